Background: an optimization exercise with open tools, aiming at small area. Do not read the settings as production practice.
In this exercise RTL edits were held to simulation tests only and were not proved equivalent to the original.
The runs stand in the order in which they began. Some may have run side by side, so a run need not build on the results above it, and the first need not be the original design.
The series may have gaps, and a smaller design here may also do less where the tests do not look.
The clock cells of runs 5 to 7 and 9 to 14 come from the design's own scripts or RTL, not from TritonCTS.
The flow treats the clock pin as an ideal source. Dropping or thinning the clock tree relies on that and would not hold on a real chip.

[flow/config.mk]
export PLATFORM = sky130hd
export DESIGN_NAME = testcounter
export DESIGN_NICKNAME = testcounter
export VERILOG_FILES = /design/flow/design.v
export SDC_FILE = /design/flow/constraint.sdc
export NUM_CORES = 4
export LEC_CHECK = 0
export CAP_MARGIN = 20
export CORE_MARGIN = 2
export CORE_UTILIZATION = 40
export SLEW_MARGIN = 20
[flow/constraint.sdc]
create_clock -name core_clock -period 20.0 [get_ports {clk}]
set_input_delay 4.0000 -clock core_clock [delete_from_list [all_inputs] [get_ports {clk}]]
set_output_delay 4.0000 -clock core_clock [all_outputs]
set_load 0.01 [all_outputs]
[flow/design.v]
module testcounter(clk,rst,sw1,sw2,sw3, sw4, teststart,teststop1,teststop2,
						teststop3,teststop4,led,clkout);
    input clk;
	input rst;
    input sw1;
	 input sw2;
	 input sw3;
	 input sw4;
	 output [4:0] led;
    output teststart;
    output teststop1;
	 output teststop2;
	 output teststop3;
	 output teststop4;
	 output clkout;
reg [27:0] test1;
reg [3:0] test2;
reg [27:0] value;
reg [11:0] shift1;
reg [11:0] shift2;
reg [2:0] cnt;
reg teststart1;
reg teststop;
reg [4:0] ledreg;
wire sw1;
wire teststart;
wire sw3_sync;
wire sw2_sync;
wire clk4x;
wire clk1x;
parameter s0=0, s1=1,s2=2,s3=3;
reg [1:2] cs;
reg trig_pulse;
reg inc;
reg rst1;
reg rst2;
reg [3:0] pulse_cnt;
reg [16:0] delay_cnt;
wire time_5sec;
assign clkout=trig_pulse; 
assign clk4x=clk;
assign teststart =  teststart1;
assign teststop1  =  teststop;
assign teststop2 =   teststop;
assign teststop3 =   teststop;
assign teststop4 =   teststop;
 always  @(posedge clk4x or posedge rst)
 if(rst)
 	shift1<=0;
 else	 if (~sw3)	 
  shift1<=12'h3ff; 
 else	if (shift1==5)
  shift1<=shift1;
 else
 	shift1<=shift1-1;
assign sw3_sync = (shift1==10)?1:0;
always  @(posedge clk4x or posedge rst)
 if (rst)
 	test1<=0;
 else if(trig_pulse)
 	test1<=0;
else if (test1==28'h0_C0_00_00)
  test1<=test1;
 else
 	test1<=test1+1;
always  @(posedge clk4x or posedge rst)
 if (rst)
 	delay_cnt<=0;
 else if(rst1)
 	delay_cnt<=0;
 else	
  delay_cnt<=delay_cnt+1;
assign  time_5sec=delay_cnt[16]&delay_cnt[15];
always  @(posedge clk4x or posedge rst)
 if (rst)
 	pulse_cnt<=0;
 else if(rst2)
   pulse_cnt<=0;
 else	if(inc) 
  pulse_cnt<=pulse_cnt+1;
 else
 	pulse_cnt<=pulse_cnt;
always @(posedge clk4x or posedge rst)
if(rst)
	begin
	cs<=s0;
	trig_pulse<=0;
	inc <=0;
	rst1<=1;
	rst2<=1;
	end
else
begin
case(cs)
s0:	begin 
		trig_pulse<=0;
		inc<=0;
		rst1<=1;
		rst2<=1;
		if(sw3_sync==1) 
			cs <= s1 ;
		else 
			cs <= s0;
		end
s1:	begin
		trig_pulse<=1;
		if(sw4==0) 
			cs <=s2;
		else
			cs <=s0; 	 
		end
s2:	begin
			trig_pulse<=0;
			inc<=0;
			rst1<=0;
			rst2<=0;
			if(time_5sec==1)
				begin
				cs<=s3;
				rst1<=1;
				end
			else
				cs<=s2;
		end
s3:	begin
      trig_pulse<=1;
		inc<=1;
		if(pulse_cnt==8)
			cs<=s0;
		else
			cs<=s2;
		end
default: cs<=s0;
endcase
end
always @(negedge clk4x or posedge rst)
if(rst)
	teststart1<=0;
else if (test1==80)
	teststart1<=1;
else if (test1==90) 
	teststart1<=0;
else
	teststart1<=teststart1;
always @(negedge clk4x or posedge rst)
if(rst)
	teststop<=0;
else if (test1==value+80)
	teststop<=1;
else if (test1==value+90) 
	teststop<=0;
 always  @(posedge clk4x or posedge rst)
 if(rst)
 	shift2<=0;
 else	 if (~sw2)	  
  shift2<=12'h3ff;
 else	if (shift2==5)
  shift2<=shift2;
 else
 	shift2<=shift2-1;
assign sw2_sync = (shift2==10)?1:0;
always @(negedge clk4x or posedge rst)
if (rst)
	cnt<=0;
else if (cnt==5)
	cnt<=0;
else if (sw2_sync)
	cnt<= cnt + 1;		
else 
	cnt<=cnt;
always @ (cnt or   sw1)
case ({~sw1,cnt})	  
0:	value<=25;        
1:	value<=125;  
2:	value<=250; 
3:	value<=1250; 
4:	value<=2250; 
8:	 value<=25_000; 
9:	 value<=125_000; 
10: value<=250_000; 
11: value<=1250_000; 
12: value<=2250_000; 
default:	value<=25; 
endcase
always @ (cnt)
case (cnt)
0:	ledreg<= 5'b00001;
1:	ledreg<= 5'b00010;
2:	ledreg<= 5'b00100;
3:	ledreg<= 5'b01000;
4:	ledreg<= 5'b10000;
default:	ledreg<= 5'b00001;
endcase
assign led[0] = ledreg[0]& (~delay_cnt[14]);
assign led[1] = ledreg[1]&(~delay_cnt[14]);
assign led[2] = ledreg[2]&(~delay_cnt[14]);
assign led[3] = ledreg[3]&(~delay_cnt[14]);
assign led[4] = ledreg[4]&(~delay_cnt[14]);
endmodule
[flow/run.sh]
#!/bin/bash
# synth_recipe.tcl (not shown) runs the flow's synth.tcl, then flattens the netlist and writes it again
# the make line also repeats each setting of config.mk as NAME=value (left out here)
make -C /OpenROAD-flow-scripts/flow DESIGN_CONFIG=/design/flow/config.mk WORK_HOME=/design/flow/orfs CLKGATE_MAP_FILE= SYNTH_SCRIPT=/design/flow/synth_recipe.tcl finish
==> results of run 1 <==
[cell families (layout without fill, tap and decap cells)]
logic type / count (synthesis) / count (layout) / share of synthesized area [%]
compound gates: 68 / 68 / 8.27
xor+xnor: 85 / 85 / 14.1
flops: 84 / 84 / 39.9
mux: 6 / 6 / 1.33
buf+inv: 50 / 58 / 4.60
simple gates: 253 / 253 / 26.1
fa+ha+maj: 24 / 24 / 5.69
[area by class of cell]
cell class              instances  area share (%)
flip-flops and latches         84            36.3
clock inverters                 5           0.906
well taps                     172            3.71
repair buffers                 17            2.89
clock buffers                  11            4.01
inverters                      25            1.64
multi-input cells             436            50.6
[through the flow]
step                hold slack [ps]  std cells
finish                          444        750
global route                    499        750
CTS                             447        750
detailed placement              438        734
global placement                431        734
floorplan                       417        570
[worst max-delay path, delay by kind of cell, from the launching register on]
family	cells	cell delay (ps)
simple gates	1	210
buf+inv	2	1010
fa+ha+maj	1	450
flops	1	1010
[layout by cell type (no fill, tap or decap), types with 3 or more instances in the layout]
| cell | n |
|---|---|
| a211oi_1 | 4 |
| a21oi_1 | 20 |
| a31oi_1 | 3 |
| and2_1 | 5 |
| and3_1 | 11 |
| and4_1 | 5 |
| clkbuf_16 | 9 |
| clkdlybuf4s50_1 | 16 |
| clkinv_2 | 4 |
| dfrtn_1 | 5 |
| dfrtp_1 | 77 |
| ha_1 | 24 |
| inv_1 | 23 |
| mux2i_1 | 4 |
| nand2_1 | 39 |
| nand3_1 | 34 |
| nand4_1 | 9 |
| nor2_1 | 77 |
| nor2b_1 | 10 |
| nor3_1 | 11 |
| nor4_1 | 9 |
| o2111ai_1 | 3 |
| o21ai_0 | 15 |
| o21ai_1 | 6 |
| o22ai_1 | 3 |
| or3_1 | 6 |
| or4_4 | 3 |
| xnor2_1 | 50 |
| xor2_1 | 35 |
[metal layers]
metal / vias to the layer above / routed length [µm]
met5: - / 0
met1: 1882 / 5090
li1: 1959 / -
met2: 41 / 4920
met4: 0 / 195
met3: 16 / 315
[final timing paths]
path	from	to	slack [ps]	depth (start not counted)
hold / removal	delay_cnt[0]$_DFF_PP0_	delay_cnt[0]$_DFF_PP0_	440	1
max in group asynchronous	rst	teststop$_DFFE_NP0P_	5540	2
min in group asynchronous	rst	delay_cnt[5]$_DFF_PP0_	4080	2
hold reg to reg	delay_cnt[0]$_DFF_PP0_	delay_cnt[0]$_DFF_PP0_	440	1
setup reg to reg	test1[18]$_DFFE_PP0P_	teststop$_DFFE_NP0P_	7760	7
setup / recovery	cnt[2]$_DFFE_NP0P_	led[3]	2980	4
[sequential cells by signal (all words and copies together), names as in the netlist]
register	cells
rst2	1
cs	2
delay_cnt	17
test1	28
rst1	1
cnt	3
shift1	12
teststart1	1
inc	1
shift2	12
teststop	1
pulse_cnt	4
trig_pulse	1
==> parameters.txt, run 1 <==
Parameter                              Value

Run status
  Outcome  timing/DRC/antenna clean

Cells and area
  Nets    603
  Final core occ    between 40% and 50%
  Layout overhead on the synthesized area    9.86%
  Layout filler cell count    between 1,000 and 1,500
  Antenna Cells    0
  Fraction of final layout cells sized beyond drive strength 1    7.44%
  Area of all placed cells without fillers    5800 µm²
  Area occupied by multi-input gates    2930 µm²
  Register area    2100 µm²

Global routing
  Met2 capacity usage during global routing    25.5%
  GR Util All Layers    16.0%
  Maximum number of pins on one net before global-route repair    44
  Most Crowded Layer GR    met2
  Vias in the first global route    3,844
  First-pass GRT wire length    between 15,000 and 20,000 µm
  Met1 usage in global routing    21.2%
  GR met3 Demand/Resource    between 3 and 4%
  Number of antenna violations at the first check in global routing    0
  Aggregate global routing overflow    0

Synth
  Primary FF master, synth    dfrtp_1
  Number of library cell types mapped by synthesis    73
  Synthesized netlist net count    600
  Post-synthesis sequential area ratio    39.9%
  Leading post-synthesis cells by instance count    dfrtp_1, nor2_1, xnor2_1
  Average size of a mapped cell    9.26 µm²
  Fraction of synthesized cell area taken by the top area cell type    36.5%
  Area of the mapped netlist    5280 µm²
  #FFs+latches synth    84
  Count of warnings emitted by yosys    1
  Share of flip-flops with an asynchronous set or reset    100%
  Cell types with the largest area share after synthesis    dfrtp_1, xnor2_1, xor2_1
  Number of enable-type register cells in the synthesized netlist    0
  Largest area contributor in the netlist    dfrtp_1
  Synthesized instance count    between 500 and 600

Drt
  Post-detailed-route count of antenna-violating nets    0
  Via density    slightly above 5
  Count of routing violations after the opening detailed-route iteration    180
  Post-DR wirelength/cell    ~14 µm
  Post-route DRC violation count    0
  Detailed Routing Iterations Pass 1    6
  Wire length after detailed routing    roughly 11,000 µm
  Total vias in the final route    3,898

Setup path
  CP max FO    29
  Slowest cell on the critical path    dfrtn_1
  CP peak stage delay    slightly above 1000 ps
  Category of the worst setup path capture point    output port
  Crit-path cells    clkinv_1 -> ha_1 -> and3b_1 -> clkdlybuf4s50_1
  Data arrival, critical path    ~13,000 ps
  CP required    16,000 ps
  Worst setup path class    reg2out
  Type of element launching the critical path    register

Floorplanning
  Die Span X    approximately 120 µm
  Row count    between 40 and 50
  IO Pins    17
  Height of the die    approximately 120 µm
  Effective utilization at floorplan    41.3%
  Die Area    14,100 µm²
  Floorplan Core Area    12,800 µm²

CTS
  H-tree level count    3
  TritonCTS clock tree    done
  Skew-Pair Late Insertion Delay    350 ps
  Count of instances resized after the clock tree is built    0
  Number of post-CTS setup repair buffers    0
  Root buf cell    clkbuf_16
  Clock slew seen by the registers of the worst setup and hold paths    roughly 60 ps
  Number of clock sinks    84
  Max Buffers Root-to-Sink    2
  CTS Hold Buffers Added    0
  CTS buffer count    9

STA
  Headroom to the max-slew limit    36.3%
  Minimum setup slack in the final design    2980 ps
  Number of hold violations in the final report    0
  Setup violators final    0
  RSZ-0062 raised after global routing    no
  Number of pins with negative max-slew slack in the final report    0
  Total negative slack for setup checks    0 ps
  Final Skew    10.3 ps
  Slew of the pin with the lowest slew margin    around 950 ps

Placed design
  Post-detailed-placement half-perimeter wirelength    7530 µm
  Routability-driven placement congestion ratio    0.856
  Area post-placement    roughly 5500 µm²
  Buffers added on ports    16
  Setup slack after placement    roughly 3000 ps

Flow run
  Max capacitance violation total    0

Min path
  Class of the tightest hold or removal check    reg2reg
Power of run 1 is not shown: the default activity estimate is doubtful for this run.
==> inputs of run 2 (changes only) <==
==> flow/design.v (replaced) <==
module testcounter(clk,rst,sw1,sw2,sw3,sw4,teststart,teststop1,teststop2,
                   teststop3,teststop4,led,clkout);
  input clk;
  input rst;
  input sw1;
  input sw2;
  input sw3;
  input sw4;
  output [4:0] led;
  output teststart;
  output teststop1;
  output teststop2;
  output teststop3;
  output teststop4;
  output clkout;
  localparam [11:0] DB_RST  = 12'h1b7;
  localparam [11:0] DB_LOAD = 12'h275;
  reg [11:0] shift1;
  reg [11:0] shift2;
  wire z1 = ~|shift1[10:0];
  wire z2 = ~|shift2[10:0];
  wire fb1 = (shift1[11] ^ shift1[7] ^ shift1[1] ^ shift1[0]) & ~z1;
  wire fb2 = (shift2[11] ^ shift2[7] ^ shift2[1] ^ shift2[0]) & ~z2;
  wire sw3_sync = shift1[11] & z1;
  wire sw2_sync = shift2[11] & z2;
  always @(posedge clk or posedge rst)
    if (rst)       shift1 <= DB_RST;
    else if (~sw3) shift1 <= DB_LOAD;
    else           shift1 <= {shift1[10:0], fb1};
  always @(posedge clk or posedge rst)
    if (rst)       shift2 <= DB_RST;
    else if (~sw2) shift2 <= DB_LOAD;
    else           shift2 <= {shift2[10:0], fb2};
  reg [21:0] test1;
  reg trig_pulse;
  always @(posedge clk or posedge rst)
    if (rst)             test1 <= 0;
    else if (trig_pulse) test1 <= 0;
    else                 test1 <= test1 + {21'd0, ~(test1[21] & test1[20])};
  localparam [1:0] S0 = 2'd0, S1 = 2'd1, S2 = 2'd2, S3 = 2'd3;
  reg [1:0] cs;
  reg [3:0] pulse_cnt;
  wire time_5sec = ~trig_pulse & test1[16] & test1[15];
  always @(posedge clk or posedge rst)
    if (rst) begin
      cs <= S0;
      trig_pulse <= 1'b0;
      pulse_cnt <= 4'd0;
    end else begin
      trig_pulse <= cs[0];
      case (cs)
        S0: begin
          pulse_cnt <= 4'd0;
          if (sw3_sync) cs <= S1;
        end
        S1: cs <= sw4 ? S0 : S2;
        S2: if (time_5sec) cs <= S3;
        S3: begin
          pulse_cnt <= pulse_cnt + 4'd1;
          cs <= pulse_cnt[3] ? S0 : S2;
        end
      endcase
    end
  reg [2:0] cnt;
  always @(negedge clk or posedge rst)
    if (rst)             cnt <= 3'd0;
    else if (cnt == 3'd5) cnt <= 3'd0;
    else if (sw2_sync)   cnt <= cnt + 3'd1;
  reg [21:0] value;
  always @(*)
    case ({~sw1, cnt})
      4'd0:  value = 22'd25;
      4'd1:  value = 22'd125;
      4'd2:  value = 22'd250;
      4'd3:  value = 22'd1250;
      4'd4:  value = 22'd2250;
      4'd8:  value = 22'd25000;
      4'd9:  value = 22'd125000;
      4'd10: value = 22'd250000;
      4'd11: value = 22'd1250000;
      4'd12: value = 22'd2250000;
      default: value = 22'd25;
    endcase
  reg teststart1;
  reg teststop;
  wire [21:0] start_pt = teststart1 ? 22'd90 : 22'd80;
  wire [21:0] stop_pt  = value + (teststop ? 22'd90 : 22'd80);
  always @(negedge clk or posedge rst)
    if (rst) teststart1 <= 1'b0;
    else     teststart1 <= teststart1 ^ (test1 == start_pt);
  always @(negedge clk or posedge rst)
    if (rst) teststop <= 1'b0;
    else     teststop <= teststop ^ (test1 == stop_pt);
  assign clkout    = trig_pulse;
  assign teststart = teststart1;
  assign teststop1 = teststop;
  assign teststop2 = teststop;
  assign teststop3 = teststop;
  assign teststop4 = teststop;
  wire blank = cs[1] & ~trig_pulse & test1[14];
  assign led[0] = ((cnt == 3'd0) | (cnt == 3'd5)) & ~blank;
  assign led[1] = (cnt == 3'd1) & ~blank;
  assign led[2] = (cnt == 3'd2) & ~blank;
  assign led[3] = (cnt == 3'd3) & ~blank;
  assign led[4] = (cnt == 3'd4) & ~blank;
endmodule
==> parameters.txt, run 2 <==
Parameter                              Value

Run status
  Outcome  timing/DRC/antenna clean (unchanged)

STA
  Slew of the pin with the lowest slew margin    1060 ps (was 953 ps)
  RSZ-0062 raised after global routing    no (unchanged)
  Number of pins with negative max-slew slack in the final report    0 (unchanged)
  Setup violators final    0 (unchanged)
  Final worst hold slack    465 ps (was 444 ps)
  Headroom to the max-slew limit    28.9% (was 36.3%)
  Number of hold violations in the final report    0 (unchanged)
  Total negative slack for setup checks    0 ps (unchanged)
  Final Skew    16.3 ps (was 10.3 ps)

Synth
  Leading post-synthesis cells by instance count    dfrtp_1, nand2_1, nor2_1 (was dfrtp_1, nor2_1, xnor2_1)
  Number of library cell types mapped by synthesis    67 (was 73)
  Post-synthesis sequential area ratio    39.2% (was 39.9%)
  Fraction of synthesized cell area taken by the top area cell type    26.1% (was 36.5%)
  Number of enable-type register cells in the synthesized netlist    0 (unchanged)
  #FFs+latches synth    58 (was 84)
  Largest area contributor in the netlist    dfrtp_1 (unchanged)
  Cell types with the largest area share after synthesis    dfrtp_1, dfstp_2, ha_1 (was dfrtp_1, xnor2_1, xor2_1)
  Synthesized instance count    396 (was 570)
  Share of flip-flops with an asynchronous set or reset    100% (unchanged)
  Average size of a mapped cell    9.46 µm² (was 9.26 µm²)
  Most common cell in the synthesized netlist    dfrtp_1
  Count of warnings emitted by yosys    1 (unchanged)
  Primary FF master, synth    dfrtp_1 (unchanged)
  Area of the mapped netlist    3740 µm² (was 5280 µm²)
  Synthesized netlist net count    420 (was 600)

Setup path
  CP peak stage delay    1170 ps (was 1010 ps)
  Type of element launching the critical path    primary input (was register)
  Number of buffer and inverter instances along the worst setup path    2 (unchanged)
  Slowest cell on the critical path    clkdlybuf4s50_1 (was dfrtn_1)
  Worst setup path class    in2reg (was reg2out)
  Critical path's most frequent cell    a21oi_1
  Data arrival, critical path    7560 ps (was 13,020 ps)
  Crit-path cells    clkdlybuf4s50_1 -> inv_1 -> nand2_1 -> a21oi_1 -> a31oi_1 -> ha_1 -> a211oi_1 -> nor3_1 -> o2111ai_1 -> a21oi_1 -> nor4b_2 -> nor4_2 -> xor2_1 (was clkinv_1 -> ha_1 -> and3b_1 -> clkdlybuf4s50_1)
  Largest delay share family, worst path    buffers and inverters (was flip-flops)
  CP required    10,160 ps (was 16,000 ps)
  CP max FO    31 (was 29)
  Category of the worst setup path capture point    register (was output port)

Floorplanning
  IO Pins    17 (unchanged)
  Effective utilization at floorplan    40.9% (was 41.3%)
  Height of the die    101 µm (was 119 µm)
  Floorplan Core Area    9150 µm² (was 12,800 µm²)
  Die Span X    101 µm (was 119 µm)
  Die Area    10,200 µm² (was 14,100 µm²)
  Row count    35 (was 41)

Drt
  Count of routing violations after the opening detailed-route iteration    171 (was 180)
  Detailed Routing Iterations Pass 1    4 (was 6)
  Total vias in the final route    2,800 (was 3,898)
  Post-route DRC violation count    0 (unchanged)
  Via density    5.38 (was 5.20)
  Wire length after detailed routing    8310 µm (was 10,500 µm)
  Post-detailed-route count of antenna-violating nets    0 (unchanged)
  Post-DR wirelength/cell    16.0 µm (was 14.0 µm)

CTS
  Root buf cell    clkbuf_8 (was clkbuf_16)
  Clock slew seen by the registers of the worst setup and hold paths    70 ps (was 60 ps)
  Count of instances resized after the clock tree is built    0 (unchanged)
  Max Buffers Root-to-Sink    2 (unchanged)
  TritonCTS clock tree    done (unchanged)
  Skew-Pair Late Insertion Delay    340 ps (was 350 ps)
  CTS Hold Buffers Added    0 (unchanged)
  Number of clock sinks    58 (was 84)
  CTS buffer count    9 (unchanged)
  Number of post-CTS setup repair buffers    0 (unchanged)
  H-tree level count    3 (unchanged)

Flow run
  Max capacitance violation total    0 (unchanged)

Global routing
  GR Util All Layers    17.5% (was 16.0%)
  Aggregate global routing overflow    0 (unchanged)
  Maximum number of pins on one net before global-route repair    59 (was 44)
  Number of antenna violations at the first check in global routing    0 (unchanged)
  Vias in the first global route    2,716 (was 3,844)
  First-pass GRT wire length    13,900 µm (was 18,300 µm)

Cells and area
  Top library cells by usage in the layout, fill and taps aside    dfrtp_1, nand2_1, nor2_1 (was nor2_1, dfrtp_1, xnor2_1)
  Fraction of final layout cells sized beyond drive strength 1    12.2% (was 7.44%)
  Registers with the highest flip-flop counts    test1 x22, shift1 x12, shift2 x12 (was test1 x28, delay_cnt x17)
  Nets    428 (was 603)
  Antenna Cells    0 (unchanged)
  Number of flip-flops under the largest register name    22 (was 28)
  Top reg by flops    test1 (unchanged)
  Layout overhead on the synthesized area    9.62% (was 9.86%)
  Commonest non-fill, non-tap cell in the layout    dfrtp_1

Min path
  Class of the tightest hold or removal check    reg2reg (unchanged)

Placed design
  Routability-driven placement congestion ratio    0.862 (was 0.856)
  Post-detailed-placement half-perimeter wirelength    5830 µm (was 7530 µm)
  Buffers added on ports    16 (unchanged)
==> run 2: final cells by class <==
type	instances	area, µm²
tap	111	139
clock buffer	9	124
sequential	58	1470
clock inverter	7	70.1
timing repair buffer	18	175
fill	884	5050
inverter	12	45.0
multi-input combinational	305	2080
==> run 2: worst register-to-register path, delay by kind of cell, from the launching register on <==
kind                      cells  cell delay, ps
AOI/OAI and AO/OA             4            1010
xor gates and xnor gates      1             100
DFF                           1             510
and+or+nand+nor               2             330
==> run 2: worst paths after layout <==
path / from / end / slack [ps] / cells after the start
hold reg to reg: cs[0]$_DFFE_PP0P_ / trig_pulse$_DFF_PP0_ / 470 / 0
setup reg to reg: test1[8]$_DFF_PP0_ / teststop$_DFF_NP0_ / 7860 / 7
min in group asynchronous: rst / shift2[6]$_DFF_PP0_ / 4200 / 3
max in group asynchronous: rst / teststart1$_DFF_NP0_ / 5380 / 3
setup / recovery: sw1 / teststop$_DFF_NP0_ / 2600 / 13
hold / removal: cs[0]$_DFFE_PP0P_ / trig_pulse$_DFF_PP0_ / 470 / 0
==> run 2: per-stage QoR <==
step	instances	instance area, µm²	util, %	worst slack (ps)
4_1_cts	520	4110	44.9	2690
6_report	520	4110	44.9	2600
2_1_floorplan	396	3740	-	3730
5_1_grt	520	4110	44.9	2300
3_5_place_dp	504	3910	42.7	2370
3_3_place_gp	504	3910	42.7	2480
==> run 2: per-layer routing <==
| layer | global-route usage, % | vias to the layer above | part of all wire, % |
|---|---|---|---|
| li1 | - | 1405 | - |
| met1 | 25.2 | 1339 | 49 |
| met2 | 26.5 | 44 | 46 |
| met3 | 3.26 | 12 | 3.5 |
| met4 | 6.11 | 0 | 1.9 |
| met5 | 0 | - | 0 |
==> run 2: cell families (layout without fill, tap and decap cells) <==
logic type | after synthesis | in the layout | synth area share (%)
multiplexers | 4 | 4 | 1.14
flip-flops | 58 | 58 | 39.2
AO/OA/AOI/OAI | 80 | 80 | 15.2
adder cells (fa/ha/maj) | 18 | 18 | 6.01
XOR/XNOR | 37 | 37 | 8.65
AND/OR/NAND/NOR | 166 | 166 | 24.6
buffers and inverters | 33 | 46 | 5.15
Power of run 2 is not shown: the default activity estimate is doubtful for this run.
==> inputs of run 3 (changes only) <==
--- a/flow/config.mk
+++ b/flow/config.mk
@@ -6,6 +6,8 @@
 export NUM_CORES = 4
 export LEC_CHECK = 0
+export ABC_AREA = 1
 export CAP_MARGIN = 20
 export CORE_MARGIN = 2
-export CORE_UTILIZATION = 40
+export CORE_UTILIZATION = 75
+export PLACE_DENSITY = 0.85
 export SLEW_MARGIN = 20
==> parameters.txt, run 3 <==
Parameter                              Value

Run status
  Outcome  timing/DRC/antenna clean (unchanged)

Floorplanning
  Die Span X    74.3 µm (was 101 µm)
  Floorplan Core Area    4750 µm² (was 9150 µm²)
  Die Area    5520 µm² (was 10,200 µm²)
  Effective utilization at floorplan    77.9% (was 40.9%)
  Row count    25 (was 35)
  IO Pins    17 (unchanged)
  Height of the die    74.3 µm (was 101 µm)

STA
  Number of pins with negative max-slew slack in the final report    0 (unchanged)
  Minimum setup slack in the final design    3770 ps (was 2600 ps)
  Final Skew    20.4 ps (was 16.3 ps)
  Setup violators final    0 (unchanged)
  Total negative slack for setup checks    0 ps (unchanged)
  Slew of the pin with the lowest slew margin    692 ps (was 1060 ps)
  Number of hold violations in the final report    0 (unchanged)
  RSZ-0062 raised after global routing    no (unchanged)
  Headroom to the max-slew limit    53.9% (was 28.9%)

Cells and area
  Top library cells by usage in the layout, fill and taps aside    nand2_1, inv_1, dfrtp_1 (was dfrtp_1, nand2_1, nor2_1)
  Antenna Cells    0 (unchanged)
  Registers with the highest flip-flop counts    test1 x22, shift1 x12, shift2 x12 (unchanged)
  Final cell count without fillers    568 (was 520)
  Fraction of final layout cells sized beyond drive strength 1    12.2% (about the same)
  Nets    520 (was 428)
  Commonest non-fill, non-tap cell in the layout    nand2_1 (was dfrtp_1)
  Top reg by flops    test1 (unchanged)
  Final core occ    86.1% (was 44.9%)
  Layout overhead on the synthesized area    10.4% (was 9.62%)
  Number of flip-flops under the largest register name    22 (unchanged)

Setup path
  Largest delay share family, worst path    simple AND/OR/NAND/NOR gates (was buffers and inverters)
  Worst setup path class    in2reg (unchanged)
  Category of the worst setup path capture point    register (unchanged)
  CP peak stage delay    630 ps (was 1170 ps)
  Data arrival, critical path    6410 ps (was 7560 ps)
  Type of element launching the critical path    primary input (unchanged)
  Critical path's most frequent cell    nand2_1 (was a21oi_1)
  Levels on crit path    17 (was 13)
  Register-to-Register Setup Slack    8190 ps (was 7860 ps)
  CP max FO    13 (was 31)
  Count of cells along the worst register-to-register path    5 (was 7)
  CP required    10,190 ps (was 10,160 ps)
  Slowest cell on the critical path    clkdlybuf4s50_1 (unchanged)
  Number of buffer and inverter instances along the worst setup path    2 (unchanged)
  Crit-path cells    clkdlybuf4s50_1 -> nand2_1 -> inv_1 -> ha_1 -> ha_1 -> a21oi_1 -> nand2_1 -> nand2_2 -> nand2_1 -> nand2_1 -> nand2_1 -> nor2_1 -> nand3_1 -> nor2_1 -> nand3_1 -> nand2_1 -> nand2_1 (was clkdlybuf4s50_1 -> inv_1 -> nand2_1 -> a21oi_1 -> a31oi_1 -> ha_1 -> a211oi_1 -> nor3_1 -> o2111ai_1 -> a21oi_1 -> nor4b_2 -> nor4_2 -> xor2_1)

Placed design
  Setup slack after placement    3500 ps (was 2370 ps)
  Post-detailed-placement half-perimeter wirelength    5730 µm (was 5830 µm)
  Routability-driven placement congestion ratio    0.974 (was 0.862)
  Cells after DPL    552 (was 504)
  Buffers added on ports    16 (unchanged)

Drt
  Post-route DRC violation count    0 (unchanged)
  Post-DR wirelength/cell    15.3 µm (was 16.0 µm)
  Post-detailed-route count of antenna-violating nets    0 (unchanged)
  Detailed Routing Iterations Pass 1    6 (was 4)
  Total vias in the final route    3,214 (was 2,800)
  Wire length after detailed routing    8680 µm (was 8310 µm)
  Via density    5.66 (was 5.38)
  Count of routing violations after the opening detailed-route iteration    259 (was 171)

CTS
  CTS buffer count    9 (unchanged)
  Count of instances resized after the clock tree is built    0 (unchanged)
  Root buf cell    clkbuf_8 (unchanged)
  Max Buffers Root-to-Sink    2 (unchanged)
  TritonCTS clock tree    done (unchanged)
  Number of clock sinks    58 (unchanged)
  Clock slew seen by the registers of the worst setup and hold paths    70 ps (about the same)
  CTS Hold Buffers Added    0 (unchanged)
  H-tree level count    3 (unchanged)
  Skew-Pair Late Insertion Delay    350 ps (was 340 ps)
  Number of post-CTS setup repair buffers    0 (unchanged)

Global routing
  Vias in the first global route    3,068 (was 2,716)
  Maximum number of pins on one net before global-route repair    59 (unchanged)
  Aggregate global routing overflow    0 (unchanged)
  GR Util All Layers    34.5% (was 17.5%)
  Number of antenna violations at the first check in global routing    0 (unchanged)
  First-pass GRT wire length    14,100 µm (was 13,900 µm)

Flow run
  Max capacitance violation total    0 (unchanged)

Synth
  #FFs+latches synth    58 (unchanged)
  Share of flip-flops with an asynchronous set or reset    100% (unchanged)
  Cell types with the largest area share after synthesis    dfrtp_1, nand2_1, dfstp_2 (was dfrtp_1, dfstp_2, ha_1)
  Fraction of synthesized cell area taken by the top area cell type    26.3% (was 26.1%)
  Synthesized instance count    478 (was 396)
  Primary FF master, synth    dfrtp_1 (unchanged)
  Largest area contributor in the netlist    dfrtp_1 (unchanged)
  Count of warnings emitted by yosys    1 (unchanged)
  Most common cell in the synthesized netlist    nand2_1 (was dfrtp_1)
  Post-synthesis sequential area ratio    39.6% (was 39.2%)
  Area of the mapped netlist    3710 µm² (was 3740 µm²)
  Average size of a mapped cell    7.75 µm² (was 9.46 µm²)
  Number of enable-type register cells in the synthesized netlist    0 (unchanged)
  Leading post-synthesis cells by instance count    nand2_1, inv_1, dfrtp_1 (was dfrtp_1, nand2_1, nor2_1)
  Synthesized netlist net count    502 (was 420)
  Number of library cell types mapped by synthesis    41 (was 67)

Min path
  Class of the tightest hold or removal check    reg2reg (unchanged)
  Worst hold path depth    2 (was 0)
[run 3: changes by cell type in the layout (fill, tap and decap cells not counted), moves of 9 or more]
cell,before,now
nand2b_1,13,0
xnor2_1,18,6
nand2_1,33,113
nor2b_1,9,0
and2_1,13,0
inv_1,11,77
nand3_1,9,28
[run 3: cell families (layout without fill, tap and decap cells)]
| family | Yosys count | in the layout | share of synthesized area (%) |
|---|---|---|---|
| AND/OR/NAND/NOR | 233 | 233 | 30.4 |
| buffers and inverters | 93 | 116 | 11.1 |
| flip-flops | 58 | 58 | 39.6 |
| AO/OA/AOI/OAI | 55 | 55 | 7.80 |
| XOR/XNOR | 21 | 21 | 4.96 |
| adder cells (fa/ha/maj) | 18 | 18 | 6.08 |
[run 3: worst paths after layout]
path                                     start                    to
max                                        sw1    teststop$_DFF_NP0_
min reg2reg                shift1[6]$_DFF_PP0_   shift1[7]$_DFF_PP1_
max in group asynchronous                  rst    teststop$_DFF_NP0_
min                        shift1[6]$_DFF_PP0_   shift1[7]$_DFF_PP1_
min in group asynchronous                  rst   shift2[9]$_DFF_PP0_
max reg2reg                 test1[7]$_DFF_PP0_  teststart1$_DFF_NP0_
[run 3: area by class of cell]
class / instances / area, µm²
Sequential cell: 58 / 1470
Clock inverter: 6 / 90.1
Tap cell: 67 / 83.8
Inverter: 83 / 319
Timing Repair Buffer: 17 / 168
Multi-Input combinational cell: 327 / 1820
Clock buffer: 10 / 138
Fill cell: 274 / 663
[run 3: per-stage QoR]
step | instance area [µm²] | hold WS (ps)
final | 4090 | 453
after global routing | 4090 | 462
after CTS | 4090 | 455
after detailed placement | 3860 | 434
after global placement | 3860 | 425
after floorplan | 3710 | 405
[run 3: per-layer routing]
layer  GRT usage (%)  wire length, µm
met1            40.4             3480
met2            60.9             4460
met3            7.72              489
met4            15.5              257
met5               0                0
[run 3: tightest hold or removal path, delay by kind of cell, from the launching register on]
family,cells,cell delay [ps]
DFF,1,340
buffers and inverters,1,40
and+or+nand+nor,1,50
Power of run 3 is not shown: the default activity estimate is doubtful for this run.
==> inputs of run 4 (changes only) <==
==> flow/flow/run.sh (new file) <==
#!/bin/bash
# Layout flow: the standard synthesis, then the combinational gates are
# mapped again with an area-oriented ABC script (flip-flops untouched), then
# the standard ORFS flow from floorplan to finish with a smaller clock tree
# and minimum-size port buffers.
set -euo pipefail
W=$(pwd)
F=$W/flow
R=$W/orfs/results/$FLOW_PLATFORM/testcounter/base
LIB=$FLOW_HOME/platforms/$FLOW_PLATFORM/lib/sky130_fd_sc_hd__tt_025C_1v80.lib
YOSYS=$(command -v yosys || echo "$FLOW_HOME/../tools/install/yosys/bin/yosys")

bash standard.sh synth > $W/log_synth_std.txt 2>&1

cp $R/1_2_yosys.v $W/synth_std.v
python3 $F/gencells.py $LIB > $W/cellfuncs.v 2> $W/log_gencells.txt
export REMAP_LIB=$LIB REMAP_IN=$W/synth_std.v REMAP_TOP=$FLOW_TOP REMAP_CELLS=$W/cellfuncs.v
export REMAP_ABC=$F/area.abc REMAP_STAT=$W/remap_stat.txt REMAP_OUT=$W/synth_remap.v
export REMAP_DONT_USE="$(sed -n '/DONT_USE_CELLS/,/^$/p' $FLOW_HOME/platforms/$FLOW_PLATFORM/config.mk | grep -o 'sky130_fd_sc_hd__[a-z0-9_]*' | tr '\n' ' ')"
$YOSYS -c $F/remap.tcl > $W/log_remap.txt 2>&1
cp $W/synth_remap.v $R/1_2_yosys.v
touch $R/1_2_yosys.v

bash standard.sh \
  "CTS_ARGS=-sink_clustering_enable -repair_clock_nets -dont_use_dummy_load -buf_list sky130_fd_sc_hd__clkbuf_8 -sink_clustering_size 30 -sink_clustering_max_diameter 200" \
  "BUFFER_PORTS_ARGS=-buffer_cell sky130_fd_sc_hd__buf_1" \
  finish > $W/log_finish.txt 2>&1
==> flow/flow/area.abc (new file) <==
strash
balance -l
resub -K 6 -l
rewrite -l
resub -K 6 -N 2 -l
refactor -l
resub -K 8 -l
balance -l
resub -K 8 -N 2 -l
rewrite -l
resub -K 10 -l
rewrite -z -l
resub -K 10 -N 2 -l
balance -l
resub -K 12 -l
refactor -z -l
resub -K 12 -N 2 -l
rewrite -z -l
balance -l
balance -l
resub -K 6 -l
rewrite -l
resub -K 6 -N 2 -l
refactor -l
resub -K 8 -l
balance -l
resub -K 8 -N 2 -l
rewrite -l
resub -K 10 -l
rewrite -z -l
resub -K 10 -N 2 -l
balance -l
resub -K 12 -l
refactor -z -l
resub -K 12 -N 2 -l
rewrite -z -l
balance -l
dch -f
amap
==> flow/flow/gencells.py (new file) <==
# Writes a Yosys techmap file with the logic function of every combinational
# sky130hd cell, read from the liberty file, so that a mapped netlist's gates
# can be turned back into logic and mapped again.
import re, sys
lib = open(sys.argv[1]).read()
out = []
for m in re.finditer(r'\n\s*cell\s*\(\s*"?(\w+)"?\s*\)\s*\{', lib):
    name = m.group(1)
    # find the cell body by brace matching
    i = m.end(); depth = 1
    while depth:
        c = lib[i]
        if c == '{': depth += 1
        elif c == '}': depth -= 1
        i += 1
    body = lib[m.end():i]
    if re.search(r'\b(ff|latch|statetable|ff_bank)\s*\(', body): continue
    if 'three_state' in body: continue
    pins = []
    for pm in re.finditer(r'\n\s*pin\s*\(\s*"?(\w+)"?\s*\)\s*\{', body):
        j = pm.end(); d = 1
        while d:
            c = body[j]
            if c == '{': d += 1
            elif c == '}': d -= 1
            j += 1
        pb = body[pm.end():j]
        dm = re.search(r'direction\s*:\s*"?(\w+)"?', pb)
        fm = re.search(r'\bfunction\s*:\s*"([^"]*)"', pb)
        pins.append((pm.group(1), dm.group(1) if dm else None, fm.group(1) if fm else None))
    outs = [p for p in pins if p[1] == 'output']
    ins = [p for p in pins if p[1] == 'input']
    if not outs or any(p[2] is None for p in outs): continue
    names = {p[0] for p in ins}
    if any(set(re.findall(r'[A-Za-z_]\w*', p[2])) - names for p in outs): continue
    lines = [f"module {name}(" + ", ".join(p[0] for p in ins + outs) + ");"]
    for p in ins: lines.append(f"  input {p[0]};")
    for p in outs: lines.append(f"  output {p[0]};")
    for p in outs:
        f = p[2].replace('!', '~').replace('+', '|').replace('*', '&')
        lines.append(f"  assign {p[0]} = {f};")
    lines.append("endmodule")
    out.append("\n".join(lines))
print("(* techmap_celltype *)\n" if False else "", end="")
print("\n\n".join(out))
==> flow/flow/remap.tcl (new file) <==
# Re-maps the combinational gates of the standard synthesis netlist with a
# stronger ABC script; flip-flops are left as they are (same names and cells).
set lib $::env(REMAP_LIB)
yosys read_liberty -lib $lib
yosys read_verilog $::env(REMAP_IN)
yosys hierarchy -top $::env(REMAP_TOP)
yosys techmap -map $::env(REMAP_CELLS)
yosys techmap
yosys opt -fast
yosys opt -purge
set dont_use {}
foreach c $::env(REMAP_DONT_USE) { lappend dont_use -dont_use $c }
yosys abc -liberty $lib {*}$dont_use -script $::env(REMAP_ABC)
yosys opt_clean -purge
yosys splitnets
yosys opt_clean -purge
yosys hilomap -singleton -hicell sky130_fd_sc_hd__conb_1 HI -locell sky130_fd_sc_hd__conb_1 LO
yosys insbuf -buf sky130_fd_sc_hd__buf_4 A X
yosys check -assert -mapped
yosys tee -o $::env(REMAP_STAT) stat -liberty $lib
yosys write_verilog -noattr -nohex -nodec $::env(REMAP_OUT)
==> flow/standard.sh (new file) <==
#!/bin/bash
# synth_recipe.tcl (not shown) runs the flow's synth.tcl, then flattens the netlist and writes it again
# the make line also repeats each setting of config.mk as NAME=value (left out here)
make -C /OpenROAD-flow-scripts/flow DESIGN_CONFIG=/design/flow/config.mk WORK_HOME=/design/flow/orfs CLKGATE_MAP_FILE= SYNTH_SCRIPT=/design/flow/synth_recipe.tcl "${@:-finish}"
--- a/flow/config.mk
+++ b/flow/config.mk
@@ -6,8 +6,7 @@
 export NUM_CORES = 4
 export LEC_CHECK = 0
-export ABC_AREA = 1
 export CAP_MARGIN = 20
 export CORE_MARGIN = 2
-export CORE_UTILIZATION = 75
+export CORE_UTILIZATION = 70
 export PLACE_DENSITY = 0.85
 export SLEW_MARGIN = 20
removed: flow/run.sh
==> parameters.txt, run 4 <==
Parameter                              Value

CTS
  Number of post-CTS setup repair buffers    0 (unchanged)
  TritonCTS clock tree    done (unchanged)
  Clock slew seen by the registers of the worst setup and hold paths    60 ps (was 70 ps)
  CTS Hold Buffers Added    0 (unchanged)
  Skew-Pair Late Insertion Delay    330 ps (was 350 ps)
  CTS buffer count    9 (unchanged)
  Count of instances resized after the clock tree is built    0 (unchanged)
  Max Buffers Root-to-Sink    2 (unchanged)
  Root buf cell    clkbuf_8 (unchanged)
  Number of clock sinks    58 (unchanged)
  H-tree level count    3 (unchanged)

STA
  Number of pins with negative max-slew slack in the final report    0 (unchanged)
  RSZ-0062 raised after global routing    no (unchanged)
  Headroom to the max-slew limit    53.3% (was 53.9%)
  Setup violators final    0 (unchanged)
  Total negative slack for setup checks    0 ps (unchanged)
  Final Skew    16.5 ps (was 20.4 ps)
  Number of hold violations in the final report    0 (unchanged)
  Slew of the pin with the lowest slew margin    700 ps (was 692 ps)

Placed design
  Buffers added on ports    16 (unchanged)
  Routability-driven placement congestion ratio    0.995 (was 0.974)
  Area post-placement    3040 µm² (was 3860 µm²)
  Post-detailed-placement half-perimeter wirelength    4820 µm (was 5730 µm)

Min path
  Class of the tightest hold or removal check    reg2reg (unchanged)

Cells and area
  Layout overhead on the synthesized area    8.17% (was 10.4%)
  Final core occ    79.1% (was 86.1%)
  Number of flip-flops under the largest register name    22 (unchanged)
  Nets    376 (was 520)
  Fraction of final layout cells sized beyond drive strength 1    7.07% (was 12.2%)
  Top library cells by usage in the layout, fill and taps aside    nor2_1, clkinv_1, dfrtp_1 (was nand2_1, inv_1, dfrtp_1)
  Area of all placed cells without fillers    3160 µm² (was 4090 µm²)
  Antenna Cells    0 (unchanged)
  Registers with the highest flip-flop counts    test1 x22, shift1 x12, shift2 x12 (unchanged)
  Commonest non-fill, non-tap cell in the layout    nor2_1 (was nand2_1)
  Top reg by flops    test1 (unchanged)

Drt
  Wire length after detailed routing    6630 µm (was 8680 µm)
  Via density    6.26 (was 5.66)
  Post-DR wirelength/cell    15.9 µm (was 15.3 µm)
  Post-route DRC violation count    0 (unchanged)
  Total vias in the final route    2,615 (was 3,214)
  Detailed Routing Iterations Pass 1    6 (unchanged)
  Post-detailed-route count of antenna-violating nets    0 (unchanged)
  Count of routing violations after the opening detailed-route iteration    345 (was 259)

Synth
  Count of warnings emitted by yosys    1 (unchanged)
  Synthesized netlist net count    350 (was 502)
  Area of the mapped netlist    2930 µm² (was 3710 µm²)
  Average size of a mapped cell    8.50 µm² (was 7.75 µm²)
  Synthesized instance count    344 (was 478)

Run status
  Outcome  timing/DRC/antenna clean (unchanged)

Global routing
  Most Crowded Layer GR    met2 (unchanged)
  Number of antenna violations at the first check in global routing    0 (unchanged)
  GR Util All Layers    32.3% (was 34.5%)
  Met2 capacity usage during global routing    49.8% (was 60.9%)
  Aggregate global routing overflow    0 (unchanged)
  Vias in the first global route    2,315 (was 3,068)
  Maximum number of pins on one net before global-route repair    59 (unchanged)
  GR met3 Demand/Resource    7.95% (was 7.72%)
  First-pass GRT wire length    10,900 µm (was 14,100 µm)
  Met1 usage in global routing    44.7% (was 40.4%)

Setup path
  Worst Setup SP    sw1 (unchanged)
  Startpoint of the worst-slack reg-to-reg timing path    test1[13]$_DFF_PP0_ (was test1[7]$_DFF_PP0_)
  Register-to-Register Setup Slack    6910 ps (was 8190 ps)
  Count of cells along the worst register-to-register path    13 (was 5)
  CP max FO    8 (was 13)
  Type of element launching the critical path    primary input (unchanged)
  Category of the worst setup path capture point    register (unchanged)
  Worst reg2reg path endpoint    teststop$_DFF_NP0_ (was teststart1$_DFF_NP0_)
  CP required    10,160 ps (was 10,190 ps)
  Worst setup path class    in2reg (unchanged)
  Data arrival, critical path    7080 ps (was 6410 ps)
  Setup crit end    teststop$_DFF_NP0_ (unchanged)

Floorplanning
  Floorplan Core Area    4000 µm² (was 4750 µm²)
  Die Span X    68.6 µm (was 74.3 µm)
  Die Area    4710 µm² (was 5520 µm²)
  Row count    23 (was 25)
  Effective utilization at floorplan    73.1% (was 77.9%)
  Height of the die    68.6 µm (was 74.3 µm)
  IO Pins    17 (unchanged)

Flow run
  Max capacitance violation total    0 (unchanged)
run 4: critical path, cell delays in order:
cell and delay, ps:
buf_1 270, clkinv_1 280, o21ai_0 390, a21oi_1 120
nor2_1 190, clkinv_1 150, nor2_1 130, o41ai_1 70
or3_1 320, a2111oi_0 480, o221ai_1 230, nor2_1 120
nand2b_1 80, a211oi_1 180, nor2b_1 70
run 4: cell type report:
type / count / area [µm²]
sequential: 58 / 1470
multi-input combinational: 235 / 1250
fill: 251 / 836
inverter: 48 / 180
clock buffer: 9 / 124
timing repair buffer: 18 / 75.1
tap: 50 / 62.6
run 4: routing by layer:
| metal | share of wire, % | up-vias |
|---|---|---|
| met5 | 0 | - |
| met1 | 43 | 1235 |
| met2 | 47 | 126 |
| li1 | - | 1237 |
| met3 | 8.7 | 17 |
| met4 | 1.4 | 0 |
run 4: worst min-delay path by stage:
stage | start | endpoint | slack (ps) | depth (start not counted)
global placement | cs[0]$_DFFE_PP0P_ | trig_pulse$_DFF_PP0_ | 410 | 0
finish | cs[0]$_DFFE_PP0P_ | trig_pulse$_DFF_PP0_ | 420 | 0
detailed placement | cs[0]$_DFFE_PP0P_ | trig_pulse$_DFF_PP0_ | 420 | 0
CTS | cs[0]$_DFFE_PP0P_ | trig_pulse$_DFF_PP0_ | 420 | 0
global route | cs[0]$_DFFE_PP0P_ | trig_pulse$_DFF_PP0_ | 450 | 0
floorplan | cs[0]$_DFFE_PP0P_ | trig_pulse$_DFF_PP0_ | 400 | 0
run 4: per-stage QoR:
stage | hold WS, ps | std cells | setup WS, ps
floorplan | 395 | 344 | 3820
global placement | 407 | 409 | 3130
detailed placement | 418 | 409 | 2900
CTS | 420 | 418 | 3250
global route | 450 | 418 | 2810
finish | 423 | 418 | 3080
Power of run 4 is not shown: the default activity estimate is doubtful for this run.
==> inputs of run 5 (changes only) <==
==> flow/flow/run.sh (replaced) <==
#!/bin/bash
# Layout flow:
#  1. the standard synthesis (standard.sh synth);
#  2. its combinational gates mapped again with an area-oriented ABC script,
#     flip-flops left as they are (same instances, names and cells);
#  3. the standard ORFS floorplan and placement, with minimum-size port buffers;
#  4. ORFS's CTS step with TritonCTS replaced by a small clock tree: the clock
#     port drives a few clock buffers, each driving one cluster of flip-flops;
#  5. the standard ORFS flow from global routing to finish.
# Each tool's output goes to a log_*.txt file in the work folder.
set -euo pipefail
W=$(pwd)
F=$W/flow
R=$W/orfs/results/$FLOW_PLATFORM/testcounter/base
LIB=$FLOW_HOME/platforms/$FLOW_PLATFORM/lib/sky130_fd_sc_hd__tt_025C_1v80.lib
YOSYS=$(command -v yosys || echo "$FLOW_HOME/../tools/install/yosys/bin/yosys")
KNOBS=("BUFFER_PORTS_ARGS=-buffer_cell sky130_fd_sc_hd__buf_1")

bash standard.sh synth > $W/log_synth_std.txt 2>&1

cp $R/1_2_yosys.v $W/synth_std.v
python3 $F/gencells.py $LIB > $W/cellfuncs.v 2> $W/log_gencells.txt
export REMAP_LIB=$LIB REMAP_IN=$W/synth_std.v REMAP_TOP=$FLOW_TOP REMAP_CELLS=$W/cellfuncs.v
export REMAP_ABC=$F/area.abc REMAP_STAT=$W/remap_stat.txt REMAP_OUT=$W/synth_remap.v
export REMAP_DONT_USE="$(sed -n '/DONT_USE_CELLS/,/^$/p' $FLOW_HOME/platforms/$FLOW_PLATFORM/config.mk | grep -o 'sky130_fd_sc_hd__[a-z0-9_]*' | tr '\n' ' ')"
$YOSYS -c $F/remap.tcl > $W/log_remap.txt 2>&1
cp $W/synth_remap.v $R/1_2_yosys.v
touch $R/1_2_yosys.v

bash standard.sh "${KNOBS[@]}" place > $W/log_place.txt 2>&1

# CTS step with the manual clock tree in place of clock_tree_synthesis
rm -rf $W/scripts_cts
cp -r $FLOW_HOME/scripts $W/scripts_cts
sed -i 's|^log_cmd clock_tree_synthesis {\*}$cts_args$|source $::env(MANUAL_CTS_TCL)\nset_propagated_clock [all_clocks]|' $W/scripts_cts/cts.tcl
grep -q MANUAL_CTS_TCL $W/scripts_cts/cts.tcl
export MANUAL_CTS_TCL=$F/clocktree.tcl CLKNET_NAME=clk
export CLKBUF_CELL=${CLKBUF_CELL:-sky130_fd_sc_hd__clkbuf_8} CLKBUF_N=${CLKBUF_N:-3}
bash standard.sh "${KNOBS[@]}" SCRIPTS_DIR=$W/scripts_cts do-4_1_cts do-4_cts > $W/log_cts.txt 2>&1

bash standard.sh "${KNOBS[@]}" finish > $W/log_finish.txt 2>&1
==> flow/flow/clocktree.tcl (new file) <==
# Manual clock tree: the clock port drives CLKBUF_N buffers directly, each
# driving one cluster of clock sinks (k-means on sink locations) from the
# cluster's centroid.
set block [ord::get_db_block]
set clknet [$block findNet $::env(CLKNET_NAME)]
set master [[ord::get_db] findMaster $::env(CLKBUF_CELL)]
set k $::env(CLKBUF_N)
set sinks {}
foreach it [$clknet getITerms] {
  if {[$it isInputSignal] || 1} {
    set bb [[$it getInst] getBBox]
    lappend sinks [list $it [expr {([$bb xMin] + [$bb xMax]) / 2.0}] [expr {([$bb yMin] + [$bb yMax]) / 2.0}]]
  }
}
set n [llength $sinks]
# initial centres: sinks spread along the sorted-by-x order
set sorted [lsort -real -index 1 $sinks]
set cx {}; set cy {}
for {set c 0} {$c < $k} {incr c} {
  set s [lindex $sorted [expr {int(($c + 0.5) * $n / $k)}]]
  lappend cx [lindex $s 1]; lappend cy [lindex $s 2]
}
for {set iter 0} {$iter < 50} {incr iter} {
  set assign {}
  foreach s $sinks {
    set best 0; set bd 1e30
    for {set c 0} {$c < $k} {incr c} {
      set d [expr {abs([lindex $s 1] - [lindex $cx $c]) + abs([lindex $s 2] - [lindex $cy $c])}]
      if {$d < $bd} {set bd $d; set best $c}
    }
    lappend assign $best
  }
  set nx {}; set ny {}
  for {set c 0} {$c < $k} {incr c} {
    set sx 0; set sy 0; set m 0
    foreach s $sinks a $assign {
      if {$a == $c} { set sx [expr {$sx + [lindex $s 1]}]; set sy [expr {$sy + [lindex $s 2]}]; incr m }
    }
    if {$m > 0} { lappend nx [expr {$sx / $m}]; lappend ny [expr {$sy / $m}] } else { lappend nx [lindex $cx $c]; lappend ny [lindex $cy $c] }
  }
  set cx $nx; set cy $ny
}
for {set c 0} {$c < $k} {incr c} {
  set inst [odb::dbInst_create $block $master clkbuf_m$c]
  set net [odb::dbNet_create $block clknet_m$c]
  $net setSigType CLOCK
  set m 0
  foreach s $sinks a $assign {
    if {$a == $c} { set it [lindex $s 0]; $it disconnect; $it connect $net; incr m }
  }
  [$inst findITerm A] connect $clknet
  [$inst findITerm X] connect $net
  $inst setLocation [expr {int([lindex $cx $c])}] [expr {int([lindex $cy $c])}]
  $inst setPlacementStatus PLACED
  puts "clock buffer clkbuf_m$c drives $m sinks"
}
==> parameters.txt, run 5 <==
Parameter                              Value

Run status
  Outcome  timing/DRC/antenna clean (unchanged)

Global routing
  Maximum number of pins on one net before global-route repair    59 (unchanged)
  Vias in the first global route    2,260 (was 2,315)
  Number of antenna violations at the first check in global routing    0 (unchanged)
  First-pass GRT wire length    10,600 µm (was 10,900 µm)
  GR Util All Layers    29.5% (was 32.3%)
  Aggregate global routing overflow    0 (unchanged)

Min path
  Class of the tightest hold or removal check    reg2reg (unchanged)

Floorplanning
  Die Area    4710 µm² (unchanged)
  Height of the die    68.6 µm (unchanged)
  Floorplan Core Area    4000 µm² (unchanged)
  IO Pins    17 (unchanged)
  Effective utilization at floorplan    73.1% (unchanged)
  Die Span X    68.6 µm (unchanged)
  Row count    23 (unchanged)

Cells and area
  Antenna Cells    0 (unchanged)
  Top library cells by usage in the layout, fill and taps aside    nor2_1, clkinv_1, dfrtp_1 (unchanged)
  Area occupied by multi-input gates    1250 µm² (unchanged)
  Layout overhead on the synthesized area    5.35% (was 8.17%)
  Top reg by flops    test1 (unchanged)
  Commonest non-fill, non-tap cell in the layout    nor2_1 (unchanged)
  Number of flip-flops under the largest register name    22 (unchanged)
  Registers with the highest flip-flop counts    test1 x22, shift1 x12, shift2 x12 (unchanged)
  Final cell count without fillers    412 (was 418)
  Nets    370 (was 376)
  Fraction of final layout cells sized beyond drive strength 1    5.52% (was 7.07%)
  Layout filler cell count    271 (was 251)
  Register area    1470 µm² (unchanged)

Setup path
  Worst setup path class    in2reg (unchanged)
  Startpoint of the worst-slack reg-to-reg timing path    test1[13]$_DFF_PP0_ (unchanged)
  Critical path's most frequent cell    nor2_1 (unchanged)
  Worst Setup SP    sw1 (unchanged)
  CP peak stage delay    480 ps (about the same)
  Register-to-Register Setup Slack    6910 ps (about the same)
  Count of cells along the worst register-to-register path    13 (unchanged)
  Setup crit end    teststop$_DFF_NP0_ (unchanged)
  Slowest cell on the critical path    a2111oi_0 (unchanged)
  Worst reg2reg path endpoint    teststop$_DFF_NP0_ (unchanged)
  Crit-path cells    buf_1 -> clkinv_1 -> o21ai_0 -> a21oi_1 -> nor2_1 -> clkinv_1 -> nor2_1 -> o41ai_1 -> or3_1 -> a2111oi_0 -> o221ai_1 -> nor2_1 -> nand2b_1 -> a211oi_1 -> nor2b_1 (unchanged)
  CP max FO    8 (unchanged)
  Type of element launching the critical path    primary input (unchanged)
  Data arrival, critical path    7070 ps (was 7080 ps)
  Category of the worst setup path capture point    register (unchanged)
  CP required    10,010 ps (was 10,160 ps)

Synth
  Average size of a mapped cell    8.50 µm² (unchanged)
  Count of warnings emitted by yosys    1 (unchanged)
  Area of the mapped netlist    2930 µm² (unchanged)
  Synthesized netlist net count    350 (unchanged)
  Synthesized instance count    344 (unchanged)

CTS
  Clock slew seen by the registers of the worst setup and hold paths    110 ps (was 60 ps)
  Skew-Pair Late Insertion Delay    170 ps (was 330 ps)
  Count of instances resized after the clock tree is built    0 (unchanged)
  Number of post-CTS setup repair buffers    0 (unchanged)
  CTS Hold Buffers Added    0 (unchanged)

Drt
  Count of routing violations after the opening detailed-route iteration    284 (was 345)
  Post-route DRC violation count    0 (unchanged)
  Post-detailed-route count of antenna-violating nets    0 (unchanged)
  Total vias in the final route    2,544 (was 2,615)
  Post-DR wirelength/cell    15.3 µm (was 15.9 µm)
  Detailed Routing Iterations Pass 1    4 (was 6)
  Via density    6.17 (was 6.26)
  Wire length after detailed routing    6290 µm (was 6630 µm)

STA
  Setup violators final    0 (unchanged)
  Number of pins with negative max-slew slack in the final report    0 (unchanged)
  Minimum setup slack in the final design    2950 ps (was 3080 ps)
  Final Skew    16.1 ps (was 16.5 ps)
  Number of hold violations in the final report    0 (unchanged)
  Slew of the pin with the lowest slew margin    694 ps (was 700 ps)
  Total negative slack for setup checks    0 ps (unchanged)
  RSZ-0062 raised after global routing    no (unchanged)
  Headroom to the max-slew limit    53.7% (was 53.3%)

Placed design
  Cells after DPL    409 (unchanged)
  Routability-driven placement congestion ratio    0.995 (unchanged)
  Setup slack after placement    2900 ps (unchanged)
  Post-detailed-placement half-perimeter wirelength    4820 µm (unchanged)
  Buffers added on ports    16 (unchanged)

Flow run
  Max capacitance violation total    0 (unchanged)
==> run 5: cell type report <==
class	count	share of cell area, %
Multi-Input combinational cell	235	40.7
Timing Repair Buffer	18	2.44
Sequential cell	58	47.7
Inverter	48	5.85
Buffer	3	1.34
Tap cell	50	2.03
==> run 5: routing by layer <==
layer / part of all wire, % / global-route usage, % / up-vias
li1: - / - / 1216
met1: 44 / 44.6 / 1218
met2: 47 / 47.1 / 98
met3: 7.6 / 2.76 / 12
met4: 1.4 / 5.50 / 0
met5: 0 / 0 / -
==> run 5: critical path: cells and delay by family <==
| kind | cells | cell delay, ps |
|---|---|---|
| compound gates | 6 | 1440 |
| buf+inv | 3 | 720 |
| simple gates | 6 | 900 |
==> run 5: through the flow <==
| stage | util (%) | cell area [µm²] | hold WS (ps) |
|---|---|---|---|
| after global placement | 76.0 | 3040 | 407 |
| after detailed placement | 76.0 | 3040 | 418 |
| after floorplan | - | 2930 | 395 |
| final | 77.0 | 3080 | 442 |
| after CTS | 77.0 | 3080 | 442 |
| after global routing | 77.0 | 3080 | 470 |
==> run 5: worst min path at each step <==
stage	from	to	depth (start not counted)
after global routing	cs[0]$_DFFE_PP0P_	trig_pulse$_DFF_PP0_	0
after floorplan	cs[0]$_DFFE_PP0P_	trig_pulse$_DFF_PP0_	0
after detailed placement	cs[0]$_DFFE_PP0P_	trig_pulse$_DFF_PP0_	0
after CTS	cs[0]$_DFFE_PP0P_	trig_pulse$_DFF_PP0_	0
final	cs[0]$_DFFE_PP0P_	trig_pulse$_DFF_PP0_	0
after global placement	cs[0]$_DFFE_PP0P_	trig_pulse$_DFF_PP0_	0
Power of run 5 is not shown: the default activity estimate is doubtful for this run.
==> inputs of run 6 (changes only) <==
--- a/flow/design.v
+++ b/flow/design.v
@@ -16,6 +16,8 @@
   localparam [11:0] DB_RST  = 12'h1b7;
   localparam [11:0] DB_LOAD = 12'h275;
-  reg [11:0] shift1;
-  reg [11:0] shift2;
+  reg [11:0] q1;
+  reg [11:0] q2;
+  wire [11:0] shift1 = q1 ^ DB_RST;
+  wire [11:0] shift2 = q2 ^ DB_RST;
   wire z1 = ~|shift1[10:0];
   wire z2 = ~|shift2[10:0];
@@ -25,11 +27,11 @@
   wire sw2_sync = shift2[11] & z2;
   always @(posedge clk or posedge rst)
-    if (rst)       shift1 <= DB_RST;
-    else if (~sw3) shift1 <= DB_LOAD;
-    else           shift1 <= {shift1[10:0], fb1};
+    if (rst)       q1 <= 12'd0;
+    else if (~sw3) q1 <= DB_LOAD ^ DB_RST;
+    else           q1 <= {shift1[10:0], fb1} ^ DB_RST;
   always @(posedge clk or posedge rst)
-    if (rst)       shift2 <= DB_RST;
-    else if (~sw2) shift2 <= DB_LOAD;
-    else           shift2 <= {shift2[10:0], fb2};
+    if (rst)       q2 <= 12'd0;
+    else if (~sw2) q2 <= DB_LOAD ^ DB_RST;
+    else           q2 <= {shift2[10:0], fb2} ^ DB_RST;
   reg [21:0] test1;
   reg trig_pulse;
--- a/flow/flow/run.sh
+++ b/flow/flow/run.sh
@@ -22,8 +22,21 @@
 python3 $F/gencells.py $LIB > $W/cellfuncs.v 2> $W/log_gencells.txt
 export REMAP_LIB=$LIB REMAP_IN=$W/synth_std.v REMAP_TOP=$FLOW_TOP REMAP_CELLS=$W/cellfuncs.v
-export REMAP_ABC=$F/area.abc REMAP_STAT=$W/remap_stat.txt REMAP_OUT=$W/synth_remap.v
 export REMAP_DONT_USE="$(sed -n '/DONT_USE_CELLS/,/^$/p' $FLOW_HOME/platforms/$FLOW_PLATFORM/config.mk | grep -o 'sky130_fd_sc_hd__[a-z0-9_]*' | tr '\n' ' ')"
-$YOSYS -c $F/remap.tcl > $W/log_remap.txt 2>&1
-cp $W/synth_remap.v $R/1_2_yosys.v
+# try each ABC script (in parallel) and keep the smallest netlist
+for A in $F/abc*.abc; do
+  n=$(basename $A .abc)
+  ( REMAP_ABC=$A REMAP_STAT=$W/remap_stat_$n.txt REMAP_OUT=$W/synth_remap_$n.v \
+      $YOSYS -c $F/remap.tcl > $W/log_remap_$n.txt 2>&1 || true ) &
+done
+wait
+best=""; bestarea=""
+for A in $F/abc*.abc; do
+  n=$(basename $A .abc)
+  a=$(grep -h "Chip area" $W/remap_stat_$n.txt 2>/dev/null | awk '{print $NF}' || true)
+  [[ -n "$a" && -f $W/synth_remap_$n.v ]] || continue
+  if [[ -z "$bestarea" ]] || awk "BEGIN{exit !($a < $bestarea)}"; then best=$n; bestarea=$a; fi
+done
+echo "remap: best $best area $bestarea" > $W/log_remap_choice.txt
+if [[ -n "$best" ]]; then cp $W/synth_remap_$best.v $R/1_2_yosys.v; fi
 touch $R/1_2_yosys.v
 
==> flow/flow/abc1.abc (new file) <==
strash
&get -n
&deepsyn -T 20
&put
strash
dch -f
amap
&get -n
&st
&deepsyn -T 20
&put
dch -f
amap
==> flow/flow/abc2.abc (new file) <==
strash
&get -n
&deepsyn -T 60
&put
dch -f
amap
==> flow/flow/abc3.abc (new file) <==
strash
balance -l
resub -K 6 -l
rewrite -l
resub -K 6 -N 2 -l
refactor -l
resub -K 8 -l
balance -l
resub -K 8 -N 2 -l
rewrite -l
resub -K 10 -l
rewrite -z -l
resub -K 10 -N 2 -l
balance -l
resub -K 12 -l
refactor -z -l
resub -K 12 -N 2 -l
rewrite -z -l
balance -l
balance -l
resub -K 6 -l
rewrite -l
resub -K 6 -N 2 -l
refactor -l
resub -K 8 -l
balance -l
resub -K 8 -N 2 -l
rewrite -l
resub -K 10 -l
rewrite -z -l
resub -K 10 -N 2 -l
balance -l
resub -K 12 -l
refactor -z -l
resub -K 12 -N 2 -l
rewrite -z -l
balance -l
dch -f
amap
--- a/flow/config.mk
+++ b/flow/config.mk
@@ -8,5 +8,5 @@
 export CAP_MARGIN = 20
 export CORE_MARGIN = 2
-export CORE_UTILIZATION = 70
-export PLACE_DENSITY = 0.85
+export CORE_UTILIZATION = 80
+export PLACE_DENSITY = 0.9
 export SLEW_MARGIN = 20
removed: flow/flow/area.abc
==> parameters.txt, run 6 <==
Parameter                              Value

CTS
  Clock slew seen by the registers of the worst setup and hold paths    100 ps (was 110 ps)
  Number of post-CTS setup repair buffers    0 (unchanged)
  Skew-Pair Late Insertion Delay    170 ps (about the same)
  CTS Hold Buffers Added    0 (unchanged)
  Count of instances resized after the clock tree is built    0 (unchanged)

Floorplanning
  Floorplan Core Area    3280 µm² (was 4000 µm²)
  Row count    21 (was 23)
  Effective utilization at floorplan    81.7% (was 73.1%)
  Die Span X    61.9 µm (was 68.6 µm)
  Height of the die    61.9 µm (was 68.6 µm)
  IO Pins    17 (unchanged)
  Die Area    3830 µm² (was 4710 µm²)

Placed design
  Post-detailed-placement half-perimeter wirelength    4500 µm (was 4820 µm)
  Routability-driven placement congestion ratio    0.984 (was 0.995)
  Buffers added on ports    16 (unchanged)
  Cells after DPL    370 (was 409)

Setup path
  Worst Setup SP    sw1 (unchanged)
  Type of element launching the critical path    primary input (unchanged)
  Category of the worst setup path capture point    register (unchanged)
  Data arrival, critical path    6290 ps (was 7070 ps)
  Count of cells along the worst register-to-register path    10 (was 13)
  Setup crit end    teststop$_DFF_NP0_ (unchanged)
  Startpoint of the worst-slack reg-to-reg timing path    test1[8]$_DFF_PP0_ (was test1[13]$_DFF_PP0_)
  Register-to-Register Setup Slack    7420 ps (was 6910 ps)
  CP required    10,190 ps (was 10,010 ps)
  Worst setup path class    in2reg (unchanged)
  Worst reg2reg path endpoint    teststop$_DFF_NP0_ (unchanged)
  CP max FO    8 (unchanged)

Global routing
  GR Util All Layers    34.2% (was 29.5%)
  Vias in the first global route    2,142 (was 2,260)
  First-pass GRT wire length    9740 µm (was 10,600 µm)
  Maximum number of pins on one net before global-route repair    59 (unchanged)
  Number of antenna violations at the first check in global routing    0 (unchanged)
  Aggregate global routing overflow    0 (unchanged)

Cells and area
  Final core occ    86.1% (was 77.0%)
  Layout filler cell count    175 (was 271)
  Layout overhead on the synthesized area    5.36% (was 5.35%)
  Commonest non-fill, non-tap cell in the layout    nor2_1 (unchanged)
  Top library cells by usage in the layout, fill and taps aside    nor2_1, dfrtp_1, clkinv_1 (was nor2_1, clkinv_1, dfrtp_1)
  Registers with the highest flip-flop counts    test1 x22, q1 x12, q2 x12 (was test1 x22, shift1 x12, shift2 x12)
  Area occupied by multi-input gates    1070 µm² (was 1250 µm²)
  Register area    1450 µm² (was 1470 µm²)
  Final cell count without fillers    373 (was 412)
  Number of flip-flops under the largest register name    22 (unchanged)
  Top reg by flops    test1 (unchanged)
  Nets    335 (was 370)
  Antenna Cells    0 (unchanged)
  Fraction of final layout cells sized beyond drive strength 1    1.53% (was 5.52%)

STA
  Number of pins with negative max-slew slack in the final report    0 (unchanged)
  Total negative slack for setup checks    0 ps (unchanged)
  Setup violators final    0 (unchanged)
  Headroom to the max-slew limit    47.5% (was 53.7%)
  Number of hold violations in the final report    0 (unchanged)
  Final worst hold slack    438 ps (was 442 ps)
  RSZ-0062 raised after global routing    no (unchanged)
  Final Skew    16.2 ps (was 16.1 ps)
  Slew of the pin with the lowest slew margin    781 ps (was 694 ps)

Drt
  Via density    6.45 (was 6.17)
  Post-route DRC violation count    0 (unchanged)
  Detailed Routing Iterations Pass 1    5 (was 4)
  Wire length after detailed routing    6080 µm (was 6290 µm)
  Post-DR wirelength/cell    16.3 µm (was 15.3 µm)
  Count of routing violations after the opening detailed-route iteration    274 (was 284)
  Total vias in the final route    2,407 (was 2,544)
  Post-detailed-route count of antenna-violating nets    0 (unchanged)

Synth
  Area of the mapped netlist    2680 µm² (was 2930 µm²)
  Average size of a mapped cell    8.66 µm² (was 8.50 µm²)
  Synthesized netlist net count    316 (was 350)
  Count of warnings emitted by yosys    1 (unchanged)
  Synthesized instance count    310 (was 344)

Min path
  Worst hold path depth    1 (was 0)
  Class of the tightest hold or removal check    reg2reg (unchanged)

Run status
  Outcome  timing/DRC/antenna clean (unchanged)

Flow run
  Max capacitance violation total    0 (unchanged)
==> run 6: layout make-up <==
class | count | share of cell area, %
Sequential cell | 58 | 51.3
Multi-Input combinational cell | 213 | 38.0
Inverter | 36 | 4.78
Timing Repair Buffer | 17 | 2.39
Tap cell | 46 | 2.04
Buffer | 3 | 1.46
==> run 6: worst min path at each step <==
| stage | start | to | slack, ps |
|---|---|---|---|
| 2_1_floorplan | q1[3]$_DFF_PP0_ | q1[4]$_DFF_PP0_ | 390 |
| 3_3_place_gp | q1[3]$_DFF_PP0_ | q1[4]$_DFF_PP0_ | 410 |
| 3_5_place_dp | q2[8]$_DFF_PP0_ | q2[9]$_DFF_PP0_ | 430 |
| 4_1_cts | q1[2]$_DFF_PP0_ | q1[3]$_DFF_PP0_ | 450 |
| 5_1_grt | q1[2]$_DFF_PP0_ | q1[3]$_DFF_PP0_ | 470 |
| 6_report | q1[2]$_DFF_PP0_ | q1[3]$_DFF_PP0_ | 440 |
==> run 6: stage by stage <==
stage | instance area (µm²) | worst slack [ps]
after floorplan | 2680 | 4300
after global placement | 2790 | 3850
after detailed placement | 2790 | 3770
after CTS | 2830 | 3970
after global routing | 2830 | 3750
final | 2830 | 3900
==> run 6: critical path: stages <==
cell       delay [ps]
buf_1             270
clkinv_1          190
a221oi_1          300
nor2_1             70
o21a_1            170
a211oi_1          170
o2111ai_1         120
or3_1             370
nor2b_1           160
clkinv_1           80
o32ai_1           210
nand2b_1          170
==> run 6: routing by layer <==
| metal | GRT usage [%] | wire, µm |
|---|---|---|
| met1 | 48.9 | 2490 |
| met2 | 55.6 | 2970 |
| met3 | 3.73 | 425 |
| met4 | 11.6 | 192 |
| met5 | 0 | 0 |
Power of run 6 is not shown: the default activity estimate is doubtful for this run.
==> inputs of run 7 (changes only) <==
--- a/flow/design.v
+++ b/flow/design.v
@@ -34,13 +34,24 @@
     else if (~sw2) q2 <= DB_LOAD ^ DB_RST;
     else           q2 <= {shift2[10:0], fb2} ^ DB_RST;
+  localparam [1:0] S0 = 2'd0, S1 = 2'd1, S2 = 2'd2, S3 = 2'd3;
+  reg [1:0] cs;
   reg [21:0] test1;
   reg trig_pulse;
+  reg first;                        
+  wire bump = (cs == S3) & ~test1[20];
+  wire keep_hi = (cs == S2) & ~first;
+  wire [17:0] lo_nx = {1'b0, test1[16:0]} + {17'd0, ~(test1[21] & test1[20])};
   always @(posedge clk or posedge rst)
-    if (rst)             test1 <= 0;
-    else if (trig_pulse) test1 <= 0;
-    else                 test1 <= test1 + {21'd0, ~(test1[21] & test1[20])};
-  localparam [1:0] S0 = 2'd0, S1 = 2'd1, S2 = 2'd2, S3 = 2'd3;
-  reg [1:0] cs;
-  reg [3:0] pulse_cnt;
+    if (rst) test1 <= 22'd0;
+    else if (trig_pulse) begin
+      test1[16:0]  <= 17'd0;
+      test1[21:17] <= keep_hi ? test1[21:17] : 5'd0;
+    end else begin
+      test1[16:0]  <= lo_nx[16:0];
+      test1[21:17] <= test1[21:17] + {4'd0, lo_nx[17] | bump};
+    end
+  wire masked = trig_pulse ? ~first : cs[1];
+  wire [4:0] hi = masked ? 5'd0 : test1[21:17];
+  wire [21:0] t = {hi, test1[16:0]};
   wire time_5sec = ~trig_pulse & test1[16] & test1[15];
   always @(posedge clk or posedge rst)
@@ -48,18 +59,13 @@
       cs <= S0;
       trig_pulse <= 1'b0;
-      pulse_cnt <= 4'd0;
+      first <= 1'b0;
     end else begin
       trig_pulse <= cs[0];
+      first <= (cs == S1);
       case (cs)
-        S0: begin
-          pulse_cnt <= 4'd0;
-          if (sw3_sync) cs <= S1;
-        end
+        S0: if (sw3_sync) cs <= S1;
         S1: cs <= sw4 ? S0 : S2;
         S2: if (time_5sec) cs <= S3;
-        S3: begin
-          pulse_cnt <= pulse_cnt + 4'd1;
-          cs <= pulse_cnt[3] ? S0 : S2;
-        end
+        S3: cs <= test1[20] ? S0 : S2;
       endcase
     end
@@ -90,8 +96,8 @@
   always @(negedge clk or posedge rst)
     if (rst) teststart1 <= 1'b0;
-    else     teststart1 <= teststart1 ^ (test1 == start_pt);
+    else     teststart1 <= teststart1 ^ (t == start_pt);
   always @(negedge clk or posedge rst)
     if (rst) teststop <= 1'b0;
-    else     teststop <= teststop ^ (test1 == stop_pt);
+    else     teststop <= teststop ^ (t == stop_pt);
   assign clkout    = trig_pulse;
   assign teststart = teststart1;
==> flow/flow/run.sh (replaced) <==
#!/bin/bash
# Layout flow:
#  1. the standard synthesis (standard.sh synth);
#  2. a second run of the same ORFS synthesis script in a separate folder,
#     without the adder-extraction step and with an area-oriented ABC script;
#     used only if its flip-flops are exactly the standard synthesis's
#     (same instance names and cells);
#  3. the combinational gates of each netlist mapped again with several ABC
#     scripts, flip-flops left as they are; the smallest result is kept;
#  4. the standard ORFS floorplan and placement, with minimum-size port buffers;
#  5. ORFS's CTS step with TritonCTS replaced by a small clock tree: the clock
#     port drives a few clock buffers, each driving one cluster of flip-flops;
#  6. the standard ORFS flow from global routing to finish.
# Each tool's output goes to a log_*.txt file in the work folder.
set -euo pipefail
W=$(pwd)
F=$W/flow
R=$W/orfs/results/$FLOW_PLATFORM/testcounter/base
LIB=$FLOW_HOME/platforms/$FLOW_PLATFORM/lib/sky130_fd_sc_hd__tt_025C_1v80.lib
YOSYS=$(command -v yosys || echo "$FLOW_HOME/../tools/install/yosys/bin/yosys")
KNOBS=("BUFFER_PORTS_ARGS=-buffer_cell sky130_fd_sc_hd__buf_1")

bash standard.sh synth > $W/log_synth_std.txt 2>&1
cp $R/1_2_yosys.v $W/synth_std.v

# alternative synthesis
rm -rf $W/scripts_syn $W/orfs_alt
cp -r $FLOW_HOME/scripts $W/scripts_syn
cp $F/synth_area.abc $W/scripts_syn/abc_area.script
( make -C $FLOW_HOME DESIGN_CONFIG=$W/config.mk WORK_HOME=$W/orfs_alt SYNTH_SCRIPT=$W/synth_recipe.tcl \
    SCRIPTS_DIR=$W/scripts_syn ABC_AREA=1 ADDER_MAP_FILE= CLKGATE_MAP_FILE= \
    $W/orfs_alt/results/$FLOW_PLATFORM/testcounter/base/1_2_yosys.v > $W/log_synth_alt.txt 2>&1 || true )
INPUTS=(std)
ALT=$W/orfs_alt/results/$FLOW_PLATFORM/testcounter/base/1_2_yosys.v
if [[ -f $ALT ]]; then
  cp $ALT $W/synth_alt.v
  python3 $F/ffcheck.py $W/synth_std.v $W/synth_alt.v > $W/log_ffcheck_alt.txt 2>&1 || true
  if grep -qx same $W/log_ffcheck_alt.txt; then INPUTS+=(alt); fi
fi

python3 $F/gencells.py $LIB > $W/cellfuncs.v 2> $W/log_gencells.txt
export REMAP_LIB=$LIB REMAP_TOP=$FLOW_TOP REMAP_CELLS=$W/cellfuncs.v
export REMAP_DONT_USE="$(sed -n '/DONT_USE_CELLS/,/^$/p' $FLOW_HOME/platforms/$FLOW_PLATFORM/config.mk | grep -o 'sky130_fd_sc_hd__[a-z0-9_]*' | tr '\n' ' ')"
for I in "${INPUTS[@]}"; do
  for A in $F/abc*.abc; do
    n=${I}_$(basename $A .abc)
    ( REMAP_IN=$W/synth_$I.v REMAP_ABC=$A REMAP_STAT=$W/remap_stat_$n.txt REMAP_OUT=$W/synth_remap_$n.v \
        $YOSYS -c $F/remap.tcl > $W/log_remap_$n.txt 2>&1 || true ) &
  done
done
wait
best=""; bestarea=""
for f in $W/remap_stat_*.txt; do
  n=$(basename $f .txt); n=${n#remap_stat_}
  a=$(grep -h "Chip area" $f 2>/dev/null | awk '{print $NF}' || true)
  [[ -n "$a" && -f $W/synth_remap_$n.v ]] || continue
  s=$(python3 $F/ffcheck.py $W/synth_std.v $W/synth_remap_$n.v)
  [[ "$s" == same ]] || continue
  if [[ -z "$bestarea" ]] || awk "BEGIN{exit !($a < $bestarea)}"; then best=$n; bestarea=$a; fi
done
echo "remap: inputs ${INPUTS[*]}; best $best area $bestarea" > $W/log_remap_choice.txt
if [[ -n "$best" ]]; then cp $W/synth_remap_$best.v $R/1_2_yosys.v; touch $R/1_2_yosys.v; fi

bash standard.sh "${KNOBS[@]}" place > $W/log_place.txt 2>&1

# CTS step with the manual clock tree in place of clock_tree_synthesis
rm -rf $W/scripts_cts
cp -r $FLOW_HOME/scripts $W/scripts_cts
sed -i 's|^log_cmd clock_tree_synthesis {\*}$cts_args$|source $::env(MANUAL_CTS_TCL)\nset_propagated_clock [all_clocks]|' $W/scripts_cts/cts.tcl
grep -q MANUAL_CTS_TCL $W/scripts_cts/cts.tcl
export MANUAL_CTS_TCL=$F/clocktree.tcl CLKNET_NAME=clk
export CLKBUF_CELL=${CLKBUF_CELL:-sky130_fd_sc_hd__clkbuf_8} CLKBUF_N=${CLKBUF_N:-3}
bash standard.sh "${KNOBS[@]}" SCRIPTS_DIR=$W/scripts_cts do-4_1_cts do-4_cts > $W/log_cts.txt 2>&1

bash standard.sh "${KNOBS[@]}" finish > $W/log_finish.txt 2>&1
==> flow/flow/ffcheck.py (new file) <==
# Prints "same" when two netlists have the same flip-flop instances (name and
# cell type), else the differences.
import re, sys
def ffs(p):
    r = re.compile(r'^\s*(sky130_fd_sc_hd__(?:df|ed|sd)\w*)\s+(\S+)\s*\(', re.M)
    return sorted(r.findall(open(p).read()))
a, b = ffs(sys.argv[1]), ffs(sys.argv[2])
print("same" if a == b and a else "differ %d %d %s" % (len(a), len(b), sorted(set(a) ^ set(b))[:10]))
==> flow/flow/synth_area.abc (new file) <==
strash
&get -n
&deepsyn -T 20
&put
strash
dch -f
amap
&get -n
&st
&deepsyn -T 20
&put
dch -f
amap
--- a/flow/config.mk
+++ b/flow/config.mk
@@ -8,5 +8,5 @@
 export CAP_MARGIN = 20
 export CORE_MARGIN = 2
-export CORE_UTILIZATION = 80
-export PLACE_DENSITY = 0.9
+export CORE_UTILIZATION = 85
+export PLACE_DENSITY = 0.92
 export SLEW_MARGIN = 20
==> parameters.txt, run 7 <==
Parameter                              Value

STA
  Number of pins with negative max-slew slack in the final report    0 (unchanged)
  Minimum setup slack in the final design    3730 ps (was 3900 ps)
  Final Skew    37.6 ps (was 16.2 ps)
  Setup violators final    0 (unchanged)
  Total negative slack for setup checks    0 ps (unchanged)
  Slew of the pin with the lowest slew margin    645 ps (was 781 ps)
  Number of hold violations in the final report    0 (unchanged)
  RSZ-0062 raised after global routing    no (unchanged)
  Headroom to the max-slew limit    57.0% (was 47.5%)

Setup path
  Slowest cell on the critical path    a221o_1 (was or3_1)
  CP peak stage delay    290 ps (was 370 ps)
  Setup crit end    teststop$_DFF_NP0_ (unchanged)
  CP max FO    5 (was 8)
  Worst setup path class    in2reg (unchanged)
  Data arrival, critical path    6250 ps (was 6290 ps)
  Register-to-Register Setup Slack    6720 ps (was 7420 ps)
  Levels on crit path    14 (was 12)
  Worst reg2reg path endpoint    teststop$_DFF_NP0_ (unchanged)
  CP required    9980 ps (was 10,190 ps)
  Type of element launching the critical path    primary input (unchanged)
  Crit-path cells    buf_1 -> clkinv_1 -> nand2_1 -> nor2_1 -> nor2_1 -> or2_0 -> a32oi_1 -> a221o_1 -> nor3_1 -> o2111ai_1 -> nor4_1 -> o21ai_0 -> a221oi_1 -> nor2_1 (was buf_1 -> clkinv_1 -> a221oi_1 -> nor2_1 -> o21a_1 -> a211oi_1 -> o2111ai_1 -> or3_1 -> nor2b_1 -> clkinv_1 -> o32ai_1 -> nand2b_1)
  Largest delay share family, worst path    compound AO/OA/AOI/OAI gates (unchanged)
  Count of cells along the worst register-to-register path    12 (was 10)
  Number of buffer and inverter instances along the worst setup path    2 (was 3)
  Category of the worst setup path capture point    register (unchanged)
  Critical path's most frequent cell    nor2_1 (was clkinv_1)
  Worst Setup SP    sw1 (unchanged)
  Startpoint of the worst-slack reg-to-reg timing path    trig_pulse$_DFF_PP0_ (was test1[8]$_DFF_PP0_)

Run status
  Outcome  timing/DRC/antenna clean (unchanged)

CTS
  Count of instances resized after the clock tree is built    0 (unchanged)
  Skew-Pair Late Insertion Delay    170 ps (about the same)
  Number of post-CTS setup repair buffers    0 (unchanged)
  CTS Hold Buffers Added    0 (unchanged)
  Clock slew seen by the registers of the worst setup and hold paths    120 ps (was 100 ps)

Placed design
  Setup slack after placement    3770 ps (about the same)
  Post-detailed-placement half-perimeter wirelength    4620 µm (was 4500 µm)
  Routability-driven placement congestion ratio    1.08 (was 0.984)
  Area post-placement    2690 µm² (was 2790 µm²)
  Buffers added on ports    16 (unchanged)

Drt
  Post-DR wirelength/cell    18.4 µm (was 16.3 µm)
  Met2 Wirelength    3150 µm (was 2970 µm)
  Metal3 WL    603 µm (was 425 µm)
  Total vias in the final route    2,436 (was 2,407)
  Wire length after detailed routing    6420 µm (was 6080 µm)
  Via density    6.98 (was 6.45)
  Met1 wire length    2350 µm (was 2490 µm)
  Highest metal layer with signal wires    met4 (unchanged)
  Post-route DRC violation count    0 (unchanged)
  Count of routing violations after the opening detailed-route iteration    306 (was 274)
  Post-detailed-route count of antenna-violating nets    0 (unchanged)
  Detailed Routing Iterations Pass 1    12 (was 5)

Cells and area
  Layout overhead on the synthesized area    4.90% (was 5.36%)
  Fraction of final layout cells sized beyond drive strength 1    1.58% (was 1.53%)
  Top reg by flops    test1 (unchanged)
  Antenna Cells    0 (unchanged)
  Registers with the highest flip-flop counts    test1 x22, q1 x12, q2 x12 (unchanged)
  Layout filler cell count    130 (was 175)
  Area of all placed cells without fillers    2730 µm² (was 2830 µm²)
  Nets    324 (was 335)
  Top library cells by usage in the layout, fill and taps aside    nor2_1, dfrtp_1, clkinv_1 (unchanged)
  Number of flip-flops under the largest register name    22 (unchanged)
  Commonest non-fill, non-tap cell in the layout    nor2_1 (unchanged)

Global routing
  Maximum number of pins on one net before global-route repair    56 (was 59)
  Aggregate global routing overflow    0 (unchanged)
  Vias in the first global route    2,230 (was 2,142)
  First-pass GRT wire length    10,400 µm (was 9740 µm)
  GR Util All Layers    38.7% (was 34.2%)
  Number of antenna violations at the first check in global routing    0 (unchanged)

Floorplanning
  IO Pins    17 (unchanged)
  Height of the die    59.3 µm (was 61.9 µm)
  Die Area    3520 µm² (was 3830 µm²)
  Effective utilization at floorplan    87.4% (was 81.7%)
  Floorplan Core Area    2980 µm² (was 3280 µm²)
  Die Span X    59.3 µm (was 61.9 µm)
  Row count    20 (was 21)

Min path
  Class of the tightest hold or removal check    reg2reg (unchanged)

Synth
  Synthesized netlist net count    305 (was 316)
  Average size of a mapped cell    8.71 µm² (was 8.66 µm²)
  Area of the mapped netlist    2600 µm² (was 2680 µm²)
  Count of warnings emitted by yosys    1 (unchanged)
  Synthesized instance count    299 (was 310)

Flow run
  Max capacitance violation total    0 (unchanged)
## run 7: area by class of cell
type,instances,area (µm²),area share (%)
Tap cell,33,41.3,1.51
Timing Repair Buffer,17,67.6,2.47
Inverter,37,139,5.08
Buffer,3,41.3,1.51
Sequential cell,55,1380,50.4
Multi-Input combinational cell,204,1070,39.0
## run 7: stage by stage
step	std cells	hold WS [ps]	util, %
after detailed placement	346	416	90.3
after CTS	349	431	91.7
after global routing	349	432	91.7
after floorplan	299	394	-
final	349	431	91.7
after global placement	346	410	90.3
## run 7: worst reg2reg max path, stage by stage (launching register included)
cell,delay (ps)
dfrtp_1,710
clkinv_1,410
o21ai_0,350
a21oi_1,110
nor2_1,150
clkinv_1,80
a221o_1,310
nor3_1,170
o2111ai_1,140
nor4_1,170
o21ai_0,170
a221oi_1,240
nor2_1,80
## run 7: worst min path at each step
stage	startpoint	to	slack, ps	cells after the start
3_3_place_gp	q1[6]$_DFF_PP0_	q1[7]$_DFF_PP0_	410	1
2_1_floorplan	q1[3]$_DFF_PP0_	q1[4]$_DFF_PP0_	390	1
4_1_cts	q1[8]$_DFF_PP0_	q1[9]$_DFF_PP0_	430	1
6_report	q1[8]$_DFF_PP0_	q1[9]$_DFF_PP0_	430	1
3_5_place_dp	q2[3]$_DFF_PP0_	q2[4]$_DFF_PP0_	420	1
5_1_grt	q1[8]$_DFF_PP0_	q1[9]$_DFF_PP0_	430	1
## run 7: metal layers
layer  up-vias  global-route usage [%]
met5         -                       0
met4         0                    12.0
met3        46                    4.59
met2       185                    66.9
met1      1127                    51.3
li1       1078                       -
Power of run 7 is not shown: the default activity estimate is doubtful for this run.
==> inputs of run 8 (changes only) <==
--- a/flow/flow/run.sh
+++ b/flow/flow/run.sh
@@ -70,5 +70,5 @@
 grep -q MANUAL_CTS_TCL $W/scripts_cts/cts.tcl
 export MANUAL_CTS_TCL=$F/clocktree.tcl CLKNET_NAME=clk
-export CLKBUF_CELL=${CLKBUF_CELL:-sky130_fd_sc_hd__clkbuf_8} CLKBUF_N=${CLKBUF_N:-3}
+export CLKBUF_CELL=${CLKBUF_CELL:-sky130_fd_sc_hd__clkbuf_8} CLKBUF_N=${CLKBUF_N:-4}
 bash standard.sh "${KNOBS[@]}" SCRIPTS_DIR=$W/scripts_cts do-4_1_cts do-4_cts > $W/log_cts.txt 2>&1
 
==> parameters.txt, run 8 <==
Parameter                              Value

Run status
  Outcome    aborted with a tool error (was timing/DRC/antenna clean)
  Failing step    global placement (3_3_place_gp)
  First Error    [ERROR GPL-0301] Utilization 100.415 % exceeds 100%.

Floorplanning
  Height of the die    59.6 µm (was 59.3 µm)
  Effective utilization at floorplan    87.5% (was 87.4%)
  Row count    20 (unchanged)
  IO Pins    17 (unchanged)
  Die Span X    59.6 µm (was 59.3 µm)

Synth
  Synthesized instance count    314 (was 299)
  Synthesized netlist net count    320 (was 305)
  Area of the mapped netlist    2630 µm² (was 2600 µm²)
  Average size of a mapped cell    8.36 µm² (was 8.71 µm²)
  Count of warnings emitted by yosys    1 (unchanged)

Placed design
  Buffers added on ports    16 (unchanged)
==> inputs of run 9 (changes only) <==
--- a/flow/design.v
+++ b/flow/design.v
@@ -34,11 +34,8 @@
     else if (~sw2) q2 <= DB_LOAD ^ DB_RST;
     else           q2 <= {shift2[10:0], fb2} ^ DB_RST;
-  localparam [1:0] S0 = 2'd0, S1 = 2'd1, S2 = 2'd2, S3 = 2'd3;
-  reg [1:0] cs;
+  reg trig_pulse;
+  reg [1:0] q;
   reg [21:0] test1;
-  reg trig_pulse;
-  reg first;                        
-  wire bump = (cs == S3) & ~test1[20];
-  wire keep_hi = (cs == S2) & ~first;
+  wire bump = ~trig_pulse & q[1] & q[0] & ~test1[20];
   wire [17:0] lo_nx = {1'b0, test1[16:0]} + {17'd0, ~(test1[21] & test1[20])};
   always @(posedge clk or posedge rst)
@@ -46,28 +43,25 @@
     else if (trig_pulse) begin
       test1[16:0]  <= 17'd0;
-      test1[21:17] <= keep_hi ? test1[21:17] : 5'd0;
+      test1[21:17] <= (q[1] & q[0]) ? test1[21:17] : 5'd0;
     end else begin
       test1[16:0]  <= lo_nx[16:0];
       test1[21:17] <= test1[21:17] + {4'd0, lo_nx[17] | bump};
     end
-  wire masked = trig_pulse ? ~first : cs[1];
+  wire masked = q[1];
   wire [4:0] hi = masked ? 5'd0 : test1[21:17];
   wire [21:0] t = {hi, test1[16:0]};
-  wire time_5sec = ~trig_pulse & test1[16] & test1[15];
+  wire time_5sec = test1[16] & test1[15];
   always @(posedge clk or posedge rst)
     if (rst) begin
-      cs <= S0;
       trig_pulse <= 1'b0;
-      first <= 1'b0;
-    end else begin
-      trig_pulse <= cs[0];
-      first <= (cs == S1);
-      case (cs)
-        S0: if (sw3_sync) cs <= S1;
-        S1: cs <= sw4 ? S0 : S2;
-        S2: if (time_5sec) cs <= S3;
-        S3: cs <= test1[20] ? S0 : S2;
+      q <= 2'b00;
+    end else
+      case ({trig_pulse, q})
+        3'b001:  {trig_pulse, q} <= sw4 ? 3'b100 : 3'b101;            
+        3'b010:  {trig_pulse, q} <= time_5sec ? 3'b011 : 3'b010;      
+        3'b011:  {trig_pulse, q} <= test1[20] ? 3'b110 : 3'b111;      
+        3'b101, 3'b111: {trig_pulse, q} <= 3'b010;                    
+        default: {trig_pulse, q} <= sw3_sync ? 3'b001 : 3'b000;       
       endcase
-    end
   reg [2:0] cnt;
   always @(negedge clk or posedge rst)
@@ -106,5 +100,5 @@
   assign teststop3 = teststop;
   assign teststop4 = teststop;
-  wire blank = cs[1] & ~trig_pulse & test1[14];
+  wire blank = ~trig_pulse & q[1] & test1[14];
   assign led[0] = ((cnt == 3'd0) | (cnt == 3'd5)) & ~blank;
   assign led[1] = (cnt == 3'd1) & ~blank;
--- a/flow/flow/run.sh
+++ b/flow/flow/run.sh
@@ -42,12 +42,13 @@
 export REMAP_LIB=$LIB REMAP_TOP=$FLOW_TOP REMAP_CELLS=$W/cellfuncs.v
 export REMAP_DONT_USE="$(sed -n '/DONT_USE_CELLS/,/^$/p' $FLOW_HOME/platforms/$FLOW_PLATFORM/config.mk | grep -o 'sky130_fd_sc_hd__[a-z0-9_]*' | tr '\n' ' ')"
-for I in "${INPUTS[@]}"; do
-  for A in $F/abc*.abc; do
-    n=${I}_$(basename $A .abc)
-    ( REMAP_IN=$W/synth_$I.v REMAP_ABC=$A REMAP_STAT=$W/remap_stat_$n.txt REMAP_OUT=$W/synth_remap_$n.v \
-        $YOSYS -c $F/remap.tcl > $W/log_remap_$n.txt 2>&1 || true ) &
-  done
-done
-wait
+remap_one() {  # remap_one INPUT SCRIPT
+  local n=${1}_$(basename $2 .abc)
+  REMAP_IN=$W/synth_$1.v REMAP_ABC=$2 REMAP_STAT=$W/remap_stat_$n.txt REMAP_OUT=$W/synth_remap_$n.v \
+    $YOSYS -c $F/remap.tcl > $W/log_remap_$n.txt 2>&1 || true
+}
+export -f remap_one
+export W F YOSYS
+for I in "${INPUTS[@]}"; do for A in $F/abc*.abc; do echo "$I $A"; done; done | \
+  xargs -P ${NUM_CORES:-4} -L 1 bash -c 'remap_one $0 $1'
 best=""; bestarea=""
 for f in $W/remap_stat_*.txt; do
==> flow/flow/abc4.abc (new file) <==
strash
&get -n
&deepsyn -T 20 -S 2
&put
strash
dch -f
amap
&get -n
&st
&deepsyn -T 20 -S 12
&put
dch -f
amap
==> flow/flow/abc5.abc (new file) <==
strash
&get -n
&deepsyn -T 20 -S 3
&put
strash
dch -f
amap
&get -n
&st
&deepsyn -T 20 -S 13
&put
dch -f
amap
==> flow/flow/abc6.abc (new file) <==
strash
&get -n
&deepsyn -T 20 -S 1
&put
strash
dch -f
amap
&get -n
&st
&deepsyn -T 20 -S 11
&put
dch -f
amap
removed: flow/flow/abc2.abc
==> parameters.txt, run 9 <==
Parameter                              Value

Run status
  Outcome  timing/DRC/antenna clean (was aborted with a tool error)

Flow run
  Max capacitance violation total    0

Drt
  Met1 wire length    2400 µm
  Post-route DRC violation count    0
  Detailed Routing Iterations Pass 1    5
  Wire length after detailed routing    6350 µm
  Count of routing violations after the opening detailed-route iteration    239
  Metal3 WL    553 µm
  Via density    6.87
  Total vias in the final route    2,432
  Met2 Wirelength    3060 µm
  Post-DR wirelength/cell    17.9 µm
  Highest metal layer with signal wires    met4
  Post-detailed-route count of antenna-violating nets    0

Floorplanning
  IO Pins    17 (unchanged)
  Floorplan Core Area    2980 µm²
  Die Area    3500 µm²
  Row count    20 (unchanged)
  Die Span X    59.1 µm (was 59.6 µm)
  Height of the die    59.1 µm (was 59.6 µm)
  Effective utilization at floorplan    86.7% (was 87.5%)

CTS
  Number of post-CTS setup repair buffers    0
  Count of instances resized after the clock tree is built    0
  Skew-Pair Late Insertion Delay    between 150 and 200 ps
  CTS Hold Buffers Added    0
  Clock slew seen by the registers of the worst setup and hold paths    110 ps

Cells and area
  Layout overhead on the synthesized area    5.47%
  Commonest non-fill, non-tap cell in the layout    nor2_1
  Antenna Cells    0
  Top library cells by usage in the layout, fill and taps aside    nor2_1, dfrtp_1, clkinv_1
  Fraction of final layout cells sized beyond drive strength 1    1.87%
  Number of flip-flops under the largest register name    22
  Top reg by flops    test1
  Final cell count without fillers    354
  Registers with the highest flip-flop counts    test1 x22, q1 x12, q2 x12
  Nets    329

Synth
  Average size of a mapped cell    8.52 µm² (was 8.36 µm²)
  Synthesized netlist net count    309 (was 320)
  Area of the mapped netlist    2580 µm² (was 2630 µm²)
  Synthesized instance count    303 (was 314)
  Count of warnings emitted by yosys    1 (unchanged)

Placed design
  Buffers added on ports    16 (unchanged)
  Cells after DPL    350
  Post-detailed-placement half-perimeter wirelength    4310 µm
  Routability-driven placement congestion ratio    1.08

Global routing
  Aggregate global routing overflow    0
  Number of antenna violations at the first check in global routing    0
  First-pass GRT wire length    10,400 µm
  GR Util All Layers    38.9%
  Vias in the first global route    2,206
  Maximum number of pins on one net before global-route repair    between 50 and 60

Setup path
  Register-to-Register Setup Slack    7220 ps
  Startpoint of the worst-slack reg-to-reg timing path    test1[14]$_DFF_PP0_
  Data arrival, critical path    11,980 ps
  Setup crit end    led[0]
  CP max FO    8
  Worst Setup SP    cnt[0]$_DFFE_NP0P_
  Count of cells along the worst register-to-register path    8
  CP required    16,000 ps
  Worst reg2reg path endpoint    teststop$_DFF_NP0_
  Category of the worst setup path capture point    output port
  Type of element launching the critical path    register
  Worst setup path class    reg2out

STA
  Number of hold violations in the final report    0
  Headroom to the max-slew limit    between 50% and 60%
  Slew of the pin with the lowest slew margin    642 ps
  Final Skew    about 41 ps
  Number of pins with negative max-slew slack in the final report    0
  RSZ-0062 raised after global routing    no
  Setup violators final    0
  Total negative slack for setup checks    0 ps

Min path
  Class of the tightest hold or removal check    reg2reg
## run 9: per-layer routing
| layer | track usage (%) | vias up |
|---|---|---|
| met1 | 53.0 | 1090 |
| met2 | 64.0 | 198 |
| li1 | - | 1096 |
| met3 | 4.59 | 48 |
| met5 | 0 | - |
| met4 | 16.2 | 0 |
## run 9: critical path: stages (launching register included)
cell and delay, ps:
dfrtn_1 510, clkinv_1 270, nor2_1 500, a21oi_1 220, nor3_1 160, buf_1 170
## run 9: how the worst min path moves through the flow
stage / slack [ps] / startpoint / to / cells past startpoint
after global routing: 420 / q2[5]$_DFF_PP0_ / q2[6]$_DFF_PP0_ / 1
after detailed placement: 430 / q2[2]$_DFF_PP0_ / q2[3]$_DFF_PP0_ / 1
after floorplan: 400 / q1[2]$_DFF_PP0_ / q1[3]$_DFF_PP0_ / 1
final: 420 / q2[5]$_DFF_PP0_ / q2[6]$_DFF_PP0_ / 1
after CTS: 420 / q2[5]$_DFF_PP0_ / q2[6]$_DFF_PP0_ / 1
after global placement: 420 / q1[6]$_DFF_PP0_ / q1[7]$_DFF_PP0_ / 1
## run 9: per-stage QoR
step / worst slack, ps / hold slack, ps / utilization [%] / instance area, µm²
3_5_place_dp: 4090 / 428 / 89.6 / 2670
5_1_grt: 3930 / 420 / 91.5 / 2720
3_3_place_gp: 4180 / 416 / 89.6 / 2670
4_1_cts: 4120 / 419 / 91.5 / 2720
2_1_floorplan: 4360 / 397 / - / 2580
6_report: 4020 / 416 / 91.5 / 2720
## run 9: cell type report
cell class | count | area [µm²]
fillers | 126 | 254
well taps | 33 | 41.3
repair buffers | 17 | 67.6
multi-input cells | 204 | 1050
flip-flops and latches | 54 | 1350
plain buffers | 4 | 55.1
inverters | 42 | 158
Power of run 9 is not shown: the default activity estimate is doubtful for this run.
==> inputs of run 10 (changes only) <==
--- a/flow/design.v
+++ b/flow/design.v
@@ -35,7 +35,8 @@
     else           q2 <= {shift2[10:0], fb2} ^ DB_RST;
   reg trig_pulse;
-  reg [1:0] q;
+  reg qm;   
+  reg qb;                           
   reg [21:0] test1;
-  wire bump = ~trig_pulse & q[1] & q[0] & ~test1[20];
+  wire bump = ~trig_pulse & qm & qb & ~test1[20];
   wire [17:0] lo_nx = {1'b0, test1[16:0]} + {17'd0, ~(test1[21] & test1[20])};
   always @(posedge clk or posedge rst)
@@ -43,25 +44,31 @@
     else if (trig_pulse) begin
       test1[16:0]  <= 17'd0;
-      test1[21:17] <= (q[1] & q[0]) ? test1[21:17] : 5'd0;
+      test1[21:17] <= (qm & qb) ? test1[21:17] : 5'd0;
     end else begin
       test1[16:0]  <= lo_nx[16:0];
       test1[21:17] <= test1[21:17] + {4'd0, lo_nx[17] | bump};
     end
-  wire masked = q[1];
-  wire [4:0] hi = masked ? 5'd0 : test1[21:17];
+  wire [4:0] hi = qm ? 5'd0 : test1[21:17];
   wire [21:0] t = {hi, test1[16:0]};
   wire time_5sec = test1[16] & test1[15];
+  reg [2:0] ctl_nx;
+  always @(*)
+    case ({trig_pulse, qm, qb})
+      3'b001:  ctl_nx = sw4 ? 3'b100 : 3'b101;            
+      3'b010:  ctl_nx = time_5sec ? 3'b011 : 3'b010;      
+      3'b011:  ctl_nx = test1[20] ? 3'b110 : 3'b111;      
+      3'b101, 3'b111: ctl_nx = 3'b010;                    
+      default: ctl_nx = sw3_sync ? 3'b001 : 3'b000;       
+    endcase
   always @(posedge clk or posedge rst)
     if (rst) begin
       trig_pulse <= 1'b0;
-      q <= 2'b00;
-    end else
-      case ({trig_pulse, q})
-        3'b001:  {trig_pulse, q} <= sw4 ? 3'b100 : 3'b101;            
-        3'b010:  {trig_pulse, q} <= time_5sec ? 3'b011 : 3'b010;      
-        3'b011:  {trig_pulse, q} <= test1[20] ? 3'b110 : 3'b111;      
-        3'b101, 3'b111: {trig_pulse, q} <= 3'b010;                    
-        default: {trig_pulse, q} <= sw3_sync ? 3'b001 : 3'b000;       
-      endcase
+      qm <= 1'b0;
+      qb <= 1'b0;
+    end else begin
+      trig_pulse <= ctl_nx[2];
+      qm <= ctl_nx[1];
+      qb <= ctl_nx[0];
+    end
   reg [2:0] cnt;
   always @(negedge clk or posedge rst)
@@ -100,5 +107,5 @@
   assign teststop3 = teststop;
   assign teststop4 = teststop;
-  wire blank = ~trig_pulse & q[1] & test1[14];
+  wire blank = ~trig_pulse & qm & test1[14];
   assign led[0] = ((cnt == 3'd0) | (cnt == 3'd5)) & ~blank;
   assign led[1] = (cnt == 3'd1) & ~blank;
--- a/flow/config.mk
+++ b/flow/config.mk
@@ -8,5 +8,5 @@
 export CAP_MARGIN = 20
 export CORE_MARGIN = 2
-export CORE_UTILIZATION = 85
-export PLACE_DENSITY = 0.92
+export CORE_UTILIZATION = 80
+export PLACE_DENSITY = 0.9
 export SLEW_MARGIN = 20
==> parameters.txt, run 10 <==
Parameter                              Value

Global routing
  GR Util All Layers    37.2% (was 38.9%)
  Number of antenna violations at the first check in global routing    0 (unchanged)
  Vias in the first global route    2,250 (was 2,206)
  Maximum number of pins on one net before global-route repair    55 (unchanged)
  First-pass GRT wire length    10,400 µm (about the same)
  Aggregate global routing overflow    0 (unchanged)

STA
  Number of pins with negative max-slew slack in the final report    0 (unchanged)
  RSZ-0062 raised after global routing    no (unchanged)
  Final Skew    19.5 ps (was 41.0 ps)
  Headroom to the max-slew limit    46.8% (was 57.2%)
  Slew of the pin with the lowest slew margin    779 ps (was 642 ps)
  Minimum setup slack in the final design    3930 ps (was 4020 ps)
  Setup violators final    0 (unchanged)
  Number of hold violations in the final report    0 (unchanged)
  Total negative slack for setup checks    0 ps (unchanged)

Run status
  Outcome  timing/DRC/antenna clean (unchanged)

Cells and area
  Nets    331 (was 329)
  Antenna Cells    0 (unchanged)
  Fraction of final layout cells sized beyond drive strength 1    1.86% (was 1.87%)
  Top reg by flops    test1 (unchanged)
  Final core occ    89.6% (was 91.5%)
  Final cell count without fillers    367 (was 354)
  Commonest non-fill, non-tap cell in the layout    nor2_1 (unchanged)
  Layout filler cell count    150 (was 126)
  Registers with the highest flip-flop counts    test1 x22, q1 x12, q2 x12 (unchanged)
  Layout overhead on the synthesized area    5.96% (was 5.47%)
  Number of flip-flops under the largest register name    22 (unchanged)
  Top library cells by usage in the layout, fill and taps aside    nor2_1, dfrtp_1, clkinv_1 (unchanged)

Flow run
  Max capacitance violation total    0 (unchanged)

Placed design
  Routability-driven placement congestion ratio    1.12 (was 1.08)
  Post-detailed-placement half-perimeter wirelength    4380 µm (was 4310 µm)
  Setup slack after placement    3820 ps (was 4090 ps)
  Buffers added on ports    16 (unchanged)
  Cells after DPL    363 (was 350)

Setup path
  Category of the worst setup path capture point    register (was output port)
  Crit-path cells    buf_1 -> clkinv_1 -> a221oi_1 -> nor2_1 -> a21oi_1 -> o2111ai_1 -> a211oi_1 -> a31oi_1 -> a2111oi_0 -> nand3_1 -> nand2_1 -> o221ai_1 (was clkinv_1 -> nor2_1 -> a21oi_1 -> nor3_1 -> buf_1)
  Setup crit end    teststop$_DFF_NP0_ (was led[0])
  Type of element launching the critical path    primary input (was register)
  Register-to-Register Setup Slack    7690 ps (was 7220 ps)
  Worst reg2reg path endpoint    teststop$_DFF_NP0_ (unchanged)
  Levels on crit path    12 (was 5)
  CP peak stage delay    360 ps (was 510 ps)
  Slowest cell on the critical path    a221oi_1 (was dfrtn_1)
  CP required    9980 ps (was 16,000 ps)
  Startpoint of the worst-slack reg-to-reg timing path    test1[8]$_DFF_PP0_ (was test1[14]$_DFF_PP0_)
  Largest delay share family, worst path    compound AO/OA/AOI/OAI gates (was simple AND/OR/NAND/NOR gates)
  Count of cells along the worst register-to-register path    8 (unchanged)
  Worst Setup SP    sw1 (was cnt[0]$_DFFE_NP0P_)
  CP max FO    6 (was 8)
  Worst setup path class    in2reg (was reg2out)
  Data arrival, critical path    6040 ps (was 11,980 ps)
  Number of buffer and inverter instances along the worst setup path    2 (unchanged)

CTS
  Number of post-CTS setup repair buffers    0 (unchanged)
  CTS Hold Buffers Added    0 (unchanged)
  Skew-Pair Late Insertion Delay    150 ps (was 170 ps)
  Clock slew seen by the registers of the worst setup and hold paths    80 ps (was 110 ps)
  Count of instances resized after the clock tree is built    0 (unchanged)

Floorplanning
  Height of the die    61.0 µm (was 59.1 µm)
  IO Pins    17 (unchanged)
  Die Span X    61.0 µm (was 59.1 µm)
  Effective utilization at floorplan    84.5% (was 86.7%)
  Row count    20 (unchanged)
  Die Area    3720 µm² (was 3500 µm²)
  Floorplan Core Area    3080 µm² (was 2980 µm²)

Synth
  Synthesized netlist net count    311 (was 309)
  Count of warnings emitted by yosys    1 (unchanged)
  Average size of a mapped cell    8.53 µm² (was 8.52 µm²)
  Synthesized instance count    305 (was 303)
  Area of the mapped netlist    2600 µm² (was 2580 µm²)

Min path
  Class of the tightest hold or removal check    reg2reg (unchanged)

Drt
  Detailed Routing Iterations Pass 1    5 (unchanged)
  Post-detailed-route count of antenna-violating nets    0 (unchanged)
  Via density    6.48 (was 6.87)
  Count of routing violations after the opening detailed-route iteration    439 (was 239)
  Post-route DRC violation count    0 (unchanged)
  Wire length after detailed routing    6300 µm (was 6350 µm)
  Post-DR wirelength/cell    17.2 µm (was 17.9 µm)
  Total vias in the final route    2,377 (was 2,432)
run 10: worst min path at each step:
| stage | to | from | depth (start not counted) |
|---|---|---|---|
| final | q1[9]$_DFF_PP0_ | q1[8]$_DFF_PP0_ | 1 |
| after global routing | q2[3]$_DFF_PP0_ | q2[2]$_DFF_PP0_ | 1 |
| after CTS | q1[4]$_DFF_PP0_ | q1[3]$_DFF_PP0_ | 1 |
| after detailed placement | q1[3]$_DFF_PP0_ | q1[2]$_DFF_PP0_ | 1 |
| after global placement | q2[9]$_DFF_PP0_ | q2[8]$_DFF_PP0_ | 1 |
| after floorplan | q1[3]$_DFF_PP0_ | q1[2]$_DFF_PP0_ | 1 |
run 10: cell type report:
cell class              instances  area, µm²  area share, %
flip-flops and latches         54       1350           49.0
multi-input cells             211       1090           39.5
inverters                      37        139           5.04
repair buffers                 17       67.6           2.45
plain buffers                   4       55.1           2.00
well taps                      44       55.1           2.00
run 10: through the flow:
stage / hold slack (ps) / cell area (µm²)
final: 441 / 2760
after global routing: 458 / 2760
after CTS: 442 / 2760
after detailed placement: 423 / 2700
after global placement: 416 / 2700
after floorplan: 397 / 2600
run 10: worst reg2reg max path: cells and delay by family, from the launching register on:
kind	cells	cell delay [ps]
compound gates	4	1060
simple gates	3	500
flops	1	470
buf+inv	1	120
run 10: per-layer routing:
metal / vias to the layer above / global-route usage (%) / part of all wire, % / wire, µm
li1: 1101 / - / - / -
met2: 160 / 61.9 / 48 / 3020
met5: - / 0 / 0 / 0
met3: 31 / 6.30 / 9.2 / 581
met1: 1085 / 49.1 / 39 / 2450
met4: 0 / 14.9 / 4.0 / 252
Power of run 10 is not shown: the default activity estimate is doubtful for this run.
==> inputs of run 11 (changes only) <==
--- a/flow/design.v
+++ b/flow/design.v
@@ -39,5 +39,8 @@
   reg [21:0] test1;
   wire bump = ~trig_pulse & qm & qb & ~test1[20];
-  wire [17:0] lo_nx = {1'b0, test1[16:0]} + {17'd0, ~(test1[21] & test1[20])};
+  wire lz = ~|test1[2:0];
+  wire lwrap = test1[3] & lz;
+  wire lfb = test1[3] ^ test1[0] ^ lz;
+  wire [13:0] mid_nx = {1'b0, test1[16:4]} + {12'd0, lwrap & ~(test1[21] & test1[20])};
   always @(posedge clk or posedge rst)
     if (rst) test1 <= 22'd0;
@@ -46,6 +49,6 @@
       test1[21:17] <= (qm & qb) ? test1[21:17] : 5'd0;
     end else begin
-      test1[16:0]  <= lo_nx[16:0];
-      test1[21:17] <= test1[21:17] + {4'd0, lo_nx[17] | bump};
+      test1[16:0]  <= {mid_nx[12:0], test1[2:0], lfb};
+      test1[21:17] <= test1[21:17] + {4'd0, mid_nx[13] | bump};
     end
   wire [4:0] hi = qm ? 5'd0 : test1[21:17];
@@ -76,23 +79,43 @@
     else if (cnt == 3'd5) cnt <= 3'd0;
     else if (sw2_sync)   cnt <= cnt + 3'd1;
-  reg [21:0] value;
-  always @(*)
-    case ({~sw1, cnt})
-      4'd0:  value = 22'd25;
-      4'd1:  value = 22'd125;
-      4'd2:  value = 22'd250;
-      4'd3:  value = 22'd1250;
-      4'd4:  value = 22'd2250;
-      4'd8:  value = 22'd25000;
-      4'd9:  value = 22'd125000;
-      4'd10: value = 22'd250000;
-      4'd11: value = 22'd1250000;
-      4'd12: value = 22'd2250000;
-      default: value = 22'd25;
-    endcase
   reg teststart1;
   reg teststop;
-  wire [21:0] start_pt = teststart1 ? 22'd90 : 22'd80;
-  wire [21:0] stop_pt  = value + (teststop ? 22'd90 : 22'd80);
+  reg [21:0] stop_pt;
+  always @(*)
+    case ({teststop, ~sw1, cnt})
+      5'd0: stop_pt = 22'd107;  
+      5'd1: stop_pt = 22'd194;  
+      5'd2: stop_pt = 22'd326;  
+      5'd3: stop_pt = 22'd1331;  
+      5'd4: stop_pt = 22'd2326;  
+      5'd5: stop_pt = 22'd107;  
+      5'd6: stop_pt = 22'd107;  
+      5'd7: stop_pt = 22'd107;  
+      5'd8: stop_pt = 22'd25077;  
+      5'd9: stop_pt = 22'd125077;  
+      5'd10: stop_pt = 22'd250080;  
+      5'd11: stop_pt = 22'd1250080;  
+      5'd12: stop_pt = 22'd2250080;  
+      5'd13: stop_pt = 22'd107;  
+      5'd14: stop_pt = 22'd107;  
+      5'd15: stop_pt = 22'd107;  
+      5'd16: stop_pt = 22'd119;  
+      5'd17: stop_pt = 22'd218;  
+      5'd18: stop_pt = 22'd351;  
+      5'd19: stop_pt = 22'd1337;  
+      5'd20: stop_pt = 22'd2351;  
+      5'd21: stop_pt = 22'd119;  
+      5'd22: stop_pt = 22'd119;  
+      5'd23: stop_pt = 22'd119;  
+      5'd24: stop_pt = 22'd25091;  
+      5'd25: stop_pt = 22'd125091;  
+      5'd26: stop_pt = 22'd250086;  
+      5'd27: stop_pt = 22'd1250086;  
+      5'd28: stop_pt = 22'd2250086;  
+      5'd29: stop_pt = 22'd119;  
+      5'd30: stop_pt = 22'd119;  
+      5'd31: stop_pt = 22'd119;  
+    endcase
+  wire [21:0] start_pt = teststart1 ? 22'd86 : 22'd80;
   always @(negedge clk or posedge rst)
     if (rst) teststart1 <= 1'b0;
==> parameters.txt, run 11 <==
Parameter                              Value

Cells and area
  Layout overhead on the synthesized area    5.90% (was 5.96%)
  Fraction of final layout cells sized beyond drive strength 1    1.79% (was 1.86%)
  Top reg by flops    test1 (unchanged)
  Commonest non-fill, non-tap cell in the layout    nor2_1 (unchanged)
  Top library cells by usage in the layout, fill and taps aside    nor2_1, dfrtp_1, clkinv_1 (unchanged)
  Nets    344 (was 331)
  Registers with the highest flip-flop counts    test1 x22, q1 x12, q2 x12 (unchanged)
  Antenna Cells    0 (unchanged)
  Layout filler cell count    149 (was 150)
  Number of flip-flops under the largest register name    22 (unchanged)

Floorplanning
  Floorplan Core Area    3080 µm² (unchanged)
  IO Pins    17 (unchanged)
  Die Span X    61.3 µm (was 61.0 µm)
  Die Area    3760 µm² (was 3720 µm²)
  Height of the die    61.3 µm (was 61.0 µm)
  Row count    20 (unchanged)
  Effective utilization at floorplan    85.4% (was 84.5%)

CTS
  Number of post-CTS setup repair buffers    0 (unchanged)
  CTS Hold Buffers Added    0 (unchanged)
  Count of instances resized after the clock tree is built    0 (unchanged)
  Clock slew seen by the registers of the worst setup and hold paths    90 ps (was 80 ps)
  Skew-Pair Late Insertion Delay    160 ps (was 150 ps)

Setup path
  CP peak stage delay    390 ps (was 360 ps)
  Crit-path cells    buf_1 -> nor2_1 -> nor2_1 -> or3_1 -> a21oi_1 -> o21ai_0 -> nor2_1 -> o2111ai_1 -> a211oi_1 -> nand2_1 -> a221oi_1 -> nor2_1 -> or2_0 (was buf_1 -> clkinv_1 -> a221oi_1 -> nor2_1 -> a21oi_1 -> o2111ai_1 -> a211oi_1 -> a31oi_1 -> a2111oi_0 -> nand3_1 -> nand2_1 -> o221ai_1)
  Slowest cell on the critical path    or3_1 (was a221oi_1)
  Category of the worst setup path capture point    register (unchanged)
  CP required    9960 ps (was 9980 ps)
  Worst setup path class    in2reg (unchanged)
  Register-to-Register Setup Slack    7400 ps (was 7690 ps)
  CP max FO    6 (unchanged)
  Number of buffer and inverter instances along the worst setup path    1 (was 2)
  Critical path's most frequent cell    nor2_1
  Type of element launching the critical path    primary input (unchanged)
  Data arrival, critical path    6470 ps (was 6040 ps)
  Largest delay share family, worst path    simple AND/OR/NAND/NOR gates (was compound AO/OA/AOI/OAI gates)

Synth
  Average size of a mapped cell    8.27 µm² (was 8.53 µm²)
  Synthesized netlist net count    324 (was 311)
  Area of the mapped netlist    2630 µm² (was 2600 µm²)
  Synthesized instance count    318 (was 305)
  Count of warnings emitted by yosys    1 (unchanged)

Global routing
  Maximum number of pins on one net before global-route repair    55 (unchanged)
  Number of antenna violations at the first check in global routing    0 (unchanged)
  Aggregate global routing overflow    0 (unchanged)
  First-pass GRT wire length    11,200 µm (was 10,400 µm)
  Vias in the first global route    2,354 (was 2,250)
  GR Util All Layers    40.4% (was 37.2%)

Drt
  Post-route DRC violation count    0 (unchanged)
  Count of routing violations after the opening detailed-route iteration    612 (was 439)
  Via density    6.72 (was 6.48)
  Total vias in the final route    2,553 (was 2,377)
  Post-detailed-route count of antenna-violating nets    0 (unchanged)
  Detailed Routing Iterations Pass 1    8 (was 5)
  Wire length after detailed routing    6840 µm (was 6300 µm)
  Post-DR wirelength/cell    18.0 µm (was 17.2 µm)

STA
  RSZ-0062 raised after global routing    no (unchanged)
  Slew of the pin with the lowest slew margin    671 ps (was 779 ps)
  Final Skew    41.2 ps (was 19.5 ps)
  Setup violators final    0 (unchanged)
  Total negative slack for setup checks    0 ps (unchanged)
  Headroom to the max-slew limit    54.1% (was 46.8%)
  Number of pins with negative max-slew slack in the final report    0 (unchanged)
  Number of hold violations in the final report    0 (unchanged)

Placed design
  Buffers added on ports    16 (unchanged)
  Post-detailed-placement half-perimeter wirelength    4710 µm (was 4380 µm)
  Routability-driven placement congestion ratio    1.18 (was 1.12)

Min path
  Class of the tightest hold or removal check    reg2reg (unchanged)

Flow run
  Max capacitance violation total    0 (unchanged)

Run status
  Outcome  timing/DRC/antenna clean (unchanged)
[run 11: cell count changes in the layout (fill, tap and decap cells not counted), sizes merged, moves of 2 or more]
cell,delta
o211ai,-2
nand4,+3
nor2,+12
a31oi,-3
o21ai,-2
nand3,-3
clkinv,+7
nor2b,-3
or3,+5
nor4,-2
[run 11: final cells by class]
cell class                 instances  area [µm²]  area share, %
sequential                        54        1350           48.5
buffer                             4        55.1           1.98
multi-input combinational        217        1090           39.2
tap                               44        55.1           1.98
inverter                          44         165           5.93
timing repair buffer              17        67.6           2.43
[run 11: final timing paths]
path,from,end,depth (start not counted)
min,q1[2]$_DFF_PP0_,q1[3]$_DFF_PP0_,1
max reg2reg,test1[3]$_DFF_PP0_,teststop$_DFF_NP0_,11
min reg2reg,q1[2]$_DFF_PP0_,q1[3]$_DFF_PP0_,1
max,sw1,teststop$_DFF_NP0_,13
max in group asynchronous,rst,teststop$_DFF_NP0_,3
min in group asynchronous,rst,test1[11]$_DFF_PP0_,3
[run 11: metrics by stage]
| step | hold slack [ps] | cells | instance area [µm²] | utilization [%] | setup slack [ps] |
|---|---|---|---|---|---|
| after floorplan | 389 | 318 | 2630 | - | 3980 |
| after global placement | 407 | 376 | 2730 | 88.7 | 3700 |
| after detailed placement | 419 | 376 | 2730 | 88.7 | 3540 |
| after CTS | 436 | 380 | 2790 | 90.5 | 3610 |
| after global routing | 453 | 380 | 2790 | 90.5 | 3210 |
| final | 438 | 380 | 2790 | 90.5 | 3500 |
[run 11: metal layers]
| layer | track usage [%] | share of wire [%] | up-vias | wire [µm] |
|---|---|---|---|---|
| met1 | 51.0 | 36 | 1175 | 2460 |
| met2 | 66.7 | 48 | 199 | 3260 |
| met5 | 0 | 0 | - | 0 |
| met4 | 14.6 | 5.5 | 0 | 374 |
| li1 | - | - | 1122 | - |
| met3 | 12.2 | 11 | 57 | 744 |
Power of run 11 is not shown: the default activity estimate is doubtful for this run.
==> inputs of run 12 (changes only) <==
==> flow/design.v: back to that of run 10 <==
--- a/flow/flow/run.sh
+++ b/flow/flow/run.sh
@@ -7,5 +7,6 @@
 #     (same instance names and cells);
 #  3. the combinational gates of each netlist mapped again with several ABC
-#     scripts, flip-flops left as they are; the smallest result is kept;
+#     scripts, flip-flops left as they are, then the smallest result mapped
+#     again with a few more; the smallest result is kept;
 #  4. the standard ORFS floorplan and placement, with minimum-size port buffers;
 #  5. ORFS's CTS step with TritonCTS replaced by a small clock tree: the clock
@@ -51,14 +52,24 @@
 for I in "${INPUTS[@]}"; do for A in $F/abc*.abc; do echo "$I $A"; done; done | \
   xargs -P ${NUM_CORES:-4} -L 1 bash -c 'remap_one $0 $1'
-best=""; bestarea=""
-for f in $W/remap_stat_*.txt; do
-  n=$(basename $f .txt); n=${n#remap_stat_}
-  a=$(grep -h "Chip area" $f 2>/dev/null | awk '{print $NF}' || true)
-  [[ -n "$a" && -f $W/synth_remap_$n.v ]] || continue
-  s=$(python3 $F/ffcheck.py $W/synth_std.v $W/synth_remap_$n.v)
-  [[ "$s" == same ]] || continue
-  if [[ -z "$bestarea" ]] || awk "BEGIN{exit !($a < $bestarea)}"; then best=$n; bestarea=$a; fi
-done
+pick_best() {  # sets best/bestarea from the remap_stat_*.txt files
+  best=""; bestarea=""
+  for f in $W/remap_stat_*.txt; do
+    n=$(basename $f .txt); n=${n#remap_stat_}
+    a=$(grep -h "Chip area" $f 2>/dev/null | awk '{print $NF}' || true)
+    [[ -n "$a" && -f $W/synth_remap_$n.v ]] || continue
+    s=$(python3 $F/ffcheck.py $W/synth_std.v $W/synth_remap_$n.v)
+    [[ "$s" == same ]] || continue
+    if [[ -z "$bestarea" ]] || awk "BEGIN{exit !($a < $bestarea)}"; then best=$n; bestarea=$a; fi
+  done
+}
+pick_best
 echo "remap: inputs ${INPUTS[*]}; best $best area $bestarea" > $W/log_remap_choice.txt
+# second round: the best netlist mapped again with other ABC seeds
+if [[ -n "$best" ]]; then
+  cp $W/synth_remap_$best.v $W/synth_r1.v
+  for A in $F/again_*.abc; do echo "r1 $A"; done | xargs -P ${NUM_CORES:-4} -L 1 bash -c 'remap_one $0 $1'
+  pick_best
+  echo "round 2: best $best area $bestarea" >> $W/log_remap_choice.txt
+fi
 if [[ -n "$best" ]]; then cp $W/synth_remap_$best.v $R/1_2_yosys.v; touch $R/1_2_yosys.v; fi
 
==> flow/flow/abc7.abc (new file) <==
strash
&get -n
&deepsyn -T 25 -S 21
&put
strash
dch -f
amap
&get -n
&st
&deepsyn -T 25 -S 51
&put
dch -f
amap
==> flow/flow/abc8.abc (new file) <==
strash
&get -n
&deepsyn -T 25 -S 22
&put
strash
dch -f
amap
&get -n
&st
&deepsyn -T 25 -S 52
&put
dch -f
amap
==> flow/flow/again_23.abc (new file) <==
strash
&get -n
&deepsyn -T 25 -S 23
&put
strash
dch -f
amap
&get -n
&st
&deepsyn -T 25 -S 53
&put
dch -f
amap
==> flow/flow/again_24.abc (new file) <==
strash
&get -n
&deepsyn -T 25 -S 24
&put
strash
dch -f
amap
&get -n
&st
&deepsyn -T 25 -S 54
&put
dch -f
amap
==> flow/flow/again_25.abc (new file) <==
strash
&get -n
&deepsyn -T 25 -S 25
&put
strash
dch -f
amap
&get -n
&st
&deepsyn -T 25 -S 55
&put
dch -f
amap
==> flow/flow/again_26.abc (new file) <==
strash
&get -n
&deepsyn -T 25 -S 26
&put
strash
dch -f
amap
&get -n
&st
&deepsyn -T 25 -S 56
&put
dch -f
amap
==> parameters.txt, run 12 <==
Parameter                              Value

Drt
  Via density    6.50 (was 6.72)
  Count of routing violations after the opening detailed-route iteration    216 (was 612)
  Post-DR wirelength/cell    16.8 µm (was 18.0 µm)
  Detailed Routing Iterations Pass 1    7 (was 8)
  Post-detailed-route count of antenna-violating nets    0 (unchanged)
  Post-route DRC violation count    0 (unchanged)
  Total vias in the final route    2,380 (was 2,553)
  Wire length after detailed routing    6160 µm (was 6840 µm)

Setup path
  Levels on crit path    7 (was 13)
  Largest delay share family, worst path    flip-flops (was simple AND/OR/NAND/NOR gates)
  CP required    16,000 ps (was 9960 ps)
  Category of the worst setup path capture point    output port (was register)
  Crit-path cells    clkinv_1 -> nand2_1 -> nand2_1 -> o21ai_0 -> nand2_1 -> nor2_1 -> buf_1 (was buf_1 -> nor2_1 -> nor2_1 -> or3_1 -> a21oi_1 -> o21ai_0 -> nor2_1 -> o2111ai_1 -> a211oi_1 -> nand2_1 -> a221oi_1 -> nor2_1 -> or2_0)
  Number of buffer and inverter instances along the worst setup path    2 (was 1)
  Startpoint of the worst-slack reg-to-reg timing path    test1[20]$_DFFE_PP0N_ (was test1[3]$_DFF_PP0_)
  Count of cells along the worst register-to-register path    8 (was 11)
  Setup crit end    led[0] (was teststop$_DFF_NP0_)
  Type of element launching the critical path    register (was primary input)
  CP max FO    8 (was 6)
  Worst Setup SP    cnt[0]$_DFFE_NP0P_ (was sw1)
  Critical path's most frequent cell    nand2_1 (was nor2_1)
  CP peak stage delay    590 ps (was 390 ps)
  Data arrival, critical path    11,870 ps (was 6470 ps)
  Worst setup path class    reg2out (was in2reg)
  Slowest cell on the critical path    dfrtn_1 (was or3_1)
  Worst reg2reg path endpoint    teststop$_DFF_NP0_ (unchanged)
  Register-to-Register Setup Slack    7760 ps (was 7400 ps)

Global routing
  Aggregate global routing overflow    0 (unchanged)
  Maximum number of pins on one net before global-route repair    55 (unchanged)
  Vias in the first global route    2,214 (was 2,354)
  Number of antenna violations at the first check in global routing    0 (unchanged)
  First-pass GRT wire length    10,200 µm (was 11,200 µm)
  GR Util All Layers    36.8% (was 40.4%)

Cells and area
  Register area    1350 µm² (unchanged)
  Number of flip-flops under the largest register name    22 (unchanged)
  Commonest non-fill, non-tap cell in the layout    nor2_1 (unchanged)
  Top reg by flops    test1 (unchanged)
  Registers with the highest flip-flop counts    test1 x22, q1 x12, q2 x12 (unchanged)
  Area of all placed cells without fillers    2750 µm² (was 2790 µm²)
  Nets    330 (was 344)
  Layout overhead on the synthesized area    5.99% (was 5.90%)
  Antenna Cells    0 (unchanged)
  Layout filler cell count    161 (was 149)
  Area occupied by multi-input gates    1080 µm² (was 1090 µm²)
  Top library cells by usage in the layout, fill and taps aside    nor2_1, dfrtp_1, clkinv_1 (unchanged)
  Fraction of final layout cells sized beyond drive strength 1    1.86% (was 1.79%)

Floorplanning
  Effective utilization at floorplan    84.1% (was 85.4%)
  Height of the die    60.9 µm (was 61.3 µm)
  Die Area    3710 µm² (was 3760 µm²)
  IO Pins    17 (unchanged)
  Row count    20 (unchanged)
  Floorplan Core Area    3080 µm² (unchanged)
  Die Span X    60.9 µm (was 61.3 µm)

CTS
  Number of post-CTS setup repair buffers    0 (unchanged)
  Clock slew seen by the registers of the worst setup and hold paths    60 ps (was 90 ps)
  Count of instances resized after the clock tree is built    0 (unchanged)
  CTS Hold Buffers Added    0 (unchanged)
  Skew-Pair Late Insertion Delay    150 ps (was 160 ps)

Placed design
  Routability-driven placement congestion ratio    0.979 (was 1.18)
  Post-detailed-placement half-perimeter wirelength    4250 µm (was 4710 µm)
  Area post-placement    2690 µm² (was 2730 µm²)
  Buffers added on ports    16 (unchanged)

STA
  RSZ-0062 raised after global routing    no (unchanged)
  Final Skew    15.5 ps (was 41.2 ps)
  Slew of the pin with the lowest slew margin    647 ps (was 671 ps)
  Number of pins with negative max-slew slack in the final report    0 (unchanged)
  Headroom to the max-slew limit    56.9% (was 54.1%)
  Total negative slack for setup checks    0 ps (unchanged)
  Setup violators final    0 (unchanged)
  Number of hold violations in the final report    0 (unchanged)

Min path
  Class of the tightest hold or removal check    reg2reg (unchanged)
  Startpoint of the most critical hold path    cnt[1]$_DFFE_NP0P_ (was q1[2]$_DFF_PP0_)

Synth
  Count of warnings emitted by yosys    1 (unchanged)
  Synthesized netlist net count    310 (was 324)
  Area of the mapped netlist    2590 µm² (was 2630 µm²)
  Synthesized instance count    304 (was 318)
  Average size of a mapped cell    8.52 µm² (was 8.27 µm²)

Run status
  Outcome  timing/DRC/antenna clean (unchanged)

Flow run
  Max capacitance violation total    0 (unchanged)
==> run 12: how the worst min path moves through the flow <==
stage,to,slack [ps],depth (start not counted)
after CTS,cnt[1]$_DFFE_NP0P_,450,1
final,cnt[1]$_DFFE_NP0P_,450,1
after detailed placement,q2[7]$_DFF_PP0_,420,1
after floorplan,q1[4]$_DFF_PP0_,390,1
after global placement,q1[4]$_DFF_PP0_,410,1
after global routing,q1[7]$_DFF_PP0_,460,1
==> run 12: stage by stage <==
step	utilization [%]	cells	hold slack [ps]	setup WS, ps
global placement	87.4	362	407	4300
detailed placement	87.4	362	422	4190
finish	89.2	366	447	4130
floorplan	-	304	390	4500
CTS	89.2	366	450	4190
global route	89.2	366	463	4010
==> run 12: routing by layer <==
layer	wire length, µm	GRT usage [%]	vias up	part of all wire [%]
met4	318	14.3	0	5.2
met1	2360	48.9	1089	38
met5	0	0	-	0
met2	2990	62.5	155	49
li1	-	-	1088	-
met3	484	4.05	48	7.9
==> run 12: area by class of cell <==
class,instances,area share [%]
flip-flops and latches,54,49.2
multi-input cells,210,39.2
inverters,37,5.06
well taps,44,2.01
plain buffers,4,2.01
repair buffers,17,2.46
Power of run 12 is not shown: the default activity estimate is doubtful for this run.
==> inputs of run 13 (changes only) <==
--- a/flow/design.v
+++ b/flow/design.v
@@ -16,8 +16,9 @@
   localparam [11:0] DB_RST  = 12'h1b7;
   localparam [11:0] DB_LOAD = 12'h275;
+  localparam [11:0] DB_MASK = 12'h555;
   reg [11:0] q1;
   reg [11:0] q2;
-  wire [11:0] shift1 = q1 ^ DB_RST;
-  wire [11:0] shift2 = q2 ^ DB_RST;
+  wire [11:0] shift1 = q1 ^ DB_MASK;
+  wire [11:0] shift2 = q2 ^ DB_MASK;
   wire z1 = ~|shift1[10:0];
   wire z2 = ~|shift2[10:0];
@@ -27,11 +28,11 @@
   wire sw2_sync = shift2[11] & z2;
   always @(posedge clk or posedge rst)
-    if (rst)       q1 <= 12'd0;
-    else if (~sw3) q1 <= DB_LOAD ^ DB_RST;
-    else           q1 <= {shift1[10:0], fb1} ^ DB_RST;
+    if (rst)       q1 <= DB_RST ^ DB_MASK;
+    else if (~sw3) q1 <= DB_LOAD ^ DB_MASK;
+    else           q1 <= {shift1[10:0], fb1} ^ DB_MASK;
   always @(posedge clk or posedge rst)
-    if (rst)       q2 <= 12'd0;
-    else if (~sw2) q2 <= DB_LOAD ^ DB_RST;
-    else           q2 <= {shift2[10:0], fb2} ^ DB_RST;
+    if (rst)       q2 <= DB_RST ^ DB_MASK;
+    else if (~sw2) q2 <= DB_LOAD ^ DB_MASK;
+    else           q2 <= {shift2[10:0], fb2} ^ DB_MASK;
   reg trig_pulse;
   reg qm;   
==> parameters.txt, run 13 <==
Parameter                              Value

STA
  Setup violators final    0 (unchanged)
  Headroom to the max-slew limit    58.7% (was 56.9%)
  RSZ-0062 raised after global routing    no (unchanged)
  Number of pins with negative max-slew slack in the final report    0 (unchanged)
  Final Skew    37.8 ps (was 15.5 ps)
  Total negative slack for setup checks    0 ps (unchanged)
  Number of hold violations in the final report    0 (unchanged)
  Slew of the pin with the lowest slew margin    603 ps (was 647 ps)

Flow run
  Max capacitance violation total    0 (unchanged)

Setup path
  Type of element launching the critical path    primary input (was register)
  CP max FO    6 (was 8)
  Category of the worst setup path capture point    register (was output port)
  CP required    9990 ps (was 16,000 ps)
  Worst setup path class    in2reg (was reg2out)
  Data arrival, critical path    5710 ps (was 11,870 ps)

Drt
  Via density    6.65 (was 6.50)
  Post-DR wirelength/cell    17.3 µm (was 16.8 µm)
  Total vias in the final route    2,407 (was 2,380)
  Wire length after detailed routing    6270 µm (was 6160 µm)
  Post-detailed-route count of antenna-violating nets    0 (unchanged)
  Post-route DRC violation count    0 (unchanged)
  Detailed Routing Iterations Pass 1    5 (was 7)
  Count of routing violations after the opening detailed-route iteration    405 (was 216)

Floorplanning
  Floorplan Core Area    3050 µm² (was 3080 µm²)
  IO Pins    17 (unchanged)
  Height of the die    60.7 µm (was 60.9 µm)
  Die Area    3680 µm² (was 3710 µm²)
  Row count    20 (unchanged)
  Die Span X    60.7 µm (was 60.9 µm)
  Effective utilization at floorplan    84.1% (about the same)

Synth
  Count of warnings emitted by yosys    1 (unchanged)
  Synthesized netlist net count    306 (was 310)
  Synthesized instance count    300 (was 304)
  Average size of a mapped cell    8.56 µm² (was 8.52 µm²)
  Area of the mapped netlist    2570 µm² (was 2590 µm²)

Cells and area
  Number of flip-flops under the largest register name    22 (unchanged)
  Layout overhead on the synthesized area    6.04% (was 5.99%)
  Fraction of final layout cells sized beyond drive strength 1    5.03% (was 1.86%)
  Commonest non-fill, non-tap cell in the layout    nor2_1 (unchanged)
  Top library cells by usage in the layout, fill and taps aside    nor2_1, dfrtp_1, clkinv_1 (unchanged)
  Nets    326 (was 330)
  Top reg by flops    test1 (unchanged)
  Registers with the highest flip-flop counts    test1 x22, q1 x12, q2 x12 (unchanged)
  Antenna Cells    0 (unchanged)
  Layout filler cell count    172 (was 161)

Global routing
  Number of antenna violations at the first check in global routing    0 (unchanged)
  Vias in the first global route    2,176 (was 2,214)
  GR Util All Layers    36.1% (was 36.8%)
  First-pass GRT wire length    9870 µm (was 10,200 µm)
  Aggregate global routing overflow    0 (unchanged)
  Maximum number of pins on one net before global-route repair    55 (unchanged)

CTS
  Number of post-CTS setup repair buffers    0 (unchanged)
  Clock slew seen by the registers of the worst setup and hold paths    110 ps (was 60 ps)
  Skew-Pair Late Insertion Delay    160 ps (was 150 ps)
  Count of instances resized after the clock tree is built    0 (unchanged)
  CTS Hold Buffers Added    0 (unchanged)

Placed design
  Post-detailed-placement half-perimeter wirelength    4490 µm (was 4250 µm)
  Buffers added on ports    16 (unchanged)
  Routability-driven placement congestion ratio    1.14 (was 0.979)

Run status
  Outcome  timing/DRC/antenna clean (unchanged)

Min path
  Class of the tightest hold or removal check    reg2reg (unchanged)
==> run 13: changes by cell type in the layout (fill, tap and decap cells not counted), moves of 4 or more <==
cell     change
a21oi_1      +6
dfrtp_1     -10
nor2b_1      -8
nand2_1      -8
dfstp_2     +10
nor3_1       +4
or2_0        -4
o21ai_0      +9
==> run 13: path summary, 6_finish.rpt <==
| check | startpoint | to | slack, ps | cells past startpoint |
|---|---|---|---|---|
| worst max-delay path | sw1 | teststop$_DFF_NP0_ | 4280 | 7 |
| worst min-delay path | q2[3]$_DFF_PP0_ | q2[4]$_DFF_PP0_ | 400 | 1 |
| worst max register to register | test1[8]$_DFF_PP0_ | teststop$_DFF_NP0_ | 7610 | 10 |
| worst min register to register | q2[3]$_DFF_PP0_ | q2[4]$_DFF_PP0_ | 400 | 1 |
| max in group asynchronous | rst | teststart1$_DFF_NP0_ | 5680 | 3 |
| min in group asynchronous | rst | q2[9]$_DFF_PP0_ | 3980 | 3 |
==> run 13: final cells by class <==
class,instances,area [µm²],area share (%)
repair buffers,17,67.6,2.48
flip-flops and latches,54,1360,50.1
well taps,44,55.1,2.02
plain buffers,4,55.1,2.02
multi-input cells,206,1040,38.3
inverters,37,139,5.10
==> run 13: per-stage QoR <==
stage / utilization [%] / cells / setup WS (ps) / cell area (µm²) / hold slack, ps
floorplan: - / 300 / 4620 / 2570 / 374
global placement: 87.4 / 358 / 4280 / 2670 / 382
detailed placement: 87.4 / 358 / 4180 / 2670 / 398
CTS: 89.2 / 362 / 4340 / 2720 / 393
global route: 89.2 / 362 / 4110 / 2720 / 407
finish: 89.2 / 362 / 4280 / 2720 / 405
==> run 13: per-layer routing <==
metal  vias up  track usage, %  wire length (µm)
met1      1086            47.4              2380
met5         -               0                 0
met2       177            59.1              2870
met3        61            5.33               635
met4         0            18.3               379
li1       1083               -                 -
==> run 13: critical path, stage by stage <==
cell and delay, ps:
buf_1 210, clkinv_1 180, a2111oi_0 420, a31oi_1 70, or4_1 540, o21ai_0 170, o21ai_0 110
Power of run 13 is not shown: the default activity estimate is doubtful for this run.
==> inputs of run 14 (changes only) <==
--- a/flow/flow/run.sh
+++ b/flow/flow/run.sh
@@ -82,5 +82,5 @@
 grep -q MANUAL_CTS_TCL $W/scripts_cts/cts.tcl
 export MANUAL_CTS_TCL=$F/clocktree.tcl CLKNET_NAME=clk
-export CLKBUF_CELL=${CLKBUF_CELL:-sky130_fd_sc_hd__clkbuf_8} CLKBUF_N=${CLKBUF_N:-4}
+export CLKBUF_CELL=${CLKBUF_CELL:-sky130_fd_sc_hd__clkbuf_8} CLKBUF_N=${CLKBUF_N:-3}
 bash standard.sh "${KNOBS[@]}" SCRIPTS_DIR=$W/scripts_cts do-4_1_cts do-4_cts > $W/log_cts.txt 2>&1
 
==> parameters.txt, run 14 <==
Parameter                              Value

Run status
  Outcome  timing/DRC/antenna clean (unchanged)

Floorplanning
  Effective utilization at floorplan    84.1% (unchanged)
  Die Span X    60.7 µm (unchanged)
  Height of the die    60.7 µm (unchanged)
  Row count    20 (unchanged)
  IO Pins    17 (unchanged)
  Die Area    3680 µm² (unchanged)
  Floorplan Core Area    3050 µm² (unchanged)

Drt
  Detailed Routing Iterations Pass 1    5 (unchanged)
  Total vias in the final route    2,423 (was 2,407)
  Count of routing violations after the opening detailed-route iteration    318 (was 405)
  Via density    6.71 (was 6.65)
  Wire length after detailed routing    6030 µm (was 6270 µm)
  Post-detailed-route count of antenna-violating nets    0 (unchanged)
  Post-DR wirelength/cell    16.7 µm (was 17.3 µm)
  Post-route DRC violation count    0 (unchanged)

Synth
  Synthesized netlist net count    306 (unchanged)
  Synthesized instance count    300 (unchanged)
  Count of warnings emitted by yosys    1 (unchanged)
  Average size of a mapped cell    8.56 µm² (unchanged)
  Area of the mapped netlist    2570 µm² (unchanged)

Setup path
  Critical path's most frequent cell    o21ai_0 (unchanged)
  Startpoint of the worst-slack reg-to-reg timing path    test1[8]$_DFF_PP0_ (unchanged)
  Crit-path cells    buf_1 -> clkinv_1 -> a2111oi_0 -> a31oi_1 -> or4_1 -> o21ai_0 -> o21ai_0 (unchanged)
  Type of element launching the critical path    primary input (unchanged)
  Worst reg2reg path endpoint    teststop$_DFF_NP0_ (unchanged)
  CP peak stage delay    540 ps (about the same)
  CP max FO    6 (unchanged)
  Count of cells along the worst register-to-register path    10 (unchanged)
  CP required    9990 ps (about the same)
  Category of the worst setup path capture point    register (unchanged)
  Data arrival, critical path    5710 ps (about the same)
  Register-to-Register Setup Slack    7530 ps (was 7610 ps)
  Worst setup path class    in2reg (unchanged)
  Slowest cell on the critical path    or4_1 (unchanged)

Cells and area
  Top reg by flops    test1 (unchanged)
  Top library cells by usage in the layout, fill and taps aside    nor2_1, dfrtp_1, clkinv_1 (unchanged)
  Commonest non-fill, non-tap cell in the layout    nor2_1 (unchanged)
  Final cell count without fillers    361 (was 362)
  Registers with the highest flip-flop counts    test1 x22, q1 x12, q2 x12 (unchanged)
  Layout overhead on the synthesized area    5.51% (was 6.04%)
  Antenna Cells    0 (unchanged)
  Fraction of final layout cells sized beyond drive strength 1    4.73% (was 5.03%)
  Nets    325 (was 326)
  Number of flip-flops under the largest register name    22 (unchanged)
  Layout filler cell count    173 (was 172)

Global routing
  GR Util All Layers    35.2% (was 36.1%)
  Number of antenna violations at the first check in global routing    0 (unchanged)
  Aggregate global routing overflow    0 (unchanged)
  Maximum number of pins on one net before global-route repair    55 (unchanged)
  Vias in the first global route    2,124 (was 2,176)
  First-pass GRT wire length    9740 µm (was 9870 µm)

STA
  Setup violators final    0 (unchanged)
  Minimum setup slack in the final design    4280 ps (about the same)
  Slew of the pin with the lowest slew margin    641 ps (was 603 ps)
  Final worst hold slack    408 ps (was 405 ps)
  Number of hold violations in the final report    0 (unchanged)
  Final Skew    28.0 ps (was 37.8 ps)
  RSZ-0062 raised after global routing    no (unchanged)
  Number of pins with negative max-slew slack in the final report    0 (unchanged)
  Total negative slack for setup checks    0 ps (unchanged)
  Headroom to the max-slew limit    57.3% (was 58.7%)

CTS
  Clock slew seen by the registers of the worst setup and hold paths    120 ps (was 110 ps)
  CTS Hold Buffers Added    0 (unchanged)
  Number of post-CTS setup repair buffers    0 (unchanged)
  Skew-Pair Late Insertion Delay    170 ps (was 160 ps)
  Count of instances resized after the clock tree is built    0 (unchanged)

Placed design
  Setup slack after placement    4180 ps (unchanged)
  Post-detailed-placement half-perimeter wirelength    4490 µm (unchanged)
  Buffers added on ports    16 (unchanged)
  Cells after DPL    358 (unchanged)
  Routability-driven placement congestion ratio    1.14 (unchanged)

Flow run
  Max capacitance violation total    0 (unchanged)

Min path
  Class of the tightest hold or removal check    reg2reg (unchanged)
  Min-Delay Endpoint    q1[5]$_DFF_PP1_ (was q2[4]$_DFF_PP0_)
  Startpoint of the most critical hold path    q1[4]$_DFF_PP0_ (was q2[3]$_DFF_PP0_)
  Worst hold path depth    1 (unchanged)
[run 14: worst max path at each step]
stage	from	end	depth (start not counted)
finish	sw1	teststop$_DFF_NP0_	7
global route	sw1	teststop$_DFF_NP0_	7
CTS	sw1	teststop$_DFF_NP0_	7
detailed placement	sw1	teststop$_DFF_NP0_	7
global placement	sw1	teststop$_DFF_NP0_	7
floorplan	sw1	teststop$_DFF_NP0_	6
[run 14: stage by stage]
stage / area (µm²) / util, %
2_1_floorplan: 2570 / -
3_3_place_gp: 2670 / 87.4
3_5_place_dp: 2670 / 87.4
4_1_cts: 2710 / 88.7
5_1_grt: 2710 / 88.7
6_report: 2710 / 88.7
[run 14: metal layers]
layer	global-route usage, %	up-vias	wire [µm]
li1	-	1081	-
met2	58.7	167	2840
met4	12.4	0	292
met1	47.4	1131	2330
met3	5.54	44	569
met5	0	-	0
[run 14: critical path, delay by kind of cell]
kind	cells	cell delay (ps)
compound gates	4	760
simple gates	1	540
buf+inv	2	400
[run 14: final cells by class]
type	count	area, µm²	area share (%)
flip-flops and latches	54	1360	50.3
multi-input cells	206	1040	38.5
inverters	37	139	5.13
repair buffers	17	67.6	2.49
well taps	44	55.1	2.03
plain buffers	3	41.3	1.52
Power of run 14 is not shown: the default activity estimate is doubtful for this run.
